Context: an optimization exercise on an open-source flow, tuned for small area and a short achievable clock period. The choices shown serve that exercise and are no tape-out recipe.
In this exercise RTL edits were held to simulation tests only and were not proved equivalent to the original.
The runs stand in the order in which they began. Some may have run side by side, so a run need not build on the results above it, and the first need not be the original design.
The series may have gaps, and a smaller design here may also do less where the tests do not look.
No activity file was given, so power comes from the tool's default toggle rates.

**flow/constraint.sdc**
```tcl
create_clock -name core_clock -period 13.0 [get_ports {w_clock}]
set_input_delay 2.6000 -clock core_clock [delete_from_list [all_inputs] [get_ports {w_clock}]]
set_output_delay 2.6000 -clock core_clock [all_outputs]
set_load 0.01 [all_outputs]
```
**flow/design.v**
```verilog
module m_2to1_8bit_mux (w_bus_mux_out, w_bus_mux_in_0, w_bus_mux_in_1, w_channel);
	output [7:0] w_bus_mux_out;
	input [7:0] w_bus_mux_in_0, w_bus_mux_in_1;
	input w_channel;
	assign w_bus_mux_out = (w_channel) ? w_bus_mux_in_1 : w_bus_mux_in_0;
endmodule
module m_2to1_8bit_mux_with_add1 (w_bus_mux_out, w_bus_mux_in_0, w_bus_mux_in_1, w_channel);
	output [7:0] w_bus_mux_out;
	input [7:0] w_bus_mux_in_0, w_bus_mux_in_1;
	input w_channel;
	assign w_bus_mux_out = (w_channel) ? (w_bus_mux_in_1 + 1) : w_bus_mux_in_0;
endmodule
module m_8bit_plus1_adder (w_bus_eight_out, w_bus_eight_in);
	output [7:0] w_bus_eight_out;
	input [7:0] w_bus_eight_in;
	assign w_bus_eight_out = w_bus_eight_in + 1;
endmodule
module m_arithmetic_logic_unit (w_bus_alu_out, w_cf, word, w_bus_high_register_value, w_bus_low_register_value, w_clock, w_reset);
	output [7:0] w_bus_alu_out;
	output w_cf;
	input [7:0] word, w_bus_high_register_value, w_bus_low_register_value;
	input w_clock, w_reset;
	reg [7:0] r_bus_alu_out;
	reg r_cf, r_temp1;
	reg [6:0] r_temp2;
	assign w_bus_alu_out = r_bus_alu_out;
	assign w_cf = r_cf;
	integer i;
	always @ (posedge w_clock) begin
		if (w_reset) r_cf <= 0;
		else if (word[3:0] != 4'b1111 & word[7:4] == 4'b1000) r_cf <= (w_bus_high_register_value >= w_bus_low_register_value);	 
		else if (word[3:0] != 4'b1111 & word[7:4] == 4'b0111) r_cf <= (w_bus_high_register_value <= w_bus_low_register_value);	 
	end
	always @ (*) begin
		r_temp1 = 0;
		r_temp2[6:0] = 7'b0000000;
		if (word[7:4] == 4'b1111 | word[3:0] == 4'b1111) r_bus_alu_out[7:0] = w_bus_high_register_value[7:0]; 			 
		else if (word[7:4] == 4'b1110) r_bus_alu_out[7:0] = w_bus_low_register_value[7:0]; 					 
		else if (word[7:4] == 4'b1101) r_bus_alu_out[7:0] = 8'b00000000;							 
		else if (word[7:4] == 4'b1100) r_bus_alu_out[7:0] = {word[3:0], 4'b0000};						 
		else if (word[7:4] == 4'b1011) r_bus_alu_out[7:0] = {4'b0000, word[3:0]};						 
		else if (word[7:4] == 4'b1010) r_bus_alu_out[7:0] = w_bus_high_register_value[7:0];					 
		else if (word[7:4] == 4'b1001) r_bus_alu_out[7:0] = (w_cf) ? w_bus_low_register_value : 8'b00000000;			 
		else if (word[7:4] == 4'b1000) r_bus_alu_out[7:0] = 8'b00000000;							 
		else if (word[7:4] == 4'b0111) r_bus_alu_out[7:0] = 8'b00000000;							 
		else if (word[7:4] == 4'b0110) begin											 
			r_bus_alu_out[7:0] = w_bus_low_register_value[7:0];
			for (i = 0; i < 8; i = i + 1) begin
				if (i < w_bus_high_register_value[2:0]) begin
					r_temp1 = r_bus_alu_out[0];
					r_temp2[6:0] = r_bus_alu_out[7:1];
					r_bus_alu_out[7:0] = {r_temp1, r_temp2[6:0]};
				end
			end
		end
		else if (word[7:4] == 4'b0101) begin											 
			r_bus_alu_out[7:0] = w_bus_low_register_value[7:0];
			for (i = 0; i < 8; i = i + 1) begin
				if (i < w_bus_high_register_value[2:0]) begin
					r_temp1 = r_bus_alu_out[7];
					r_temp2[6:0] = r_bus_alu_out[6:0];
					r_bus_alu_out[7:0] = {r_temp2[6:0], r_temp1};
				end
			end
		end
		else if (word[7:4] == 4'b0100) r_bus_alu_out[7:0] = (w_bus_high_register_value + w_bus_low_register_value);		 
		else if (word[7:4] == 4'b0011) r_bus_alu_out[7:0] = (w_bus_high_register_value[7:0] | w_bus_low_register_value[7:0]);	 
		else if (word[7:4] == 4'b0010) r_bus_alu_out[7:0] = (w_bus_high_register_value[7:0] & w_bus_low_register_value[7:0]);	 
		else if (word[7:4] == 4'b0001) r_bus_alu_out[7:0] = (~w_bus_high_register_value[7:0]);					 
		else r_bus_alu_out[7:0] = 8'b00000000;
	end
endmodule
module m_pc_reg (r_bus_addr_out, w_bus_addr_in, w_clock, w_reset);
	input [7:0] w_bus_addr_in;				 
	input w_clock, w_reset;					 
	output reg [7:0] r_bus_addr_out;			 
	always @ (posedge w_clock)				 
		if (w_reset) r_bus_addr_out <= 8'b0;		 
		else r_bus_addr_out <= w_bus_addr_in;		 
endmodule
module m_program_counter (w_bus_addr_pc_out, w_bus_jump_addr, w_channel, w_clock, w_reset);
	output [7:0] w_bus_addr_pc_out;
	input [7:0] w_bus_jump_addr;
	input w_channel, w_clock, w_reset;
	wire [7:0] w_bus_mux_out, w_bus_pc_plus1;
	m_pc_reg pc_reg (w_bus_addr_pc_out, w_bus_mux_out, w_clock, w_reset);
	m_8bit_plus1_adder add_pc (w_bus_pc_plus1, w_bus_addr_pc_out);
	m_2to1_8bit_mux pc_mux (w_bus_mux_out, w_bus_pc_plus1, w_bus_jump_addr, w_channel);
endmodule	
module m_instruction_logic_unit (w_jump_flag, w_data_mem_write_flag, w_store_word_flag, w_store_pc_flag, w_load_word_flag, w_write_back_flag, w_write_back_reg, w_bus_wordin, w_cf, w_clock);
	output w_jump_flag, w_data_mem_write_flag, w_store_word_flag, w_store_pc_flag, w_load_word_flag, w_write_back_flag;
	output [3:0]  w_write_back_reg;
	input w_cf, w_clock;
	input [7:0] w_bus_wordin;
	reg r_jump_flag, r_data_mem_write_flag, r_store_word_flag, r_store_pc_flag, r_load_word_flag, r_write_back_flag;
	reg [3:0] r_write_back_reg;
	assign w_jump_flag = r_jump_flag;
	assign w_data_mem_write_flag = r_data_mem_write_flag;
	assign w_store_word_flag = r_store_word_flag;
	assign w_store_pc_flag = r_store_pc_flag;
	assign w_load_word_flag = r_load_word_flag;
	assign w_write_back_flag = r_write_back_flag;
	assign w_write_back_reg[3:0] = r_write_back_reg[3:0];
	always @ (*) begin
		r_jump_flag = 0;
		r_data_mem_write_flag = 0;
		r_store_word_flag = 0;
		r_store_pc_flag = 0;
		r_load_word_flag = 0;
		r_write_back_flag = 0;
		r_write_back_reg[3:0] = w_bus_wordin[3:0];
		if (w_bus_wordin[3:0] == 4'b1111 | w_bus_wordin[7:4] == 4'b1100 | w_bus_wordin[7:4] == 4'b1011) begin
			r_jump_flag = 0;
			r_data_mem_write_flag = 0;
			r_store_word_flag = 0;
			r_store_pc_flag = 0;
			r_load_word_flag = 0;
			r_write_back_flag = 1;
			r_write_back_reg[3:0] = 4'b1111;
		end
		else if (w_bus_wordin[7:4] == 4'b1110) begin
			r_jump_flag = 0;
			r_data_mem_write_flag = 1;
			r_store_word_flag = 1;
			r_store_pc_flag = 0;
			r_load_word_flag = 0;
			r_write_back_flag = 0;
			r_write_back_reg[3:0] = w_bus_wordin[3:0];
		end
		else if (w_bus_wordin[7:4] == 4'b1101) begin
			r_jump_flag = 0;
			r_data_mem_write_flag = 0;
			r_store_word_flag = 0;
			r_store_pc_flag = 0;
			r_load_word_flag = 1;
			r_write_back_flag = 1;
			r_write_back_reg[3:0] = w_bus_wordin[3:0];
		end
		else if (w_bus_wordin[7:4] == 4'b1010) begin
			r_jump_flag = 1;
			r_data_mem_write_flag = 0;
			r_store_word_flag = 0;
			r_store_pc_flag = 1;
			r_load_word_flag = 0;
			r_write_back_flag = 1;
			r_write_back_reg[3:0] = w_bus_wordin[3:0];
		end
		else if (w_bus_wordin[7:4] == 4'b1001) begin
			r_jump_flag = w_cf;
			r_data_mem_write_flag = 0;
			r_store_word_flag = 0;
			r_store_pc_flag = 0;
			r_load_word_flag = 0;
			r_write_back_flag = 0;
			r_write_back_reg[3:0] = w_bus_wordin[3:0];
		end
		else if (w_bus_wordin[7:4] == 4'b1000 | w_bus_wordin[7:4] == 4'b0111) begin
			r_jump_flag = 0;
			r_data_mem_write_flag = 0;
			r_store_word_flag = 0;
			r_store_pc_flag = 0;
			r_load_word_flag = 0;
			r_write_back_flag = 0;
			r_write_back_reg[3:0] = w_bus_wordin[3:0];
		end
		else if (w_bus_wordin[7:4] == 4'b1111 | w_bus_wordin[7:4] == 4'b0110 | w_bus_wordin[7:4] == 4'b0101 | w_bus_wordin[7:4] == 4'b0100 | w_bus_wordin[7:4] == 4'b0011 | w_bus_wordin[7:4] == 4'b0010 | w_bus_wordin[7:4] == 4'b0001) begin
			r_jump_flag = 0;
			r_data_mem_write_flag = 0;
			r_store_word_flag = 0;
			r_store_pc_flag = 0;
			r_load_word_flag = 0;
			r_write_back_flag = 1;
			r_write_back_reg[3:0] = w_bus_wordin[3:0];
		end
	end
endmodule
module m_register_file (w_bus_high_reg, w_bus_low_reg, w_bus_instr_word, w_bus_write_back_value, w_bus_write_back_reg, w_write_back, w_clock, w_reset);
	output [7:0] w_bus_high_reg, w_bus_low_reg;
	input [7:0] w_bus_instr_word, w_bus_write_back_value;
	input [3:0] w_bus_write_back_reg;
	input w_write_back, w_clock, w_reset;
	reg [7:0] r_registers [0:15];
	integer i;
	assign w_bus_high_reg = r_registers[w_bus_instr_word[7:4]];
	assign w_bus_low_reg = r_registers[w_bus_instr_word[3:0]];
	always @ (posedge w_clock) begin
		if (w_write_back & w_bus_write_back_reg != 4'b0000) r_registers[w_bus_write_back_reg] <= w_bus_write_back_value;
		if (w_reset) for (i = 0; i < 16; i = i + 1) r_registers[i] <= 8'b00000000;
	end
endmodule
module m_data_memory (w_bus_data_out, w_bus_data_in, w_bus_addr, w_write_enable, w_reset, w_clock);
	output [7:0] w_bus_data_out;
	input [7:0] w_bus_data_in;
	input [7:0] w_bus_addr;
	input w_write_enable, w_reset, w_clock;
	reg [7:0] r_data_mem [0:255];
	integer i;
	assign w_bus_data_out = r_data_mem[w_bus_addr];
	always @ (posedge w_clock) begin
		if (w_write_enable) r_data_mem[w_bus_addr] <= w_bus_data_in;
		if (w_reset) for (i = 0; i < 256; i = i + 1) r_data_mem[i] <= 8'b00000000;
	end
endmodule
module m_tera (w_clock, w_reset, w_bus_instr_mem_addr, w_bus_instr_mem_word,
	w_trace_reg_write, w_trace_reg_addr, w_trace_reg_value,
	w_trace_mem_write, w_trace_mem_addr, w_trace_mem_value);
	input w_clock, w_reset;
	output [7:0] w_bus_instr_mem_addr;
	input [7:0] w_bus_instr_mem_word;
	output w_trace_reg_write;
	output [3:0] w_trace_reg_addr;
	output [7:0] w_trace_reg_value;
	output w_trace_mem_write;
	output [7:0] w_trace_mem_addr, w_trace_mem_value;
	wire [7:0] w_bus_alu_out;
	wire w_jump_flag;
	m_program_counter pc (w_bus_instr_mem_addr, w_bus_alu_out, w_jump_flag, w_clock, w_reset);
	wire [7:0] w_bus_data_mem_word, w_bus_high_register_value, w_bus_low_register_value;
	wire w_data_mem_write_enable;
	m_data_memory data_mem (w_bus_data_mem_word, w_bus_alu_out, w_bus_high_register_value, w_data_mem_write_enable, w_reset, w_clock);
	wire [7:0] w_bus_write_back_value;
	wire [3:0] w_bus_write_back_reg;
	wire w_write_back_flag;
	m_register_file regfile (w_bus_high_register_value, w_bus_low_register_value, w_bus_instr_mem_word, w_bus_write_back_value, w_bus_write_back_reg, w_write_back_flag, w_clock, w_reset);
	wire w_store_word_flag, w_store_pc_flag, w_load_word_flag, w_cf;  
	m_instruction_logic_unit ilu (w_jump_flag, w_data_mem_write_enable, w_store_word_flag, w_store_pc_flag, w_load_word_flag, w_write_back_flag, w_bus_write_back_reg, w_bus_instr_mem_word, w_cf, w_clock);
	m_arithmetic_logic_unit alu (w_bus_alu_out, w_cf, w_bus_instr_mem_word, w_bus_high_register_value, w_bus_low_register_value, w_clock, w_reset);
	wire [7:0] w_bus_mux_inter;
	m_2to1_8bit_mux load_mux (w_bus_mux_inter, w_bus_alu_out, w_bus_data_mem_word, w_load_word_flag);
	m_2to1_8bit_mux_with_add1 pc_mux (w_bus_write_back_value, w_bus_mux_inter, w_bus_instr_mem_addr, w_store_pc_flag);
	assign w_trace_reg_write = w_write_back_flag & (w_bus_write_back_reg != 4'b0000);
	assign w_trace_reg_addr = w_bus_write_back_reg;
	assign w_trace_reg_value = w_bus_write_back_value;
	assign w_trace_mem_write = w_data_mem_write_enable;
	assign w_trace_mem_addr = w_bus_high_register_value;
	assign w_trace_mem_value = w_bus_alu_out;
endmodule
```
**flow/run.sh**
```bash
#!/bin/bash
# synth_recipe.tcl (not shown) runs the flow's synth.tcl, then flattens the netlist and writes it again
# the make line also repeats each setting of config.mk as NAME=value (left out here)
make -C /OpenROAD-flow-scripts/flow DESIGN_CONFIG=/design/flow/config.mk WORK_HOME=/design/flow/orfs CLKGATE_MAP_FILE= SYNTH_SCRIPT=/design/flow/synth_recipe.tcl finish
```
**flow/config.mk**
```make
export PLATFORM = sky130hd
export DESIGN_NAME = m_tera
export DESIGN_NICKNAME = m_tera
export VERILOG_FILES = /design/flow/design.v
export SDC_FILE = /design/flow/constraint.sdc
export NUM_CORES = 4
export LEC_CHECK = 0
export CAP_MARGIN = 20
export CORE_MARGIN = 2
export CORE_UTILIZATION = 50
export PLACE_DENSITY = 0.65
export SETUP_SLACK_MARGIN = 0.8
export SLEW_MARGIN = 20
```
==> results of run 1 <==
flip-flops by register name, indices dropped and copies added, names as in the netlist:
signal	cells
data_mem.r_data_mem	2048
regfile.r_registers	128
pc.pc_reg.r_bus_addr_out	8
alu.r_cf	1
synthesized netlist by cell type, types with 11 or more instances:
library cell,instances
buf_4,74
inv_1,35
buf_6,42
nand3_1,383
o22ai_1,24
o32ai_1,13
nor4_1,27
clkbuf_1,452
nand2_1,1186
o41ai_1,20
a32oi_1,133
buf_2,523
buf_1,54
ha_1,25
nand4_1,116
a21oi_1,189
nor2_1,2375
o31ai_1,30
a31oi_1,64
o2111ai_1,22
mux2i_1,533
nor2_4,12
nor2b_1,23
a211oi_1,1823
nor3_1,47
a311oi_1,19
mux4_2,236
nand2b_1,25
dfxtp_1,2185
and2_1,11
o211ai_1,21
and3_1,17
o221ai_1,16
o21ai_0,151
a22oi_1,44
nor2_2,53
per-layer routing:
layer	GRT usage [%]	up-vias	routed length, um	share of wire (%)
met1	48.30	41630	148400	40
li1	-	38950	-	-
met5	0	-	156	0.042
met4	22.72	22	26670	7.1
met2	52.48	4873	156400	42
met3	10.11	1154	42580	11
where the power goes:
part	internal [mW]	switching, mW	total [mW]	leakage, nW
Combinational	0.199	0.785	0.984	12.5
Clock	3.80	2.82	6.62	3.69
Sequential	6.71	0.00977	6.72	17.6
kinds of logic (layout without fill, tap and decap cells):
kind of cell | Yosys count | after routing | share of synthesized area [%]
compound gates | 2649 | 2649 | 19.80
xor+xnor | 12 | 12 | 0.1076
fa+ha+maj | 26 | 26 | 0.3407
simple gates | 4312 | 4312 | 18.06
mux | 777 | 778 | 11.02
buf+inv | 1187 | 788 | 5.900
flops | 2185 | 2185 | 44.77
other cells | 0 | 8 | 0
metrics by stage:
stage               power (mW)  hold slack, ns  setup WS [ns]
floorplan                7.455          0.4386          2.898
global placement         7.801          0.4536        0.01965
detailed placement       7.805          0.4614         0.4098
CTS                      14.30          0.4700         0.9106
global route             14.64          0.4875         0.8286
finish                   14.32          0.4690         0.5848
worst paths after layout:
check	start	end	slack (ns)
worst max register to register	regfile.r_registers[6][0]	data_mem.r_data_mem[110][6]	5.01
worst max-delay path	w_bus_instr_mem_word[6]	w_trace_reg_value[1]	0.58
worst min register to register	regfile.r_registers[2][6]	regfile.r_registers[2][6]	0.47
worst min-delay path	regfile.r_registers[2][6]	regfile.r_registers[2][6]	0.47
area by class of cell:
cell class,instances,area share [%]
Multi-Input combinational cell,7777,45.77
Sequential cell,2185,41.09
Clock buffer,341,6.184
Tap cell,2542,2.987
Timing Repair Buffer,344,2.917
Clock inverter,66,0.8685
Inverter,37,0.1692
Antenna cell,8,0.01880
critical path, delay by kind of cell:
family | cells | cell delay, ns
mux | 3 | 1.63
compound gates | 5 | 1.89
buf+inv | 4 | 1.99
simple gates | 3 | 1.43
repair_timing:
action | 4_1_cts | 5_1_grt
pin swaps | 2 | 1
cloned | 1 | 0
resized for setup | 7 | 1
endpoints found under the setup margin | 2 | 1
buffers inserted | 3 | 0
==> notes.md, run 1 <==
- Run status: finished clean
- Number of non-filler instances in the completed layout: approximately 13000
- Final hold vios: 0
- Area of the multi-input gates: roughly 49000 um2
- CTS Sinks: 2185
- Clock transition at path regs: 0.06 ns
- Post-DRT Antenna Nets: 0
- Setup Skew: between 0.05 and 0.06 ns
- Total number of yosys warnings: 5
- Core area: roughly 200000 um2
- Via/cell ratio: about 6.5
- Clock buffer depth: 3
- Port bufs: 47
- CP Launch Type: input port
- Sequential element share of the synthesized area: between 40% and 50%
- GRT Total Usage: about 36%
- # DRC: 0
- Slew Limit Headroom: approximately 5.0%
- P_leak: approximately 34 nW
- Worst Hold Depth: 2
- Cell Pwr Density: ~130 nW/um2
- Synth Flop Type: dfxtp_1
- Max VDD drop: approximately 0.16 mV
- Max Fclk: ~80 MHz
- HP Class: reg -> reg
- CP dominant cell by count: a221oi_1
- CP endpoint kind: primary output
- #FFs+latches synth: 2185
- Reg area: about 44000 um2
- Pins over their slew limit: 0
- Fillcell total: between 15000 and 20000
- Area contributors post-synth: dfxtp_1 45%, a211oi_1 14%, nor2_1 9.1%, mux2i_1 5.5%, mux4_2 5.4%
- Most common cell after layout, fill and taps aside: nor2_1
- Critical Path RT: between 10 and 15 ns
- CTS tree: yes
- Max cap viols: 0
- Setup violations, final: 0
- Num rows: 162
- Root buffer cell: clkbuf_16
- FF-to-FF path depth: 19
- Clock H-tree levels: 4
- Worst-Margin Slew: ~1.4 ns
- Vias in the first global route: 79540
- Ys async rst share: 0%
- Layout cells sized above 1: a little over a tenth
- Count of cell types in the netlist: 83
- Largest net degree at the start of global routing: about 220
- Starting Density: approximately half
- Detail Placement HPWL: 240500 um
- Initial DRC Count: 12140
- Via count: about 87000
- Crit Path Max Fanout: 110
- Final wirelength: around 370000 um
- Area growth syn-to-layout: 8.974%
- Cell area after synthesis: a little under 100000 um2
- CP cell instances: dlygate4sd2_1 > mux4_2 > mux2_2 > mux2i_4 > clkinv_16 > nor2_4 > buf_12 > a221oi_1 > o211ai_1 > o41ai_1 > a221oi_1 > nand3_1 > o211ai_2 > nand2_1 > clkdlybuf4s50_1
- Total Neg Setup Slack: 0 ns
- Num CTS Buffers: 221
- Largest stage delay, worst path: between 0.8 and 0.9 ns
- First-pass DRT Iterations: 8
- Worst-skew pair later-pin latency: 0.91 ns
- Global-route wire length before repair: between 500000 and 600000 um
- Antenna violations before repair: 19
- DIE WIDTH: ~450 um
- WP data arrival: 9.82 ns
- Synth area leader: dfxtp_1
- Total gr overflow: 0
- Die Y: ~450 um
- Die area: roughly 200000 um2
- Worst path slowest cell: a221oi_1
- Placed cell count: 12880
- Finished Cell Area: around 110000 um2
- Tcrit/Tclk final: 95.50%
- Drt wl/cell: roughly 28 um
- Tmin final: between 10 and 15 ns
- Commonest cells after routing, fill and taps aside: 2256 x nor2_1, 2185 x dfxtp_1, 1823 x a211oi_1, 1183 x nand2_1, 531 x mux2i_1
- Placed inst area: between 90000 and 100000 um2
- Mapped Cells: ~11000
- EDFF count, synth: 0
- Boundary pin count: 48
- GPL Wtd Cong: between 1 and 1.5
- Layout Nets: 10600
- RSZ-0062 raised after global routing: no
- Top-area cell type share of the netlist area: between 40% and 50%
- Fin util: 54.71%
- Avg Cell Area, Syn: approximately 8.8 um2
- Hold-fix buffer count after cts: 0
- Crit Path Class: in -> out
==> run 2: changes to the inputs <==
==> flow/design.v (replaced) <==
module m_nand2 (y, a, b);
	output y;
	input a, b;
	assign y = ~(a & b);
endmodule
module m_nand3 (y, a, b, c);
	output y;
	input a, b, c;
	assign y = ~(a & b & c);
endmodule
module m_nand4 (y, a, b, c, d);
	output y;
	input a, b, c, d;
	assign y = ~(a & b & c & d);
endmodule
module m_nor2 (y, a, b);
	output y;
	input a, b;
	assign y = ~(a | b);
endmodule
module m_nor4 (y, a, b, c, d);
	output y;
	input a, b, c, d;
	assign y = ~(a | b | c | d);
endmodule
module m_aoi222 (y, a0, b0, a1, b1, a2, b2);
	output y;
	input a0, b0, a1, b1, a2, b2;
	assign y = ~((a0 & b0) | (a1 & b1) | (a2 & b2));
endmodule
module m_mem_select (w_sel, w_hi_n, w_lo_n);
	output [255:0] w_sel;
	input [15:0] w_hi_n, w_lo_n;
	genvar g;
	generate for (g = 0; g < 256; g = g + 1) begin : g_sel
		m_nor2 u (w_sel[g], w_hi_n[g / 16], w_lo_n[g % 16]);
	end endgenerate
endmodule
module m_mem_read_bit (w_out_n, w_sel, w_data);
	output w_out_n;
	input [255:0] w_sel, w_data;
	wire [257:0] w_s = {2'b00, w_sel};
	wire [257:0] w_d = {2'b00, w_data};
	wire [85:0] w_t;	 
	wire [21:0] w_u;	 
	wire [5:0] w_v;		 
	wire [1:0] w_w;		 
	genvar g;
	generate for (g = 0; g < 85; g = g + 1) begin : g_aoi
		m_aoi222 aoi (w_t[g], w_s[3*g], w_d[3*g], w_s[3*g+1], w_d[3*g+1], w_s[3*g+2], w_d[3*g+2]);
	end endgenerate
	m_nand2 last (w_t[85], w_s[255], w_d[255]);
	generate for (g = 0; g < 21; g = g + 1) begin : g_l1
		m_nand4 u (w_u[g], w_t[4*g], w_t[4*g+1], w_t[4*g+2], w_t[4*g+3]);
	end endgenerate
	m_nand2 l1_last (w_u[21], w_t[84], w_t[85]);
	generate for (g = 0; g < 5; g = g + 1) begin : g_l2
		m_nor4 u (w_v[g], w_u[4*g], w_u[4*g+1], w_u[4*g+2], w_u[4*g+3]);
	end endgenerate
	m_nor2 l2_last (w_v[5], w_u[20], w_u[21]);
	m_nand3 l3_0 (w_w[0], w_v[0], w_v[1], w_v[2]);
	m_nand3 l3_1 (w_w[1], w_v[3], w_v[4], w_v[5]);
	m_nor2 l4 (w_out_n, w_w[0], w_w[1]);
endmodule
module m_sel16 (y, w_s, w_d);
	output y;
	input [15:0] w_s, w_d;
	assign y = |(w_s & w_d);
endmodule
module m_value_bit (y, w_c, w_l, w_mtr, w_h, w_add, w_s, w_lw, w_m, w_early);
	output y;
	input [7:0] w_c, w_l;
	input w_mtr, w_h, w_add, w_s, w_lw, w_m, w_early;
	assign y = (|(w_c & w_l)) | (w_mtr & w_h) | (w_add & w_s) | (w_lw & w_m) | w_early;
endmodule
module m_sel6 (y, w_s, w_d);
	output y;
	input [5:0] w_s, w_d;
	assign y = |(w_s & w_d);
endmodule
module m_tera (w_clock, w_reset, w_bus_instr_mem_addr, w_bus_instr_mem_word,
	w_trace_reg_write, w_trace_reg_addr, w_trace_reg_value,
	w_trace_mem_write, w_trace_mem_addr, w_trace_mem_value);
	input w_clock, w_reset;
	output [7:0] w_bus_instr_mem_addr;
	input [7:0] w_bus_instr_mem_word;
	output w_trace_reg_write;
	output [3:0] w_trace_reg_addr;
	output [7:0] w_trace_reg_value;
	output w_trace_mem_write;
	output [7:0] w_trace_mem_addr, w_trace_mem_value;
	integer i;
	genvar g, k;
	reg [7:0] r_pc;
	reg r_cf;
	reg [7:0] r_registers [1:15];
	reg [7:0] r_data_mem [0:255];
	wire [7:0] w_reg [0:15];
	assign w_reg[0] = 8'b0;
	generate for (g = 1; g < 16; g = g + 1) begin : g_reg
		assign w_reg[g] = r_registers[g];
	end endgenerate
	wire [3:0] w_op = w_bus_instr_mem_word[7:4];
	wire [3:0] w_lo = w_bus_instr_mem_word[3:0];
	wire [15:0] w_lo_dec, w_op_dec;
	generate for (g = 0; g < 16; g = g + 1) begin : g_dec
		assign w_lo_dec[g] = (w_lo == g);
		assign w_op_dec[g] = (w_op == g);
	end endgenerate
	wire w_mtr = w_lo_dec[15];
	wire w_lo_nz = ~w_lo_dec[0];
	wire w_rtm = ~w_mtr & w_op_dec[15];
	wire w_sw  = ~w_mtr & w_op_dec[14];
	wire w_lw  = ~w_mtr & w_op_dec[13];
	wire w_lhi = ~w_mtr & w_op_dec[12];
	wire w_lli = ~w_mtr & w_op_dec[11];
	wire w_jal = ~w_mtr & w_op_dec[10];
	wire w_bfs = ~w_mtr & w_op_dec[9];
	wire w_sge = ~w_mtr & w_op_dec[8];
	wire w_sle = ~w_mtr & w_op_dec[7];
	wire w_rrt = ~w_mtr & w_op_dec[6];
	wire w_rlf = ~w_mtr & w_op_dec[5];
	wire w_add = ~w_mtr & w_op_dec[4];
	wire w_or  = ~w_mtr & w_op_dec[3];
	wire w_and = ~w_mtr & w_op_dec[2];
	wire w_not = ~w_mtr & w_op_dec[1];
	wire w_wb_r15 = w_mtr | w_lhi | w_lli;
	wire w_wb_lo = w_rtm | w_lw | w_jal | w_rrt | w_rlf | w_add | w_or | w_and | w_not;
	wire w_wb = w_wb_r15 | (w_wb_lo & w_lo_nz);
	wire [3:0] w_wb_reg = w_wb_r15 ? 4'b1111 : w_lo;
	wire [7:0] w_sum [0:15];
	assign w_sum[0] = r_registers[4];
	generate for (g = 1; g < 16; g = g + 1) begin : g_sum
		assign w_sum[g] = r_registers[4] + r_registers[g];
	end endgenerate
	wire [7:0] w_low, w_high, w_sum_l;
	generate for (g = 0; g < 8; g = g + 1) begin : g_opnd
		wire [15:0] w_col_reg, w_col_sum;
		for (k = 0; k < 16; k = k + 1) begin : g_col
			assign w_col_reg[k] = w_reg[k][g];
			assign w_col_sum[k] = w_sum[k][g];
		end
		m_sel16 sel_low (w_low[g], w_lo_dec, w_col_reg);
		m_sel16 sel_high (w_high[g], w_op_dec, w_col_reg);
		m_sel16 sel_sum (w_sum_l[g], w_lo_dec, w_col_sum);
	end endgenerate
	wire [15:0] w_rd_hi_n, w_rd_lo_n, w_wr_hi_n, w_wr_lo_n;
	generate for (g = 0; g < 16; g = g + 1) begin : g_predec
		assign w_rd_hi_n[g] = ~(r_registers[13][7:4] == g);
		assign w_rd_lo_n[g] = ~(r_registers[13][3:0] == g);
		assign w_wr_hi_n[g] = ~(w_reset | (w_sw & (r_registers[14][7:4] == g)));
		assign w_wr_lo_n[g] = ~(w_reset | (r_registers[14][3:0] == g));
	end endgenerate
	wire [255:0] w_rd_sel, w_wr_sel;
	m_mem_select rd_select (w_rd_sel, w_rd_hi_n, w_rd_lo_n);
	m_mem_select wr_select (w_wr_sel, w_wr_hi_n, w_wr_lo_n);
	wire [7:0] w_mem_rd_n;
	generate for (g = 0; g < 8; g = g + 1) begin : g_rdbit
		wire [255:0] w_col;
		for (k = 0; k < 256; k = k + 1) begin : g_col
			assign w_col[k] = r_data_mem[k][g];
		end
		m_mem_read_bit rd (w_mem_rd_n[g], w_rd_sel, w_col);
	end endgenerate
	wire [7:0] w_mem_rd = ~w_mem_rd_n;
	wire [7:0] w_pc_plus1 = r_pc + 8'd1;
	wire [2:0] w_rr = r_registers[6][2:0];
	wire [2:0] w_rl = r_registers[5][2:0];
	wire [7:0] w_imm_hi = {w_lo, 4'b0000};
	wire [7:0] w_imm_lo = {4'b0000, w_lo};
	wire [7:0] w_not_r1 = ~r_registers[1];
	wire [7:0] w_early;
	generate for (g = 0; g < 8; g = g + 1) begin : g_early
		m_sel6 sel_early (w_early[g], {w_rtm, w_lhi, w_lli, w_jal, w_or, w_not},
			{r_registers[15][g], w_imm_hi[g], w_imm_lo[g], w_pc_plus1[g], r_registers[3][g], w_not_r1[g]});
	end endgenerate
	wire [7:0] w_value;
	generate for (g = 0; g < 8; g = g + 1) begin : g_val
		wire [7:0] w_coef;
		for (k = 0; k < 8; k = k + 1) begin : g_coef
			assign w_coef[k] = (w_rrt & (w_rr == ((k - g) & 7)))
				| (w_rlf & (w_rl == ((g - k) & 7)))
				| ((k == g) ? (w_or | (w_and & r_registers[2][g])) : 1'b0);
		end
		m_value_bit val (w_value[g], w_coef, w_low, w_mtr, w_high[g], w_add, w_sum_l[g], w_lw, w_mem_rd[g], w_early[g]);
	end endgenerate
	wire [7:0] w_pc_next = w_jal ? r_registers[10] : ((w_bfs & r_cf) ? w_low : w_pc_plus1);
	always @ (posedge w_clock) begin
		if (w_reset) r_pc <= 8'b0;
		else r_pc <= w_pc_next;
	end
	always @ (posedge w_clock) begin
		if (w_reset) r_cf <= 1'b0;
		else if (w_sge) r_cf <= (r_registers[8] >= w_low);
		else if (w_sle) r_cf <= (r_registers[7] <= w_low);
	end
	wire [7:0] w_reg_wdata = w_reset ? 8'b0 : w_value;
	generate for (g = 1; g < 16; g = g + 1) begin : g_regw
		wire w_en = w_reset | (w_wb & (w_wb_reg == g));
		always @ (posedge w_clock)
			if (w_en) r_registers[g] <= w_reg_wdata;
	end endgenerate
	wire [7:0] w_mem_wdata = w_reset ? 8'b0 : w_low;
	generate for (g = 0; g < 256; g = g + 1) begin : g_memw
		always @ (posedge w_clock)
			if (w_wr_sel[g]) r_data_mem[g] <= w_mem_wdata;
	end endgenerate
	assign w_bus_instr_mem_addr = r_pc;
	assign w_trace_reg_write = w_wb;
	assign w_trace_reg_addr = w_wb_reg;
	assign w_trace_reg_value = w_value;
	assign w_trace_mem_write = w_sw;
	assign w_trace_mem_addr = r_registers[14];
	assign w_trace_mem_value = w_low;
endmodule
==> flow/flow/run.sh (new file) <==
#!/bin/bash
# Own layout flow: the standard ORFS flow (standard.sh: the standard synthesis
# and every layout step unchanged), with two ORFS settings added to config.mk:
#  - ports are buffered with buf_2 cells (buffer_ports otherwise picks a
#    clock delay buffer, whose intrinsic delay sits on every port path);
#  - setup repair aims for SETUP_SLACK_MARGIN ns of slack.
# Each step's full log is in orfs/logs/; make's own output is in standard.log.
set -euo pipefail
cd "$(dirname "${BASH_SOURCE[0]}")/.."
cat >> config.mk <<'EOC'
export BUFFER_PORTS_ARGS = -buffer_cell sky130_fd_sc_hd__buf_2
export SETUP_SLACK_MARGIN = 6
EOC
bash standard.sh > standard.log 2>&1
==> flow/standard.sh (new file) <==
#!/bin/bash
# synth_recipe.tcl (not shown) runs the flow's synth.tcl, then flattens the netlist and writes it again
# the make line also repeats each setting of config.mk as NAME=value (left out here)
make -C /OpenROAD-flow-scripts/flow DESIGN_CONFIG=/design/flow/config.mk WORK_HOME=/design/flow/orfs CLKGATE_MAP_FILE= SYNTH_SCRIPT=/design/flow/synth_recipe.tcl "${@:-finish}"
--- a/flow/config.mk
+++ b/flow/config.mk
@@ -10,4 +10,6 @@
 export CORE_UTILIZATION = 50
 export PLACE_DENSITY = 0.65
-export SETUP_SLACK_MARGIN = 0.8
 export SLEW_MARGIN = 20
+export SYNTH_HIERARCHICAL = 1
+export BUFFER_PORTS_ARGS = -buffer_cell sky130_fd_sc_hd__buf_2
+export SETUP_SLACK_MARGIN = 6
removed: flow/run.sh
==> run 2 against run 1 <==
  * Non-clock buffer count up 48
  * Wire length down 28%
  * Core utilization up 4.4 points
  * Clock power down 14%
  * Cell area down 6.0%
  * Worst setup slack better by 5.0 ns
  * Die area down 13%
  * Combinational power up 72%
  * Sequential share of layout area up 24 points
  * Via count down 36%
  * Maximum frequency up 67%
  * Count of clock-buffer cells in the layout down 99
  * Largest cell class is now sequential cells
==> notes.md, run 2 <==
- Run status: finished clean
- Worst Hold Depth: 3
- Largest Register: r_data_mem
- Clock H-tree levels: 4
- Ys async rst share: 0%
- Most Crowded Layer GR: met2
- Tmin final: ~7.4 ns
- Most common cell after layout, fill and taps aside: edfxtp_1
- Boundary pin count: 48
- Area growth syn-to-layout: 17.52%
- RSZ-0062 raised after global routing: yes
- HP Class: reg -> reg
- Worst Setup SP: w_bus_instr_mem_word[5]
- Max reg flops: 2048
- M1 GR Usage: between 40% and 50%
- P_leak: roughly 34 nW
- Total gr overflow: 0
- Met3 Use GR: under 10%
- Largest net degree at the start of global routing: 230
- Max VDD drop: approximately 0.17 mV
- Most frequent cells after synthesis: 2168 x edfxtp_1, 680 x a222oi_1, 618 x nor2_1
- Cell area after synthesis: roughly 85000 um2
- WP data arrival: about 4.8 ns
- Hold_ws: about 0.66 ns
- Global-route wire length before repair: approximately 380000 um
- #FFs+latches synth: between 2000 and 2500
- Via/cell ratio: roughly 7.0
- # DRC: 0
- Seq pwr share: 53.8%
- Die Y: about 420 um
- CP Launch Type: input port
- Drt wl/cell: about 34 um
- R2r setup slk: about 8.4 ns
- First-pass DRT Iterations: 8
- Clk network pwr share: between 30% and 40%
- Worst-Margin Slew: 1.190 ns
- Port bufs: 47
- Core area: about 170000 um2
- CP endpoint kind: primary output
- Num rows: between 150 and 200
- P_int: 12.04 mW
- Sequential element share of the synthesized area: about three quarters
- Synth Flop Type: edfxtp_1
- Met2 usage in global routing: 46.21%
- Layout cells sized above 1: 18.57%
- Avg Cell Area, Syn: 17.48 um2
- Combinational share of power: around a tenth
- Pins over their slew limit: 0
- Finished Cell Area: between 100000 and 150000 um2
- Fillcell total: between 10000 and 15000
- Top-area cell type share of the netlist area: 76.45%
- Die area: between 150000 and 200000 um2
- FF-to-FF path depth: 17
- Share of synthesized area spent on multiplexers: 0.1881%
- Clock buffer depth: 3
- Post-DRT Antenna Nets: 0
- Max cap viols: 0
- Final hold vios: 0
- Synth Area in Adders: under 10%
- Tcrit/Tclk final: roughly 57%
- Switching Power: ~4 mW
- CTS Sinks: 2177
- Initial DRC Count: 11380
- Mapped Cells: between 4000 and 5000
- Starting Density: 50.30%
- Largest registers: r_data_mem (2048), r_registers (120), r_pc (8)
- Area contributors post-synth: edfxtp_1 76%, a222oi_1 8.0%, nor2_1 2.7%, a221oi_2 1.7%, ha_1 1.7%
- EDFF count, synth: roughly 2200
- DIE WIDTH: ~420 um
- CTS tree: yes
- Max Fclk: roughly 130 MHz
- Placed inst area: 89470 um2
- Pwr Total: 16.05 mW
- Critical Path RT: roughly 10 ns
- Count of cell types in the netlist: 63
- Commonest cells after routing, fill and taps aside: 2168 x edfxtp_1, 680 x a222oi_1, 536 x nor2_1, 252 x buf_4, 207 x clkbuf_16
- Cell Pwr Density: around 160 nW/um2
- Worst r2r dst: r_registers[15][1]
- Sw Ratio: 25.02%
- Final wirelength: between 200000 and 300000 um
- Vias in the first global route: approximately 52000
- Root buffer cell: clkbuf_16
- Crit Path Max Fanout: 8
- Count leader, synth: edfxtp_1
- Detail Placement HPWL: roughly 160000 um
- Worst-skew pair later-pin latency: roughly 0.87 ns
- Synth Area in Compound Gates: about an eighth
- Total number of yosys warnings: 9
- Via count: roughly 55000
- Post-Synth Simple-Gate Area: under 10%
- Crit Path Class: in -> out
- Setup Skew: between 0.08 and 0.09 ns
- Clock transition at path regs: ~0.06 ns
- Antenna violations before repair: 8
- Slew Limit Headroom: 20.41%
- R2R Path Start: r_registers[13][0]
- Total Neg Setup Slack: 0 ns
- Setup violations, final: 0
- Synth area leader: edfxtp_1
- GPL Wtd Cong: 0.9920
- XOR/XNOR Fraction of Synth Area: less than 1%
- Layout Nets: ~5600
- GRT Total Usage: between 30 and 40%
- Main combinational cell family by area after synthesis: compound AO/OA/AOI/OAI gates
- Worst setup endpoint: w_trace_reg_value[5]
- Num CTS Buffers: 203
## run 2: changes by cell type after synthesis, moves of 122 or more
| cell | before | now |
|---|---|---|
| a211oi_1 | 1823 | 4 |
| a21oi_1 | 189 | 66 |
| a222oi_1 | 1 | 680 |
| a32oi_1 | 133 | 0 |
| buf_2 | 523 | 7 |
| clkbuf_1 | 452 | 12 |
| dfxtp_1 | 2185 | 9 |
| edfxtp_1 | 0 | 2168 |
| mux2i_1 | 533 | 16 |
| mux4_2 | 236 | 0 |
| nand2_1 | 1186 | 89 |
| nand3_1 | 383 | 74 |
| nor2_1 | 2375 | 618 |
| o21ai_0 | 151 | 29 |
## run 2: worst min path at each step
| stage | startpoint | to | slack, ns |
|---|---|---|---|
| finish | r_pc[0] | r_pc[0] | 0.66 |
| global route | r_pc[0] | r_pc[0] | 0.75 |
| CTS | r_pc[0] | r_pc[0] | 0.67 |
| detailed placement | r_pc[0] | r_pc[0] | 0.66 |
| global placement | r_pc[0] | r_pc[0] | 0.63 |
| floorplan | r_registers[10][2] | r_pc[2] | 0.56 |
## run 2: modules after synthesis (local to each module, per instance), a selection
| module | times used | cells inside |
|---|---|---|
| m_tera | 1 | 3112 |
| m_value_bit | 8 | 8 |
| m_nand2 | 16 | 1 |
| m_nand4 | 168 | 1 |
| m_aoi222 | 680 | 1 |
| m_sel6 | 8 | 4 |
| m_nor4 | 40 | 1 |
## run 2: area by class of cell
class                      instances  area (um2)  area share [%]
clock buffer                     242        5236           5.233
inverter                         122       462.9          0.4626
antenna                            7       17.52         0.01750
multi-input combinational       2564       21130           21.12
timing repair buffer             392        4019           4.016
clock inverter                   121        1144           1.143
tap                             2218        2775           2.773
sequential                      2177       65280           65.24
## run 2: repair_timing
item                                    in CTS  in global routing
hold buffers                                 0                  0
resized for setup                          259                 95
setup buffers                              192                 37
endpoints found under the setup margin     238                 10
cloned                                       4                  5
pin swaps                                  148                111
## run 2: power groups by stage
stage / registers (mW) / logic, mW / clock network, mW
CTS: 8.64 / 1.59 / 5.77
detailed placement: 8.79 / 1.42 / 0
floorplan: 8.70 / 0.764 / 0
global route: 8.67 / 1.76 / 6.05
global placement: 8.77 / 1.39 / 0
finish: 8.64 / 1.69 / 5.72
## run 2: critical path, cell delays in order
cell	delay (ns)
buf_2	0.21
nand2b_4	0.26
nor2_1	0.19
a22o_1	0.28
a221oi_2	0.31
nand4_1	0.39
a22oi_1	0.29
nand3_2	0.13
buf_6	0.14
## run 2: routing by layer
layer,up-vias,routed length (um)
met5,-,0
met4,0,12380
met3,590,32480
met2,3941,123100
met1,27980,101300
li1,22610,-
## run 2: cells by family (layout without fill, tap and decap cells)
group,count (synthesis),after routing
xor gates and xnor gates,78,78
other,1,32
muxes,16,16
adders and majority gates,129,129
AOI/OAI and AO/OA,1145,1145
and+or+nand+nor,1169,1171
DFF,2177,2177
buffers and inverters,157,877
## run 2: per-stage QoR
stage          utilization (%)  std cells  setup slack (ns)
2_1_floorplan                -       4896             5.761
3_3_place_gp             52.82       7230             4.665
3_5_place_dp             52.85       7233             4.565
4_1_cts                  58.59       7792             5.720
5_1_grt                  59.11       7838             5.558
6_report                 59.11       7843             5.587
==> run 3: changes to the inputs <==
--- a/flow/design.v
+++ b/flow/design.v
@@ -63,7 +63,12 @@
 	m_nor2 l4 (w_out_n, w_w[0], w_w[1]);
 endmodule
-module m_sel16 (y, w_s, w_d);
-	output y;
-	input [15:0] w_s, w_d;
+module m_sel15 (y, w_s, w_d);
+	output y;
+	input [14:0] w_s, w_d;
+	assign y = |(w_s & w_d);
+endmodule
+module m_sel14 (y, w_s, w_d);
+	output y;
+	input [13:0] w_s, w_d;
 	assign y = |(w_s & w_d);
 endmodule
@@ -131,6 +136,10 @@
 	wire [7:0] w_sum [0:15];
 	assign w_sum[0] = r_registers[4];
-	generate for (g = 1; g < 16; g = g + 1) begin : g_sum
-		assign w_sum[g] = r_registers[4] + r_registers[g];
+	assign w_sum[4] = {r_registers[4][6:0], 1'b0};
+	assign w_sum[15] = 8'b0;
+	generate for (g = 1; g < 15; g = g + 1) begin : g_sum
+		if (g != 4) begin : g_add
+			assign w_sum[g] = r_registers[4] + r_registers[g];
+		end
 	end endgenerate
 	wire [7:0] w_low, w_high, w_sum_l;
@@ -141,7 +150,7 @@
 			assign w_col_sum[k] = w_sum[k][g];
 		end
-		m_sel16 sel_low (w_low[g], w_lo_dec, w_col_reg);
-		m_sel16 sel_high (w_high[g], w_op_dec, w_col_reg);
-		m_sel16 sel_sum (w_sum_l[g], w_lo_dec, w_col_sum);
+		m_sel14 sel_low (w_low[g], w_lo_dec[14:1], w_col_reg[14:1]);
+		m_sel15 sel_high (w_high[g], w_op_dec[15:1], w_col_reg[15:1]);
+		m_sel15 sel_sum (w_sum_l[g], w_lo_dec[14:0], w_col_sum[14:0]);
 	end endgenerate
 	wire [15:0] w_rd_hi_n, w_rd_lo_n, w_wr_hi_n, w_wr_lo_n;
--- a/flow/config.mk
+++ b/flow/config.mk
@@ -9,4 +9,6 @@
 export CORE_MARGIN = 2
 export CORE_UTILIZATION = 50
+export CTS_CLUSTER_DIAMETER = 120
+export CTS_CLUSTER_SIZE = 25
 export PLACE_DENSITY = 0.65
 export SLEW_MARGIN = 20
==> run 3 against run 2 <==
  * Global-route usage decreased by 0.47 points
  * Critical path type unchanged
  * Highest routed layer unchanged
  * Clock skew decreased by 0.042 ns
  * Cell area down 5.7%
  * Total power fell by 15%
  * Worst hold slack improved by 0.068 ns
  * Combinational power fell by 11%
==> notes.md, run 3 <==
- Max VDD drop: approximately 0.15 mV
- Area growth syn-to-layout: 12.14%
- Cell area after synthesis: about 84000 um2
- Crit Path Class: in -> out
- Worst-Margin Slew: around 1.2 ns
- Num CTS Buffers: between 90 and 100
- Slew Limit Headroom: approximately 16%
- Root buffer cell: clkbuf_16
- Die Y: approximately 410 um
- Initial DRC Count: about 10000
- Clock buffer depth: 3
- Post-Place Setup Slack: between 4 and 5 ns
- Layout Nets: ~5400
- Starting Density: between 50% and 60%
- Boundary pin count: 48
- Final hold vios: 0
- Total Neg Setup Slack: 0 ns
- Mapped Cells: 4833
- R2r setup slk: approximately 8 ns
- Count leader, synth: edfxtp_1
- Max Fclk: 135.2 MHz
- Clock transition at path regs: around 0.090 ns
- Fin util: between 50% and 60%
- CP endpoint kind: primary output
- Core area: 167200 um2
- HP Class: reg -> reg
- Setup violations, final: 0
- Tcrit/Tclk final: a little under three fifths
- Layout cells sized above 1: 13.06%
- Antenna violations before repair: 4
- Tmin final: between 7 and 8 ns
- CTS tree: yes
- Num rows: 150
- RSZ-0062 raised after global routing: yes
- Synth Flop Type: edfxtp_1
- CP Launch Type: input port
- Worst-skew pair later-pin latency: approximately 0.8 ns
- #FFs+latches synth: 2177
- Run status: finished clean
- FF-to-FF path depth: 14
- Commonest cells after routing, fill and taps aside: 2168 x edfxtp_1, 696 x a222oi_1, 580 x nor2_1, 210 x buf_4, 197 x nand4_1
- First-pass DRT Iterations: 10
- Max cap viols: 0
- Placed cell count: 7152
- Via count: between 50000 and 60000
- DIE WIDTH: slightly above 400 um
- Drt wl/cell: 35.17 um
- Sequential element share of the synthesized area: 77.57%
- Post-DRT Antenna Nets: 0
- Critical Path RT: about 10 ns
- Avg Cell Area, Syn: approximately 17 um2
- Top-area cell type share of the netlist area: between 70% and 80%
- Most frequent cells after synthesis: 2168 x edfxtp_1, 696 x a222oi_1, 616 x nor2_1
- Max reg flops: 2048
- Most common cell after layout, fill and taps aside: edfxtp_1
- Ys async rst share: 0%
- Port bufs: 47
- Global-route wire length before repair: roughly 370000 um
- Detail Placement HPWL: between 150000 and 200000 um
- Pins over their slew limit: 0
- Final wirelength: around 260000 um
- Via/cell ratio: roughly 7.1
- Worst Setup SP: w_bus_instr_mem_word[3]
- Cell Pwr Density: 143.9 nW/um2
- Clock H-tree levels: 3
- Area contributors post-synth: edfxtp_1 77%, a222oi_1 8.3%, nor2_1 2.7%, ha_1 1.6%, a22oi_1 1.5%
- Die area: about 170000 um2
- Largest Register: r_data_mem
- Largest net degree at the start of global routing: about 230
- R2R Path Start: r_registers[13][5]
- Vias in the first global route: roughly 51000
- Worst r2r dst: r_registers[9][3]
- Total number of yosys warnings: 9
- EDFF count, synth: around 2200
- GRT Total Usage: roughly 30%
- Setup Skew: 0.04059 ns
- Worst setup endpoint: w_trace_reg_value[3]
- Synth area leader: edfxtp_1
- Total gr overflow: 0
- GPL Wtd Cong: just under 1
- Crit Path Max Fanout: 9
- Setup WS post-layout: roughly 5.6 ns
- Count of cell types in the netlist: 68
- # DRC: 0
- WP data arrival: between 4 and 5 ns
- CTS Sinks: 2177
- P_leak: 31.01 nW
- Largest registers: r_data_mem (2048), r_registers (120), r_pc (8)
- Number of non-filler instances in the completed layout: ~7500
==> run 3: cell types whose count changed after synthesis, sizes merged, moves of 6 or more <==
cell	change
ha	-7
a22oi	+104
a222oi	+16
a22o	-72
inv	-6
a221oi	-72
and3	+24
==> run 3: power by group <==
group / internal (mW) / switching [mW]
logic: 0.404 / 1.10
clock network: 1.41 / 2.08
registers: 8.37 / 0.212
==> run 3: final cells by class <==
cell class / count / area, um2
antenna: 2 / 5.005
clock buffer: 107 / 2529
clock inverter: 11 / 167.7
fill: 12680 / 72840
inverter: 115 / 442.9
multi-input combinational: 2517 / 20010
sequential: 2177 / 65280
tap: 2204 / 2758
timing repair buffer: 324 / 3187
==> run 3: how the worst min path moves through the flow <==
stage	from	to	slack (ns)	cells after the start
3_5_place_dp	r_pc[7]	r_pc[7]	0.71	2
2_1_floorplan	r_registers[10][2]	r_pc[2]	0.54	1
4_1_cts	r_pc[7]	r_pc[7]	0.73	2
5_1_grt	r_pc[0]	r_pc[0]	0.75	3
6_report	r_pc[7]	r_pc[7]	0.73	2
3_3_place_gp	r_pc[6]	r_pc[6]	0.73	3
==> run 3: worst max-delay path, stage by stage <==
cell      delay (ns)
buf_16          0.12
buf_12          0.13
nand2b_4        0.12
buf_4           0.14
nor2_4          0.08
buf_12          0.17
a221oi_2        0.33
nand4_1         0.28
a22oi_1         0.25
and4_4          0.27
nand3_4         0.12
buf_6           0.16
==> run 3: what timing repair did <==
action / CTS / global route
cloned: 4 / 0
setup buffers: 165 / 16
hold buffers: 0 / 0
pin swaps: 158 / 62
setup endpoints to repair: 17 / 12
gates resized for setup: 246 / 44
==> run 3: logic make-up after synthesis <==
| kind of cell | Yosys count | share of synthesized area, % |
|---|---|---|
| compound gates | 1119 | 11.95 |
| buf+inv | 149 | 0.7418 |
| simple gates | 1182 | 6.929 |
| fa+ha+maj | 121 | 1.915 |
| other cells | 1 | 0.004456 |
| xor+xnor | 72 | 0.7493 |
| flops | 2177 | 77.57 |
| mux | 12 | 0.1427 |
==> run 3: through the flow <==
step                hold slack [ns]  total power [mW]  cell area (um2)
global placement             0.7250             9.998            88300
global route                 0.7510             13.94            94380
floorplan                    0.5370             9.347            84520
detailed placement           0.7121             10.04            88300
finish                       0.7276             13.58            94380
CTS                          0.7258             13.57            94040
==> run 3: Yosys stat by module (local to each module, per instance), a selection <==
module       times used  cells inside  cell area, um2
m_sel6                8             4           27.53
m_sel15              16             9           70.07
m_nand2              16             1           3.754
m_sel14               8             9           73.82
m_value_bit           8             8           56.30
m_aoi222            680             1           10.01
m_nand4             168             1           6.256
m_nor4               40             1           12.51
m_tera                1          3073           71300
m_nand3              16             1           5.005
m_nor2              528             1           3.754
==> run 3: per-layer routing <==
layer  vias up  wire (um)  track usage [%]  part of all wire (%)
li1      21860          -                -                     -
met1     27260      99770            41.92                    38
met2      3620     119400            45.82                    46
met3       550      30050            5.536                    11
met4         0      12980            12.69                   5.0
met5         -          0                0                     0
==> run 4: changes to the inputs <==
--- a/flow/design.v
+++ b/flow/design.v
@@ -73,9 +73,29 @@
 	assign y = |(w_s & w_d);
 endmodule
+module m_aoi221 (y, a0, b0, a1, b1, c);
+	output y;
+	input a0, b0, a1, b1, c;
+	assign y = ~((a0 & b0) | (a1 & b1) | c);
+endmodule
 module m_value_bit (y, w_c, w_l, w_mtr, w_h, w_add, w_s, w_lw, w_m, w_early);
 	output y;
 	input [7:0] w_c, w_l;
 	input w_mtr, w_h, w_add, w_s, w_lw, w_m, w_early;
-	assign y = (|(w_c & w_l)) | (w_mtr & w_h) | (w_add & w_s) | (w_lw & w_m) | w_early;
+	wire [3:0] w_t;	 
+	m_aoi222 t0 (w_t[0], w_c[0], w_l[0], w_c[1], w_l[1], w_c[2], w_l[2]);
+	m_aoi222 t1 (w_t[1], w_c[3], w_l[3], w_c[4], w_l[4], w_c[5], w_l[5]);
+	m_aoi222 t2 (w_t[2], w_c[6], w_l[6], w_c[7], w_l[7], w_mtr, w_h);
+	m_aoi221 t3 (w_t[3], w_add, w_s, w_lw, w_m, w_early);
+	m_nand4 o (y, w_t[0], w_t[1], w_t[2], w_t[3]);
+endmodule
+module m_ao221 (y, a0, b0, a1, b1, c);
+	output y;
+	input a0, b0, a1, b1, c;
+	assign y = (a0 & b0) | (a1 & b1) | c;
+endmodule
+module m_ao22 (y, a0, b0, a1, b1);
+	output y;
+	input a0, b0, a1, b1;
+	assign y = (a0 & b0) | (a1 & b1);
 endmodule
 module m_sel6 (y, w_s, w_d);
@@ -143,5 +163,5 @@
 		end
 	end endgenerate
-	wire [7:0] w_low, w_high, w_sum_l;
+	wire [7:0] w_low, w_low_v, w_high, w_sum_l;	 
 	generate for (g = 0; g < 8; g = g + 1) begin : g_opnd
 		wire [15:0] w_col_reg, w_col_sum;
@@ -151,4 +171,5 @@
 		end
 		m_sel14 sel_low (w_low[g], w_lo_dec[14:1], w_col_reg[14:1]);
+		m_sel14 sel_low_v (w_low_v[g], w_lo_dec[14:1], w_col_reg[14:1]);
 		m_sel15 sel_high (w_high[g], w_op_dec[15:1], w_col_reg[15:1]);
 		m_sel15 sel_sum (w_sum_l[g], w_lo_dec[14:0], w_col_sum[14:0]);
@@ -184,13 +205,21 @@
 			{r_registers[15][g], w_imm_hi[g], w_imm_lo[g], w_pc_plus1[g], r_registers[3][g], w_not_r1[g]});
 	end endgenerate
+	wire [7:0] w_shr, w_shl;	 
+	generate for (g = 0; g < 8; g = g + 1) begin : g_sh
+		assign w_shr[g] = (w_rr == g);
+		assign w_shl[g] = (w_rl == g);
+	end endgenerate
+	wire [7:0] w_orand = {8{w_or}} | ({8{w_and}} & r_registers[2]);
 	wire [7:0] w_value;
 	generate for (g = 0; g < 8; g = g + 1) begin : g_val
 		wire [7:0] w_coef;
 		for (k = 0; k < 8; k = k + 1) begin : g_coef
-			assign w_coef[k] = (w_rrt & (w_rr == ((k - g) & 7)))
-				| (w_rlf & (w_rl == ((g - k) & 7)))
-				| ((k == g) ? (w_or | (w_and & r_registers[2][g])) : 1'b0);
-		end
-		m_value_bit val (w_value[g], w_coef, w_low, w_mtr, w_high[g], w_add, w_sum_l[g], w_lw, w_mem_rd[g], w_early[g]);
+			if (k == g) begin : g_diag
+				m_ao221 coef (w_coef[k], w_rrt, w_shr[0], w_rlf, w_shl[0], w_orand[g]);
+			end else begin : g_off
+				m_ao22 coef (w_coef[k], w_rrt, w_shr[(k - g) & 7], w_rlf, w_shl[(g - k) & 7]);
+			end
+		end
+		m_value_bit val (w_value[g], w_coef, w_low_v, w_mtr, w_high[g], w_add, w_sum_l[g], w_lw, w_mem_rd[g], w_early[g]);
 	end endgenerate
 	wire [7:0] w_pc_next = w_jal ? r_registers[10] : ((w_bfs & r_cf) ? w_low : w_pc_plus1);
--- a/flow/config.mk
+++ b/flow/config.mk
@@ -8,8 +8,8 @@
 export CAP_MARGIN = 20
 export CORE_MARGIN = 2
-export CORE_UTILIZATION = 50
+export CORE_UTILIZATION = 65
 export CTS_CLUSTER_DIAMETER = 120
 export CTS_CLUSTER_SIZE = 25
-export PLACE_DENSITY = 0.65
+export PLACE_DENSITY = 0.75
 export SLEW_MARGIN = 20
 export SYNTH_HIERARCHICAL = 1
==> run 4 against run 3 <==
  * Non-clock buffer count grew 45
  * Critical path type is now reg -> out
  * Clock power shrank 1%
  * Synthesized area grew 1.4%
  * Critical endpoint unchanged
  * Highest routed layer is now met5
  * Global-route usage grew 9.3 points
  * Sequential power is essentially flat
  * Largest cell class unchanged
  * Register-to-register slack gained 0.26 ns
==> notes.md, run 4 <==
- Worst-Margin Slew: approximately 1.3 ns
- RSZ-0062 raised after global routing: yes
- XOR/XNOR Fraction of Synth Area: less than 1%
- Initial DRC Count: 13590
- Max reg flops: 2048
- Vias in the first global route: around 52000
- Synth Area in Adders: 1.889%
- Critical Path RT: 10.40 ns
- Crit Path Class: reg -> out
- Num CTS Buffers: 98
- Synth Flop Type: edfxtp_1
- Final wirelength: 268700 um
- Largest Register: r_data_mem
- Synth Area in Compound Gates: about an eighth
- Fillcell total: slightly below 8000
- Count of cell types in the netlist: 60
- Max Fclk: ~130 MHz
- Mapped Cells: about 5000
- Worst Hold Depth: 3
- CTS Sinks: between 2000 and 2500
- Share of synthesized area spent on multiplexers: less than 1%
- Count leader, synth: edfxtp_1
- Clock buffer depth: 3
- Hold_ws: approximately 0.78 ns
- Final hold vios: 0
- Post-Synth Simple-Gate Area: between 6 and 7%
- Antenna violations before repair: 9
- CTS tree: yes
- Cell Pwr Density: 142.8 nW/um2
- Main combinational cell family by area after synthesis: compound AO/OA/AOI/OAI gates
- R2r setup slk: around 8.2 ns
- Root buffer cell: clkbuf_16
- Synth area leader: edfxtp_1
- Port bufs: between 40 and 50
- Clock transition at path regs: 0.10 ns
- Placed cell count: 6825
- Area contributors post-synth: edfxtp_1 76%, a222oi_1 8.4%, nor2_1 2.7%, ha_1 1.6%, nand4_1 1.5%
- Core area: 129800 um2
- Largest net degree at the start of global routing: between 200 and 250
- Die area: roughly 130000 um2
- Clock H-tree levels: 3
- Slew Limit Headroom: 13.44%
- Cell area after synthesis: 85310 um2
- DIE WIDTH: 366.3 um
- Sequential element share of the synthesized area: 76.52%
- Setup violations, final: 0
- Detail Placement HPWL: between 150000 and 200000 um
- GPL Wtd Cong: between 1 and 1.5
- Ys async rst share: 0%
- WP data arrival: about 5 ns
- Pins over their slew limit: 0
- Largest registers: r_data_mem (2048), r_registers (120), r_pc (8)
- Top-area cell type share of the netlist area: between 70% and 80%
- First-pass DRT Iterations: 13
- Via count: between 50000 and 60000
- Max VDD drop: between 0.15 and 0.2 mV
- Die Y: roughly 370 um
- Most frequent cells after synthesis: 2168 x edfxtp_1, 720 x a222oi_1, 625 x nor2_1
- Layout Nets: roughly 5500
- Crit Path Max Fanout: 8
- Number of non-filler instances in the completed layout: between 7000 and 8000
- P_leak: 31.74 nW
- Total number of yosys warnings: 9
- GRT Total Usage: just under 40%
- Tmin final: around 7.5 ns
- #FFs+latches synth: ~2200
- Via/cell ratio: 7.887
- Starting Density: roughly two thirds
- Pwr Total: around 14 mW
- Commonest cells after routing, fill and taps aside: 2168 x edfxtp_1, 720 x a222oi_1, 545 x nor2_1, 237 x buf_4, 211 x nand4_1
- Drt wl/cell: about 37 um
- CP endpoint kind: primary output
- Post-Place Setup Slack: around 5.0 ns
- EDFF count, synth: ~2200
- Post-DRT Antenna Nets: 0
- Area growth syn-to-layout: 11.95%
- Global-route wire length before repair: between 300000 and 400000 um
- Total Neg Setup Slack: 0 ns
- Avg Cell Area, Syn: 17.22 um2
- HP Class: reg -> reg
- Worst-skew pair later-pin latency: 0.78 ns
- CP Launch Type: flop
- Tcrit/Tclk final: between 50 and 60%
- Max cap viols: 0
- Total gr overflow: 0
- Run status: finished clean
- Most common cell after layout, fill and taps aside: edfxtp_1
- # DRC: 0
- Setup WS post-layout: between 5 and 6 ns
- Setup Skew: 0.04804 ns
- FF-to-FF path depth: 16
- Boundary pin count: 48
- Num rows: approximately 130
- Layout cells sized above 1: approximately 14%
run 4: changes by cell type after synthesis, moves of 10 or more:
cell / before / now
a22o_1: 24 / 88
a221oi_2: 8 / 24
a222oi_1: 696 / 720
nand2b_1: 21 / 11
nand4_1: 197 / 211
a21oi_1: 69 / 58
and3_1: 34 / 44
run 4: path summary, 6_finish.rpt:
kind	to	from
min	r_pc[0]	r_pc[0]
min reg2reg	r_pc[0]	r_pc[0]
max	w_trace_reg_value[3]	r_registers[13][3]
max reg2reg	r_registers[9][3]	r_registers[13][3]
run 4: Yosys stat by module (local to each module, per instance), a selection:
module    copies in the design  cell area (um2)
m_nand4                    176            6.256
m_tera                       1            71330
m_sel15                     16            70.07
m_sel14                     16            73.82
m_sel6                       8            27.53
m_nor2                     528            3.754
m_nor4                      40            12.51
m_aoi222                   704            10.01
m_ao22                      56            8.758
m_aoi221                     8            15.01
run 4: repair_timing:
item / CTS / global route
cloned: 9 / 4
setup endpoints to repair: 17 / 15
buffers inserted: 139 / 66
gates resized for setup: 249 / 118
pin swaps: 128 / 138
hold buffers: 0 / 0
run 4: cells by family after synthesis:
logic type | count (synthesis)
xor gates and xnor gates | 71
adders and majority gates | 121
other | 1
muxes | 17
AOI/OAI and AO/OA | 1211
DFF | 2177
buffers and inverters | 149
and+or+nand+nor | 1206
run 4: layout make-up:
class	instances	area [um2]	area share, %
flip-flops and latches	2177	65280	68.35
multi-input cells	2643	21210	22.20
repair buffers	369	3699	3.872
clock buffers	106	2525	2.644
well taps	1742	2180	2.282
inverters	116	440.4	0.4611
clock inverters	10	162.7	0.1703
diodes	6	15.01	0.01572
run 4: per-stage QoR:
step	util, %	area, um2
after floorplan	-	85530
after global placement	68.48	88900
after detailed placement	68.49	88910
after CTS	72.60	94240
after global routing	73.56	95500
final	73.57	95510
run 4: worst max-delay path: stages, from the launching register on:
cell and delay (ns):
edfxtp_1 0.46, buf_4 0.17, buf_4 0.12, buf_4 0.13
nand3_4 0.11, buf_12 0.23, nor2_2 0.13, a222oi_1 0.55
nand4_1 0.32, nor4_4 0.55, nand3_2 0.25, nor2_2 0.15
inv_1 0.11, a221oi_4 0.40, nand4_1 0.21, buf_2 0.19
run 4: power breakdown:
part           total [mW]  internal (mW)  switching, mW  leakage, nW
Combinational        1.59          0.416           1.17         9.44
Sequential           8.60           8.37          0.231         21.0
Clock                3.44           1.41           2.04         1.31
Total                13.6           10.2           3.44         31.7
run 4: routing by layer:
metal	track usage, %	vias up	wire (um)
li1	-	22600	-
met1	54.82	28090	93440
met2	57.75	4977	119300
met3	9.254	875	39210
met4	20.32	8	16680
met5	0	-	47
==> run 5: changes to the inputs <==
--- a/flow/design.v
+++ b/flow/design.v
@@ -73,19 +73,9 @@
 	assign y = |(w_s & w_d);
 endmodule
-module m_aoi221 (y, a0, b0, a1, b1, c);
-	output y;
-	input a0, b0, a1, b1, c;
-	assign y = ~((a0 & b0) | (a1 & b1) | c);
-endmodule
 module m_value_bit (y, w_c, w_l, w_mtr, w_h, w_add, w_s, w_lw, w_m, w_early);
 	output y;
 	input [7:0] w_c, w_l;
 	input w_mtr, w_h, w_add, w_s, w_lw, w_m, w_early;
-	wire [3:0] w_t;	 
-	m_aoi222 t0 (w_t[0], w_c[0], w_l[0], w_c[1], w_l[1], w_c[2], w_l[2]);
-	m_aoi222 t1 (w_t[1], w_c[3], w_l[3], w_c[4], w_l[4], w_c[5], w_l[5]);
-	m_aoi222 t2 (w_t[2], w_c[6], w_l[6], w_c[7], w_l[7], w_mtr, w_h);
-	m_aoi221 t3 (w_t[3], w_add, w_s, w_lw, w_m, w_early);
-	m_nand4 o (y, w_t[0], w_t[1], w_t[2], w_t[3]);
+	assign y = (|(w_c & w_l)) | (w_mtr & w_h) | (w_add & w_s) | (w_lw & w_m) | w_early;
 endmodule
 module m_ao221 (y, a0, b0, a1, b1, c);
==> run 5 against run 4 <==
  * Still clean on timing, DRC and antenna
  * Worst setup slack gained 0.10 ns
  * Synthesized area grew 0.12%
  * Cell area grew 0.29%
  * Total power is essentially flat
  * Worst hold slack lost 0.17 ns
  * Final cell count grew 0.60%
  * Count of clock-buffer cells in the layout shrank 1
  * Wire length grew 1.1%
  * Synthesized cell count grew 0.79%
  * Clock power is essentially flat
  * Sequential power is essentially flat
  * Clock skew shrank 0.019 ns
  * Critical endpoint is now w_trace_reg_value[2]
  * Largest cell class unchanged
==> notes.md, run 5 <==
- Run status: finished clean
- Crit Path Max Fanout: 8
- RSZ-0062 raised after global routing: yes
- Cell area after synthesis: between 80000 and 90000 um2
- Largest Register: r_data_mem
- Largest net degree at the start of global routing: 236
- DR WL met3: 41020 um
- EDFF count, synth: between 2000 and 2500
- Port bufs: between 40 and 50
- Total gr overflow: 0
- Max Fclk: 135.2 MHz
- Boundary pin count: 48
- Avg Cell Area, Syn: about 17 um2
- Die area: roughly 130000 um2
- #FFs+latches synth: ~2200
- Seq pwr share: between 60 and 70%
- Max Used Layer: met5
- Largest stage delay, worst path: 0.56 ns
- Setup Skew: between 0.02 and 0.03 ns
- Largest registers: r_data_mem (2048), r_registers (120), r_pc (8)
- Layout Nets: 5571
- Starting Density: about two thirds
- FF-to-FF path depth: 17
- Count of cell types in the netlist: between 60 and 70
- HP Class: reg -> reg
- Clock H-tree levels: 3
- Detail Placement HPWL: around 160000 um
- CP endpoint kind: primary output
- Tcrit/Tclk final: 56.88%
- DIE WIDTH: roughly 370 um
- Num rows: 133
- Layout cells sized above 1: roughly 15%
- Wl on met1: between 90000 and 100000 um
- Global-route wire length before repair: 383600 um
- Fin util: ~73%
- Cell Pwr Density: 142.3 nW/um2
- Final hold vios: 0
- Number of non-filler instances in the completed layout: between 7000 and 8000
- Area contributors post-synth: edfxtp_1 76%, a222oi_1 8.2%, nor2_1 2.8%, a22oi_1 1.8%, ha_1 1.6%
- Num CTS Buffers: 97
- WHS Endpoint: r_cf
- Combinational share of power: between 10% and 20%
- Pins over their slew limit: 0
- CP dominant cell by count: buf_6
- Max cap viols: 0
- CP Launch Type: flop
- Tmin final: around 7.4 ns
- Setup violations, final: 0
- Crit Path Class: reg -> out
- Clock buffer depth: 3
- Switching Power: approximately 3.4 mW
- P_int: 10.19 mW
- GPL Wtd Cong: 1.052
- Area of the multi-input gates: approximately 22000 um2
- Hold-fix buffer count after cts: 0
- Reg area: between 60000 and 70000 um2
- Fillcell total: 7894
- Max VDD drop: 0.1568 mV
- HP Start: r_cf
- Worst path slowest cell: nor4_4
- Commonest cells after routing, fill and taps aside: 2168 x edfxtp_1, 696 x a222oi_1, 548 x nor2_1, 231 x buf_4, 205 x nand4_1
- Synth area leader: edfxtp_1
- R2R Path Start: r_registers[13][1]
- Top-area cell type share of the netlist area: between 70% and 80%
- Via count: 56800
- Drt wl/cell: about 38 um
- Post-DRT Antenna Nets: 0
- CP cell instances: buf_6 > buf_6 > nand4_1 > buf_4 > buf_4 > nor2_1 > a222oi_1 > nand4_1 > nor4_4 > nand3_2 > nor2_2 > inv_2 > a22oi_2 > and4_1 > nand3_2 > buf_6
- Crit path max-delay family: simple AND/OR/NAND/NOR gates
- Ys async rst share: 0%
- Critical Path RT: around 10 ns
- CTS Sinks: about 2200
- Worst Hold Depth: 2
- Sequential element share of the synthesized area: roughly three quarters
- Setup WS post-layout: roughly 5.6 ns
- Synth Flop Type: edfxtp_1
- WP data arrival: 4.79 ns
- Met2 Wirelength: 119500 um
- GRT Total Usage: roughly two fifths
- Max reg flops: roughly 2000
- Final wirelength: approximately 270000 um
- Post-Place Setup Slack: between 4 and 5 ns
- Die Y: ~370 um
- Count leader, synth: edfxtp_1
- Antenna violations before repair: 13
- Via/cell ratio: a little under 8
- P_leak: roughly 32 nW
- CTS tree: yes
- Most common cell after layout, fill and taps aside: edfxtp_1
- Root buffer cell: clkbuf_16
- Initial DRC Count: ~13000
- Worst r2r dst: r_registers[7][2]
- Placed cell count: approximately 7000
- Sw Ratio: between 20% and 30%
- R2r setup slk: roughly 8.4 ns
- Most frequent cells after synthesis: 2168 x edfxtp_1, 696 x a222oi_1, 633 x nor2_1
- CP bufs+invs: 6
- Worst-skew pair later-pin latency: between 0.7 and 0.8 ns
- WP depth: 16
- Slew Limit Headroom: 21.42%
- Clk network pwr share: between 20% and 30%
- Vias in the first global route: roughly 54000
- First-pass DRT Iterations: 14
- Core area: ~130000 um2
- Total Neg Setup Slack: 0 ns
- Area growth syn-to-layout: 12.13%
- # DRC: 0
- Mapped Cells: between 4000 and 5000
- Worst-Margin Slew: 1.179 ns
- Clock transition at path regs: roughly 0.10 ns
- Total number of yosys warnings: 9
-- run 5: changes by cell type in the layout (fill, tap and decap cells not counted), moves of 6 or more --
cell,change
a22oi_1,+34
a222oi_1,-24
buf_2,-7
nand3_2,+12
a21o_1,-8
a221oi_4,-15
nand2_8,+6
nand2_2,-8
a22oi_2,+7
a21oi_1,+9
buf_4,-6
nand4_1,-6
nor2_2,+7
-- run 5: worst max-delay path by stage --
stage | start | to | slack, ns
after floorplan | w_bus_instr_mem_word[0] | w_trace_reg_value[0] | 5.90
after global placement | w_bus_instr_mem_word[2] | w_trace_reg_value[6] | 4.67
after detailed placement | w_bus_instr_mem_word[2] | w_trace_reg_value[1] | 4.60
after CTS | w_bus_instr_mem_word[3] | w_trace_reg_value[5] | 5.86
after global routing | r_registers[13][1] | w_trace_reg_value[2] | 5.60
final | r_registers[13][1] | w_trace_reg_value[2] | 5.61
-- run 5: stage by stage --
stage          area (um2)  power, mW  hold slack [ns]
2_1_floorplan       85700      9.382           0.5254
3_3_place_gp        89050      10.05           0.5671
3_5_place_dp        89060      10.09           0.5906
4_1_cts             95250      13.52           0.6010
5_1_grt             95770      13.92           0.6357
6_report            95780      13.63           0.6083
-- run 5: cell type report --
class | count | share of cell area [%]
Tap cell | 1755 | 2.293
Clock inverter | 7 | 0.1437
Antenna cell | 4 | 0.01045
Inverter | 115 | 0.4703
Clock buffer | 105 | 2.610
Multi-Input combinational cell | 2693 | 22.50
Timing Repair Buffer | 356 | 3.820
Sequential cell | 2177 | 68.16
-- run 5: worst reg2reg max path, stage by stage, from the launching register on --
cell and delay (ns):
edfxtp_1 0.43, buf_6 0.15, buf_6 0.13, nand4_1 0.29, buf_4 0.18, buf_4 0.13, nor2_1 0.13, a222oi_1 0.55
nand4_1 0.42, nor4_4 0.56, nand3_2 0.24, nor2_2 0.17, inv_2 0.08, a22oi_2 0.11, and4_1 0.22, nand3_2 0.10
nor2b_1 0.15, buf_4 0.28
-- run 5: per-layer routing --
metal	up-vias	track usage, %
li1	22720	-
met4	10	19.94
met5	-	0.4986
met3	934	10.27
met2	5107	59.03
met1	28040	56.01
-- run 5: kinds of logic after synthesis --
logic type | Yosys count | share of synthesized area, %
other cells | 1 | 0.004390
buf+inv | 148 | 0.7500
compound gates | 1227 | 12.93
flops | 2177 | 76.43
simple gates | 1233 | 7.106
xor+xnor | 71 | 0.7280
mux | 14 | 0.1655
fa+ha+maj | 121 | 1.887
-- run 5: power by group through the flow --
stage                     sequential [mW]  clock, mW  combinational (mW)
final                                8.61       3.42                1.61
after global routing                 8.64       3.63                1.66
after CTS                            8.59       3.42                1.52
after detailed placement             8.76          0                1.33
after global placement               8.74          0                1.31
after floorplan                      8.66          0               0.721
-- run 5: repair_timing --
action                                  4_1_cts  5_1_grt
gates resized for setup                     346       52
pin swaps                                   213       74
cloned                                       24        1
endpoints found under the setup margin       20       11
setup buffers                               174       26
-- run 5: per-module statistics from Yosys, one instance, submodules excluded, a selection --
module | cells inside | copies in the design
m_ao22 | 1 | 56
m_aoi222 | 1 | 680
m_nand2 | 1 | 16
m_nand3 | 1 | 16
m_nor4 | 1 | 40
m_sel15 | 9 | 16
m_sel6 | 4 | 8
==> run 6: changes to the inputs <==
--- a/flow/config.mk
+++ b/flow/config.mk
@@ -8,8 +8,8 @@
 export CAP_MARGIN = 20
 export CORE_MARGIN = 2
-export CORE_UTILIZATION = 65
+export CORE_UTILIZATION = 50
 export CTS_CLUSTER_DIAMETER = 120
 export CTS_CLUSTER_SIZE = 25
-export PLACE_DENSITY = 0.75
+export PLACE_DENSITY = 0.65
 export SLEW_MARGIN = 20
 export SYNTH_HIERARCHICAL = 1
==> run 6 against run 5 <==
  * Still clean on timing, DRC and antenna
  * Total power increased by 1.3%
  * Wire length increased by 5.2%
  * Sequential cell count unchanged
  * Critical endpoint unchanged
  * Final cell count increased by 6.2%
  * Worst hold slack improved by 0.093 ns
  * Register-to-register slack got worse by 0.05 ns
  * Synthesized area unchanged
  * Largest power group unchanged
  * Sequential power about the same
==> notes.md, run 6 <==
- Run status: finished clean
- Starting Density: between 50% and 60%
- Via/cell ratio: around 7.3
- EDFF count, synth: 2168
- Largest Register: r_data_mem
- Main combinational cell family by area after synthesis: compound AO/OA/AOI/OAI gates
- WHS Endpoint: r_cf
- P_int: about 10 mW
- Mapped Cells: about 5000
- Die area: about 170000 um2
- Clk network pwr share: around a quarter
- Synth Area in Compound Gates: roughly an eighth
- Max reg flops: 2048
- Antenna violations before repair: 6
- HP Start: r_cf
- Post-DRT Antenna Nets: 0
- RSZ-0062 raised after global routing: yes
- Post-Synth Simple-Gate Area: 7.106%
- Cell Pwr Density: about 140 nW/um2
- GRT Total Usage: 31.90%
- Num rows: 151
- Pins over their slew limit: 0
- Layout Nets: around 5500
- Port bufs: 47
- Boundary pin count: 48
- Combinational share of power: 12.0%
- Count of cell types in the netlist: 65
- Initial DRC Count: 11900
- Via count: 56110
- Synth Area in Adders: 1.887%
- Largest net degree at the start of global routing: approximately 210
- Sequential element share of the synthesized area: between 70% and 80%
- Max cap viols: 0
- Setup Skew: between 0.04 and 0.05 ns
- Total gr overflow: 0
- Crit Path Max Fanout: 8
- Die Y: ~420 um
- Ys async rst share: 0%
- DIE WIDTH: between 400 and 500 um
- Top-area cell type share of the netlist area: between 70% and 80%
- First-pass DRT Iterations: 13
- Avg Cell Area, Syn: 17.11 um2
- Worst Hold Depth: 2
- CP Launch Type: flop
- Post-Place Setup Slack: between 4 and 5 ns
- Setup WS post-layout: around 5.7 ns
- Final hold vios: 0
- GPL Wtd Cong: roughly 1.1
- Total number of yosys warnings: 9
- R2R Path Start: r_registers[13][1]
- CTS tree: yes
- Worst r2r dst: r_registers[10][6]
- Hold-fix buffer count after cts: 0
- Tcrit/Tclk final: a little under three fifths
- Sw Ratio: 25.77%
- Clock buffer depth: 3
- Num CTS Buffers: 99
- Clock transition at path regs: about 0.1 ns
- XOR/XNOR Fraction of Synth Area: less than 1%
- Root buffer cell: clkbuf_16
- Switching Power: ~3.6 mW
- Synth Flop Type: edfxtp_1
- Crit Path Class: reg -> out
- # DRC: 0
- Area contributors post-synth: edfxtp_1 76%, a222oi_1 8.2%, nor2_1 2.8%, a22oi_1 1.8%, ha_1 1.6%
- CP endpoint kind: primary output
- Largest registers: r_data_mem (2048), r_registers (120), r_pc (8)
- Count leader, synth: edfxtp_1
- P_leak: between 30 and 40 nW
- Max Fclk: about 140 MHz
- WP data arrival: approximately 4.7 ns
- Area growth syn-to-layout: 12.57%
- Critical Path RT: approximately 10 ns
- #FFs+latches synth: approximately 2200
- Seq pwr share: between 60% and 70%
- Cell area after synthesis: ~85000 um2
- Tmin final: between 7 and 8 ns
- CTS Sinks: between 2000 and 2500
- Most common cell after layout, fill and taps aside: edfxtp_1
- Detail Placement HPWL: between 150000 and 200000 um
- Most frequent cells after synthesis: 2168 x edfxtp_1, 696 x a222oi_1, 633 x nor2_1
- Share of synthesized area spent on multiplexers: less than 1%
- Synth area leader: edfxtp_1
- FF-to-FF path depth: 17
- Slew Limit Headroom: 20.51%
- Global-route wire length before repair: between 300000 and 400000 um
- HP Class: reg -> reg
- Core area: approximately 170000 um2
- Fillcell total: about 13000
- Commonest cells after routing, fill and taps aside: 2168 x edfxtp_1, 696 x a222oi_1, 557 x nor2_1, 211 x buf_4, 205 x nand4_1
- Pwr Total: 13.80 mW
- Worst-Margin Slew: approximately 1.2 ns
- R2r setup slk: around 8.3 ns
- Final wirelength: approximately 290000 um
- Total Neg Setup Slack: 0 ns
- Setup violations, final: 0
- Vias in the first global route: between 50000 and 60000
- Drt wl/cell: around 37 um
- Max VDD drop: approximately 0.11 mV
- Layout cells sized above 1: roughly 14%
- Clock H-tree levels: 3
- Worst-skew pair later-pin latency: roughly 0.8 ns
run 6: cell types whose count changed in the layout (fill, tap and decap cells not counted), moves of 6 or more:
cell,before,now
buf_4,231,211
nor2_2,66,56
nor2_1,548,557
nand2_2,3,11
nand2_4,18,11
clkbuf_16,100,106
run 6: cell families after synthesis:
logic type / count (synthesis)
buffers and inverters: 148
AOI/OAI and AO/OA: 1227
other: 1
muxes: 14
and+or+nand+nor: 1233
adders and majority gates: 121
xor gates and xnor gates: 71
DFF: 2177
run 6: repair_timing:
action | 4_1_cts | 5_1_grt
setup endpoints to repair | 22 | 13
pin swaps | 167 | 98
resized for setup | 320 | 62
cloned | 12 | 4
setup buffers | 140 | 33
run 6: worst max-delay path by stage:
| stage | slack (ns) | to | cells past startpoint | startpoint |
|---|---|---|---|---|
| 6_report | 5.66 | w_trace_reg_value[2] | 16 | r_registers[13][0] |
| 5_1_grt | 5.63 | w_trace_reg_value[2] | 15 | r_registers[13][1] |
| 4_1_cts | 5.79 | w_trace_reg_value[4] | 11 | w_bus_instr_mem_word[3] |
| 3_5_place_dp | 4.68 | w_trace_reg_value[7] | 10 | w_bus_instr_mem_word[2] |
| 3_3_place_gp | 4.67 | w_trace_reg_value[7] | 10 | w_bus_instr_mem_word[2] |
| 2_1_floorplan | 5.90 | w_trace_reg_value[0] | 9 | w_bus_instr_mem_word[0] |
run 6: per-module statistics from Yosys, one instance, submodules excluded, a selection:
module       cells  flip-flops and latches
m_tera        3096                    2177
m_sel14          9                       0
m_nor4           1                       0
m_nand4          1                       0
m_sel15          9                       0
m_aoi222         1                       0
m_sel6           4                       0
m_value_bit      8                       0
m_nor2           1                       0
run 6: metrics by stage:
step                utilization (%)  cell area (um2)  hold WS, ns  std cells
finish                        56.74            96160       0.7018       7658
global route                  56.74            96150       0.7356       7655
CTS                           56.30            95410       0.6736       7616
detailed placement            52.93            89700       0.6556       7344
global placement              52.92            89690       0.6617       7343
floorplan                         -            85700       0.5254       5000
run 6: critical path, cell delays in order, from the launching register on:
cell and delay, ns:
edfxtp_1 0.53, nor2_2 0.15, nand2_2 0.12, buf_12 0.12, buf_16 0.18, buf_4 0.18, nor2_1 0.14, a222oi_1 0.33
nand4_1 0.35, nor4_4 0.61, nand3_2 0.29, nor2_2 0.19, inv_2 0.08, a22oi_1 0.14, and4_1 0.23, nand3_2 0.13
buf_6 0.16
run 6: power by group through the flow:
stage | Clock [mW] | Sequential [mW] | Combinational, mW
finish | 3.55 | 8.60 | 1.66
global route | 3.80 | 8.63 | 1.71
CTS | 3.59 | 8.59 | 1.56
detailed placement | 0 | 8.76 | 1.41
global placement | 0 | 8.74 | 1.39
floorplan | 0 | 8.66 | 0.721
run 6: final cells by class:
type	instances	area, um2	area share [%]
diodes	5	12.51	0.01301
clock buffers	110	2582	2.686
clock inverters	10	171.4	0.1783
inverters	115	449.2	0.4671
multi-input cells	2686	21420	22.27
flip-flops and latches	2177	65280	67.89
well taps	2218	2775	2.886
repair buffers	337	3466	3.604
run 6: routing by layer:
layer | share of wire, % | GRT usage (%) | wire [um]
met1 | 38 | 45.16 | 107600
met2 | 45 | 48.05 | 127700
met3 | 13 | 7.643 | 37760
met4 | 4.4 | 12.35 | 12610
met5 | 0 | 0 | 0
==> run 7: changes to the inputs <==
--- a/flow/design.v
+++ b/flow/design.v
@@ -78,14 +78,4 @@
 	input w_mtr, w_h, w_add, w_s, w_lw, w_m, w_early;
 	assign y = (|(w_c & w_l)) | (w_mtr & w_h) | (w_add & w_s) | (w_lw & w_m) | w_early;
-endmodule
-module m_ao221 (y, a0, b0, a1, b1, c);
-	output y;
-	input a0, b0, a1, b1, c;
-	assign y = (a0 & b0) | (a1 & b1) | c;
-endmodule
-module m_ao22 (y, a0, b0, a1, b1);
-	output y;
-	input a0, b0, a1, b1;
-	assign y = (a0 & b0) | (a1 & b1);
 endmodule
 module m_sel6 (y, w_s, w_d);
@@ -153,5 +143,5 @@
 		end
 	end endgenerate
-	wire [7:0] w_low, w_low_v, w_high, w_sum_l;	 
+	wire [7:0] w_low, w_high, w_sum_l;
 	generate for (g = 0; g < 8; g = g + 1) begin : g_opnd
 		wire [15:0] w_col_reg, w_col_sum;
@@ -161,5 +151,4 @@
 		end
 		m_sel14 sel_low (w_low[g], w_lo_dec[14:1], w_col_reg[14:1]);
-		m_sel14 sel_low_v (w_low_v[g], w_lo_dec[14:1], w_col_reg[14:1]);
 		m_sel15 sel_high (w_high[g], w_op_dec[15:1], w_col_reg[15:1]);
 		m_sel15 sel_sum (w_sum_l[g], w_lo_dec[14:0], w_col_sum[14:0]);
@@ -195,21 +184,13 @@
 			{r_registers[15][g], w_imm_hi[g], w_imm_lo[g], w_pc_plus1[g], r_registers[3][g], w_not_r1[g]});
 	end endgenerate
-	wire [7:0] w_shr, w_shl;	 
-	generate for (g = 0; g < 8; g = g + 1) begin : g_sh
-		assign w_shr[g] = (w_rr == g);
-		assign w_shl[g] = (w_rl == g);
-	end endgenerate
-	wire [7:0] w_orand = {8{w_or}} | ({8{w_and}} & r_registers[2]);
 	wire [7:0] w_value;
 	generate for (g = 0; g < 8; g = g + 1) begin : g_val
 		wire [7:0] w_coef;
 		for (k = 0; k < 8; k = k + 1) begin : g_coef
-			if (k == g) begin : g_diag
-				m_ao221 coef (w_coef[k], w_rrt, w_shr[0], w_rlf, w_shl[0], w_orand[g]);
-			end else begin : g_off
-				m_ao22 coef (w_coef[k], w_rrt, w_shr[(k - g) & 7], w_rlf, w_shl[(g - k) & 7]);
-			end
-		end
-		m_value_bit val (w_value[g], w_coef, w_low_v, w_mtr, w_high[g], w_add, w_sum_l[g], w_lw, w_mem_rd[g], w_early[g]);
+			assign w_coef[k] = (w_rrt & (w_rr == ((k - g) & 7)))
+				| (w_rlf & (w_rl == ((g - k) & 7)))
+				| ((k == g) ? (w_or | (w_and & r_registers[2][g])) : 1'b0);
+		end
+		m_value_bit val (w_value[g], w_coef, w_low, w_mtr, w_high[g], w_add, w_sum_l[g], w_lw, w_mem_rd[g], w_early[g]);
 	end endgenerate
 	wire [7:0] w_pc_next = w_jal ? r_registers[10] : ((w_bfs & r_cf) ? w_low : w_pc_plus1);
--- a/flow/flow/run.sh
+++ b/flow/flow/run.sh
@@ -10,5 +10,5 @@
 cat >> config.mk <<'EOC'
 export BUFFER_PORTS_ARGS = -buffer_cell sky130_fd_sc_hd__buf_2
-export SETUP_SLACK_MARGIN = 6
+export SETUP_SLACK_MARGIN = 5.5
 EOC
 bash standard.sh > standard.log 2>&1
--- a/flow/config.mk
+++ b/flow/config.mk
@@ -15,3 +15,3 @@
 export SYNTH_HIERARCHICAL = 1
 export BUFFER_PORTS_ARGS = -buffer_cell sky130_fd_sc_hd__buf_2
-export SETUP_SLACK_MARGIN = 6
+export SETUP_SLACK_MARGIN = 5.5
==> run 7 against run 6 <==
  * Still clean on timing, DRC and antenna
  * Global-route usage down 3.1 points
  * Critical path type is now in -> out
  * Non-clock buffer count is 77 lower
  * Worst hold slack better by 0.010 ns
  * Via count down 6.0%
  * Worst setup slack got worse by 0.22 ns
  * Clock skew shrank 0.013 ns
==> notes.md, run 7 <==
- Die Y: 414.3 um
- Most common cell after layout, fill and taps aside: edfxtp_1
- Max cap viols: 0
- Synth area leader: edfxtp_1
- Sequential element share of the synthesized area: between 70% and 80%
- DIE WIDTH: roughly 410 um
- Post-Place Setup Slack: roughly 4.6 ns
- Max Fclk: roughly 130 MHz
- Total Neg Setup Slack: 0 ns
- Clock H-tree levels: 3
- CP endpoint kind: primary output
- Clock transition at path regs: 0.10 ns
- P_leak: around 30 nW
- Antenna violations before repair: 4
- Count leader, synth: edfxtp_1
- First-pass DRT Iterations: 9
- Vias in the first global route: 50060
- Global-route wire length before repair: 357900 um
- Tcrit/Tclk final: between 50 and 60%
- Largest Register: r_data_mem
- GRT Total Usage: around 29%
- Area contributors post-synth: edfxtp_1 77%, a222oi_1 8.3%, nor2_1 2.7%, ha_1 1.6%, a22oi_1 1.5%
- Max VDD drop: 0.1432 mV
- Drt wl/cell: 34.48 um
- Crit Path Max Fanout: 9
- Worst-Margin Slew: 1.205 ns
- Cell Pwr Density: 145.1 nW/um2
- Tmin final: roughly 7.6 ns
- Synth Flop Type: edfxtp_1
- # DRC: 0
- Num CTS Buffers: between 90 and 100
- Root buffer cell: clkbuf_16
- Layout cells sized above 1: 10.70%
- Most frequent cells after synthesis: 2168 x edfxtp_1, 696 x a222oi_1, 616 x nor2_1
- Count of cell types in the netlist: between 60 and 70
- GPL Wtd Cong: just over 1
- Mapped Cells: between 4000 and 5000
- Commonest cells after routing, fill and taps aside: 2168 x edfxtp_1, 696 x a222oi_1, 598 x nor2_1, 197 x nand4_1, 171 x buf_4
- Boundary pin count: 48
- Via/cell ratio: 7.131
- Port bufs: 47
- Final hold vios: 0
- Placed inst area: 88300 um2
- Cell area after synthesis: around 84000 um2
- Avg Cell Area, Syn: 17.41 um2
- Top-area cell type share of the netlist area: 77.35%
- Total gr overflow: 0
- CP Launch Type: input port
- Pins over their slew limit: 0
- Slew Limit Headroom: 19.53%
- Layout Nets: roughly 5300
- HP Class: reg -> reg
- WP data arrival: between 4 and 5 ns
- RSZ-0062 raised after global routing: yes
- EDFF count, synth: between 2000 and 2500
- Setup violations, final: 0
- Post-DRT Antenna Nets: 0
- Setup Skew: 0.03518 ns
- Initial DRC Count: between 10000 and 15000
- Total number of yosys warnings: 9
- Detail Placement HPWL: 159000 um
- Num rows: 150
- Ys async rst share: 0%
- Via count: about 53000
- Clock buffer depth: 3
- Run status: finished clean
- Finished Cell Area: a little over 90000 um2
- Crit Path Class: in -> out
- Final wirelength: 255100 um
- Starting Density: 50.33%
- Area growth syn-to-layout: 10.50%
- Setup WS post-layout: approximately 5.4 ns
- Worst-skew pair later-pin latency: between 0.7 and 0.8 ns
- CTS tree: yes
- Core area: 167200 um2
- Largest net degree at the start of global routing: approximately 220
- Largest registers: r_data_mem (2048), r_registers (120), r_pc (8)
- #FFs+latches synth: around 2200
- Max reg flops: 2048
- Critical Path RT: about 10 ns
- CTS Sinks: ~2200
- Die area: 171600 um2
## run 7: cell types whose count changed in the layout (fill, tap and decap cells not counted), sizes merged, moves of 8 or more
| cell | delta |
|---|---|
| buf | -74 |
| a22o | -64 |
| a22oi | -41 |
| nor2 | -23 |
| nor3 | -13 |
| nand2b | +12 |
| and3 | -10 |
| a221o | -8 |
| a221oi | -8 |
| nand4 | -8 |
## run 7: repair_timing
| action | CTS | global route |
|---|---|---|
| hold buffers | 0 | 0 |
| hold endpoints to repair | 0 | 0 |
| gates cloned | 0 | 1 |
| pin swaps | 30 | 61 |
| setup endpoints to repair | 16 | 8 |
| setup buffers | 79 | 28 |
| resized for setup | 122 | 70 |
## run 7: logic make-up after synthesis
family	synth area share (%)
DFF	77.57
and+or+nand+nor	6.929
AOI/OAI and AO/OA	11.95
buffers and inverters	0.7418
adders and majority gates	1.915
xor gates and xnor gates	0.7493
muxes	0.1427
other	0.004456
## run 7: where the power goes
group / switching, mW / leakage, nW / internal (mW)
sequential: 0.205 / 21.0 / 8.37
clock: 2.07 / 1.31 / 1.40
combinational: 1.08 / 8.09 / 0.368
total: 3.36 / 30.4 / 10.1
## run 7: path summary, 6_finish.rpt
check,from,to,slack (ns),cells after the start
max,w_bus_instr_mem_word[5],w_trace_reg_value[7],5.44,8
min,r_pc[7],r_pc[7],0.71,2
max reg2reg,r_registers[13][5],r_registers[13][0],7.73,14
min reg2reg,r_pc[7],r_pc[7],0.71,2
## run 7: layout make-up
type,count,area [um2]
repair inverters,1,5.005
well taps,2204,2758
diodes,7,17.52
fillers,12780,74220
inverters,115,442.9
flip-flops and latches,2177,65280
clock inverters,12,206.4
multi-input cells,2515,19450
repair buffers,260,2360
clock buffers,106,2482
## run 7: per-layer routing
| layer | global-route usage (%) | wire length, um | vias to the layer above |
|---|---|---|---|
| li1 | - | - | 21720 |
| met1 | 39.93 | 96410 | 26930 |
| met2 | 44.79 | 118400 | 3554 |
| met3 | 6.106 | 29610 | 541 |
| met4 | 11.24 | 10620 | 2 |
| met5 | 0 | 11 | - |
## run 7: critical path, cell delays in order
cell,delay [ns]
buf_2,0.16
nand2b_1,0.41
nor2_1,0.24
a221oi_1,0.61
nand4_1,0.27
a22oi_1,0.23
nand3_2,0.22
buf_2,0.21
## run 7: metrics by stage
step                      total power, mW  hold WS (ns)  cells  utilization [%]
after floorplan                     9.339        0.5370   4841                -
after global placement              9.993        0.6942   7157            52.76
after detailed placement            10.04        0.6928   7161            52.80
after CTS                           13.47        0.7165   7358            55.20
after global routing                13.87        0.7508   7390            55.61
final                               13.50        0.7121   7397            55.62
## run 7: Yosys stat by module, one instance, submodules excluded, excerpt
| module | area (um2) | copies in the design | flops+latches |
|---|---|---|---|
| m_nand4 | 6.256 | 168 | 0 |
| m_sel14 | 73.82 | 8 | 0 |
| m_nor2 | 3.754 | 528 | 0 |
| m_nor4 | 12.51 | 40 | 0 |
| m_tera | 71300 | 1 | 2177 |
| m_nand2 | 3.754 | 16 | 0 |
| m_value_bit | 56.30 | 8 | 0 |
| m_sel15 | 70.07 | 16 | 0 |
| m_nand3 | 5.005 | 16 | 0 |
| m_aoi222 | 10.01 | 680 | 0 |
| m_sel6 | 27.53 | 8 | 0 |

afterwards: timing with drivers on the ports:
No port has a modelled driver above. Below, the same layouts with a new extraction and two added sets of constraints. Step 1 (the two cells are an assumption about what drives the block):
set clk [get_ports {w_clock}]
set_driving_cell -lib_cell sky130_fd_sc_hd__clkbuf_16 $clk
set_driving_cell -lib_cell sky130_fd_sc_hd__buf_2 [delete_from_list [all_inputs] $clk]
Step 2 adds t to the input delays and takes it off the output delays; t is the mean of the earliest and latest rising clock arrival at the registers after step 1. Input paths then give back, and output paths get back, about the clock's delay inside the block. Slacks: ideal ports / drivers / drivers and shift; pairs: ideal ports / drivers.
| run | t, ns | slack for setup (ns) | worst setup path after step 2 | clock arrival spread, ns | worst slew at a driven data input, ns |
|---|---|---|---|---|---|
| run 1 | 0.976 | 0.585 / 0.560 / 0.560 | input to output | 0.061 / 0.061 | 0.09 |
| run 2 | 0.909 | 5.587 / 5.493 / 5.493 | input to output | 0.083 / 0.083 | 0.12 |
| run 3 | 0.841 | 5.601 / 5.532 / 5.532 | input to output | 0.041 / 0.041 | 0.10 |
| run 4 | 0.843 | 5.503 / 5.419 / 5.531 | input to output | 0.050 / 0.049 | 0.10 |
| run 5 | 0.839 | 5.605 / 5.529 / 5.552 | input to output | 0.034 / 0.034 | 0.16 |
| run 6 | 0.845 | 5.661 / 5.573 / 5.597 | input to output | 0.057 / 0.058 | 0.14 |
| run 7 | 0.839 | 5.443 / 5.409 / 5.422 | input to output | 0.038 / 0.039 | 0.06 |
After both steps setup and hold are still met in every run listed. For run 2, which loses most, drivers alone change the setup slack by -0.094 ns; drivers and shift together by -0.094 ns.
